Source: an optimization exercise on an open RTL-to-GDS flow (aim: small area). Production flows keep margins and buffers that such runs may drop.
The RTL was checked by simulation tests, not by an equivalence proof against the original design.
Runs are listed by start time; runs that overlapped did not see each other's results, and the first one shown may already differ from the original design.
Not every run is shown, and edits may drop behaviour that the tests do not exercise.

===== config.mk =====
export PLATFORM = sky130hd
export DESIGN_NAME = Loop
export DESIGN_NICKNAME = Loop
export VERILOG_FILES = /design/flow/design.v
export SDC_FILE = /design/flow/constraint.sdc
export NUM_CORES = 4
export LEC_CHECK = 0
export CAP_MARGIN = 20
export CORE_MARGIN = 2
export CORE_UTILIZATION = 40
export SLEW_MARGIN = 20

===== constraint.sdc =====
create_clock -name core_clock -period 45.0 [get_ports {clk}]
set_input_delay 9.0000 -clock core_clock [delete_from_list [all_inputs] [get_ports {clk}]]
set_output_delay 9.0000 -clock core_clock [all_outputs]
set_load 0.01 [all_outputs]

===== design.v =====
`timescale 1ps/1fs
module TDC_ENCODER(
	input wire [63:0] samples,
	input wire inv_dir,
	output reg [15:0] edges1,  
	output reg [15:0] edges2   
);
	reg [60:0] rises;
	reg [60:0] falls;
	reg [63:0] vec_samples;
	always @(*) begin
		if(inv_dir) begin
			vec_samples = ~samples;
		end else begin
			vec_samples = samples;
		end
		rises = ~vec_samples[60:0] & ~vec_samples[61:1] & ~vec_samples[62:2] & vec_samples[63:3];
		falls = vec_samples[60:0] & vec_samples[61:1] & vec_samples[62:2] & ~vec_samples[63:3];
		priority_encoder(rises, edges1);
		priority_encoder(falls, edges2);	
	end
	task priority_encoder(
		input [60:0] in,    
		output reg [15:0] out  
	);
		begin
			out = 16'd0;  
			if (in[1]) begin
				out = {6'd1, 10'd0};
			end else if (in[2]) begin
				out = {6'd2, 10'd0};
			end else if (in[3]) begin
				out = {6'd3, 10'd0};
			end else if (in[4]) begin
				out = {6'd4, 10'd0};
			end else if (in[5]) begin
				out = {6'd5, 10'd0};
			end else if (in[6]) begin
				out = {6'd6, 10'd0};
			end else if (in[7]) begin
				out = {6'd7, 10'd0};
			end else if (in[8]) begin
				out = {6'd8, 10'd0};
			end else if (in[9]) begin
				out = {6'd9, 10'd0};
			end else if (in[10]) begin
				out = {6'd10, 10'd0};
			end else if (in[11]) begin
				out = {6'd11, 10'd0};
			end else if (in[12]) begin
				out = {6'd12, 10'd0};
			end else if (in[13]) begin
				out = {6'd13, 10'd0};
			end else if (in[14]) begin
				out = {6'd14, 10'd0};
			end else if (in[15]) begin
				out = {6'd15, 10'd0};
			end else if (in[16]) begin
				out = {6'd16, 10'd0};
			end else if (in[17]) begin
				out = {6'd17, 10'd0};
			end else if (in[18]) begin
				out = {6'd18, 10'd0};
			end else if (in[19]) begin
				out = {6'd19, 10'd0};
			end else if (in[20]) begin
				out = {6'd20, 10'd0};
			end else if (in[21]) begin
				out = {6'd21, 10'd0};
			end else if (in[22]) begin
				out = {6'd22, 10'd0};
			end else if (in[23]) begin
				out = {6'd23, 10'd0};
			end else if (in[24]) begin
				out = {6'd24, 10'd0};
			end else if (in[25]) begin
				out = {6'd25, 10'd0};
			end else if (in[26]) begin
				out = {6'd26, 10'd0};
			end else if (in[27]) begin
				out = {6'd27, 10'd0};
			end else if (in[28]) begin
				out = {6'd28, 10'd0};
			end else if (in[29]) begin
				out = {6'd29, 10'd0};
			end else if (in[30]) begin
				out = {6'd30, 10'd0};
			end else if (in[31]) begin
				out = {6'd31, 10'd0};
			end else if (in[32]) begin
				out = {6'd32, 10'd0};
			end else if (in[33]) begin
				out = {6'd33, 10'd0};
			end else if (in[34]) begin
				out = {6'd34, 10'd0};
			end else if (in[35]) begin
				out = {6'd35, 10'd0};
			end else if (in[36]) begin
				out = {6'd36, 10'd0};
			end else if (in[37]) begin
				out = {6'd37, 10'd0};
			end else if (in[38]) begin
				out = {6'd38, 10'd0};
			end else if (in[39]) begin
				out = {6'd39, 10'd0};
			end else if (in[40]) begin
				out = {6'd40, 10'd0};
			end else if (in[41]) begin
				out = {6'd41, 10'd0};
			end else if (in[42]) begin
				out = {6'd42, 10'd0};
			end else if (in[43]) begin
				out = {6'd43, 10'd0};
			end else if (in[44]) begin
				out = {6'd44, 10'd0};
			end else if (in[45]) begin
				out = {6'd45, 10'd0};
			end else if (in[46]) begin
				out = {6'd46, 10'd0};
			end else if (in[47]) begin
				out = {6'd47, 10'd0};
			end else if (in[48]) begin
				out = {6'd48, 10'd0};
			end else if (in[49]) begin
				out = {6'd49, 10'd0};
			end else if (in[50]) begin
				out = {6'd50, 10'd0};
			end else if (in[51]) begin
				out = {6'd51, 10'd0};
			end else if (in[52]) begin
				out = {6'd52, 10'd0};
			end else if (in[53]) begin
				out = {6'd53, 10'd0};
			end else if (in[54]) begin
				out = {6'd54, 10'd0};
			end else if (in[55]) begin
				out = {6'd55, 10'd0};
			end else if (in[56]) begin
				out = {6'd56, 10'd0};
			end else if (in[57]) begin
				out = {6'd57, 10'd0};
			end else if (in[58]) begin
				out = {6'd58, 10'd0};
			end else if (in[59]) begin
				out = {6'd59, 10'd0};
			end else if (in[60]) begin
				out = {6'd60, 10'd0};
			end else begin
				out = 16'd0;
			end
		end
	endtask
endmodule
`timescale 1ps/1fs
module Per( 
	input wire clk,
	input wire [11:0] edges1,
	input wire [11:0] edges2,
	input wire [2:0] alpha,
	input wire rst,
	input wire rst_l,
	input wire [11:0] overwrite_effp,
	output reg [11:0] r2f,
	output reg [11:0] f2r,
	output wire [11:0] eff_period
);
wire [19:0] diff1;
wire [19:0] diff2;
wire [19:0] ext1;
wire [19:0] ext2;
wire [19:0] sum1;
wire [19:0] sum2;
wire [11:0] cr2f;
wire [11:0] cf2r;
wire bt;
wire isZero;
wire roz;
assign bt =	(edges2 > edges1);
assign isZero=(edges1==0)&(edges2==0);
assign diff1  = {edges2 - edges1,8'b0};
assign ext1 = (rst)? {12'h800,8'b0}  :{f2r,8'b0};  
assign sum1 = (diff1 >> alpha) + ext1 - (ext1 >> alpha);
assign diff2  = {edges1 - edges2,8'b0};
assign ext2 = (rst)? {12'h800,8'b0}  :{r2f,8'b0};
assign sum2 = (diff2 >> alpha) + ext2 - (ext2 >> alpha);
assign cr2f = (~bt) ? sum2[19:8]+sum2[7] : ((~rst)|(~isZero)) ? r2f : 12'h800;
assign cf2r = (bt) ? sum1[19:8]+sum1[7]  : ((~rst)|(isZero)) ? f2r : 12'h800;
assign roz=rst|isZero;
assign eff_period=(rst_l)?overwrite_effp:cr2f+cf2r;
always @(posedge clk or posedge rst) begin
	if (rst) begin
		r2f <= 12'h800;
		f2r <= 12'h800;
	end 
	else begin
		if (isZero) begin
			r2f <= 12'h800;
			f2r <= 12'h800;
		end else begin
			r2f <= cr2f;
			f2r <= cf2r;
		end		
	end
end
endmodule
`timescale 1ps/1fs
module DPD( 
	input wire clk,
	input wire [15:0] edges1,
	input wire [15:0] edges2,
	input wire [15:0] eff_period,
	input wire inv_dpd,
	input wire [15:0] frac,
	input wire openLoop,
	input wire rst_l,
	input wire [18:0] overwrite_dpd,
	output reg [15:0] finst1,
	output reg [15:0] finst2,
	output reg [15:0] ferror1,
	output reg [15:0] ferror2,
	output reg signed [18:0] dpd_out,
	output reg [15:0] prev_edges1,
	output reg [15:0] prev_edges2,
	output reg [2:0]counter,
	input wire rst_cnt
);
wire [16:0] diff1;
wire [16:0] diff2;
wire [31:0] fracper;
wire [32:0] extfracper;
wire [32:0] extper;
wire [32:0] exthalfper;
wire [32:0] extfinst1;
wire [32:0] extfinst2;
wire [32:0] sum1;
wire [32:0] sum2;
wire [32:0] extferror1;
wire [32:0] negextferror1;
wire [32:0] extferror2;
wire [32:0] negextferror2;
wire signed [16:0] avgerror;
wire signed [19:0] avgerror2;
wire signed [15:0] cferror1;
wire signed [15:0] cferror2;
wire signed [19:0] pdpd_out;
wire signed [19:0] rdpd_out;
wire signed [19:0] extdpd_out;
wire signed [19:0] ndpd_out;
wire signed [18:0] cdpd_out2;
wire [15:0] cfinst1;
wire [15:0] cfinst2;
assign diff1=(inv_dpd)?{1'b0,edges1}-{1'b0,prev_edges1}:{1'b0,prev_edges1}-{1'b0,edges1};
assign diff2=(inv_dpd)?{1'b0,edges2}-{1'b0,prev_edges2}:{1'b0,prev_edges2}-{1'b0,edges2};
assign cfinst1=(diff1[16]) ? (diff1 + {1'b0, eff_period}) :(diff1[15:0] > eff_period) ? (diff1 - {1'b0, eff_period}) : diff1[15:0];			
assign cfinst2=(diff2[16]) ? (diff2 + {1'b0, eff_period}) :(diff2[15:0] > eff_period) ? (diff2 - {1'b0, eff_period}) : diff2[15:0];
assign fracper =eff_period*frac;
assign extfracper={1'b0,fracper};
assign extper={1'b0,eff_period,16'h0000};
assign exthalfper={2'b00,eff_period,15'h0000};
assign extfinst1={1'b0,cfinst1,16'h0000};
assign extfinst2={1'b0,cfinst2,16'h0000};
assign sum1=extfinst1-extfracper+exthalfper;
assign sum2=extfinst2-extfracper+exthalfper;
assign extferror1=(sum1>extper)?sum1-extper-exthalfper:sum1-exthalfper;
assign negextferror1=-extferror1;
assign cferror1 = (extferror1[32])?-(negextferror1[31:16]+negextferror1[15]):extferror1[31:16]+extferror1[15];
assign extferror2=(sum2>extper)?sum2-extper-exthalfper:sum2-exthalfper;
assign negextferror2=-extferror2;
assign cferror2 = (extferror2[32])?-(negextferror2[31:16]+negextferror2[15]):extferror2[31:16]+extferror2[15];
assign avgerror={cferror2[15],cferror2} + {cferror1[15],cferror1};
assign avgerror2={{3{avgerror[16]}},avgerror};
assign extdpd_out=(rst_cnt)? 0 : {dpd_out,1'b0};
assign rdpd_out = extdpd_out+avgerror2;
assign pdpd_out = (rst_cnt)? 0: (~rdpd_out[19]&extdpd_out[19]&avgerror2[19]) ? -20'd524286 : rdpd_out[19]&~extdpd_out[19]&~avgerror2[19] ? 20'd524286 :rdpd_out;
assign ndpd_out = -pdpd_out;
assign cdpd_out2 =(counter>0)?0:(pdpd_out>0)?pdpd_out[19:1]+pdpd_out[0]:-(ndpd_out[19:1]+ndpd_out[0]); 
always @(posedge clk or posedge rst_cnt) begin
		if (rst_cnt) begin
			prev_edges1 <= 0;
			prev_edges2 <= 0;
			finst1 <= 0;
			finst2 <= 0;
			ferror1 <= 0;
			ferror2 <= 0;
			counter <= 1;
			dpd_out <= 0;
		end else begin
			finst1 <= cfinst1;
			finst2 <= cfinst2;
			ferror1 <= cferror1;
			ferror2 <= cferror2;
			prev_edges1 <= edges1;
			prev_edges2 <= edges2;
			if (counter == 1) begin
				counter <= 2;
			end else if (counter == 2) begin
				counter <= 0;
			end else begin
				counter <= 0;
			end
			if ((openLoop==1)|(counter > 0)) begin
				dpd_out <= 0;
			end else if (rst_l==1) begin
				dpd_out <= overwrite_dpd;
			end  else begin
				dpd_out <= cdpd_out2;
			end
		end
end
endmodule
`timescale 1ps/1fs
module DLF( 
	input wire 		 clk,
	input wire 		 rst,
	input wire [19:0] 	 dpd_out,
	input wire [3:0] 	 beta,
	input wire [10:0] 	 knormal,
	input wire [15:0] 	 dlf_bias,
	output reg signed [28:0] dlf_int,
	output reg signed [19:0] dlf_prop,
	output reg [15:0] 	 dlf_out
);
wire [28:0] w1;
wire [28:0] dlf_prop_ext;
wire [28:0] nsumext;
wire [28:0] psumext;
wire [39:0] pmul;
wire [39:0] nmul;
wire lt16bit;
wire signed [28:0] rdlf_int;
wire signed [28:0] cdlf_int2;
wire signed [28:0] cdlf_int3;
wire signed [28:0] cdlf_int;
wire signed [19:0] cdlf_prop;
wire signed [15:0] cdlf_out;
wire [15:0] cdlf_t;
assign w1 = {{9{dpd_out[19]}}, dpd_out};
assign rdlf_int= dlf_int;
assign cdlf_int3 = dlf_int + w1;
assign cdlf_int2=(rdlf_int[28]&w1[28]& ~cdlf_int3[28])?29'b1000000000000000000000000000:(~rdlf_int[28]&~w1[28]& cdlf_int3[28])?29'b01111111111111111111111111111:cdlf_int3; 
assign cdlf_prop=dpd_out;
assign cdlf_int=cdlf_int2>>>beta;
assign dlf_prop_ext=(cdlf_prop[19])?-{9'b0,-cdlf_prop}:{9'b0,cdlf_prop};
assign psumext=dlf_prop_ext+cdlf_int;
assign nsumext=-psumext;
assign pmul= psumext*knormal;
assign nmul= nsumext*knormal;
assign lt16bit= (psumext[28]) ? (nmul>40'd2147483648) ? 1 : 0 :(pmul>40'd2147483648)? 1: 0;
assign cdlf_out =(psumext[28]) ? (lt16bit) ? -16'd32768:-(nmul[31:16] + nmul[15]):(lt16bit)? 16'd32768 :pmul[31:16] + pmul[15];
assign cdlf_t=dlf_bias + cdlf_out;
always @(posedge clk or posedge rst) 
  begin
	if(rst) begin
		dlf_int <=0;
		dlf_prop<=0;
		dlf_out <=0;
	end else begin
		dlf_int <=cdlf_int2;
		dlf_prop<=dpd_out;
		dlf_out <=cdlf_t;
	end
end
endmodule
`timescale 1ps/1fs
module Loop(
	input wire clk,
	input wire rst,
	input wire [63:0] samples,
	input wire inv_dir,
	input wire inv_dpd,
	input wire [2:0] alpha,
	input wire rst_l_per,
	input wire [11:0] overwrite_effp,
	input wire openLoop,
	input wire rst_l_dpd,
	input wire [18:0] overwrite_dpd,
	input wire [15:0] frac,
	input wire [3:0] beta,
	input wire [10:0] knormal,
	input wire [15:0] dlf_bias,
	output wire [15:0] dlf_out
);
	wire [15:0] edges1;
	wire [15:0] edges2;
	wire [11:0] eff_period;
	wire [18:0] dpd_out;
	TDC_ENCODER tdc_encoder (
		.inv_dir(inv_dir),
		.samples(samples),
		.edges1(edges1),
		.edges2(edges2)
	); 
	Per period_estimator (
		.clk(clk),
		.edges1(edges1[15:4]),
		.edges2(edges2[15:4]),
		.alpha(alpha),
		.rst(rst),
		.eff_period(eff_period),
		.rst_l(rst_l_per),
		.overwrite_effp(overwrite_effp)
	); 
	DPD dpd (
		.clk(clk),
		.edges1(edges1),
		.edges2(edges2),
		.eff_period({eff_period,4'b0}),
		.frac(frac),
		.dpd_out(dpd_out),
		.rst_cnt(rst),
		.openLoop(openLoop),
		.rst_l(rst_l_dpd),
		.overwrite_dpd(overwrite_dpd),
		.inv_dpd(inv_dpd)
	);
	DLF dlf (
		.clk(clk),
		.rst(rst),
		.dpd_out({dpd_out,1'b0}),
		.beta(beta),
		.knormal(knormal),
		.dlf_bias(dlf_bias),
		.dlf_out(dlf_out)
	);
endmodule

===== run.sh =====
#!/bin/bash
# synth_recipe.tcl (not shown) runs the flow's synth.tcl, then flattens the netlist and writes it again
# the make line also repeats each setting of config.mk as NAME=value (left out here)
make -C /OpenROAD-flow-scripts/flow DESIGN_CONFIG=/design/flow/config.mk WORK_HOME=/design/flow/orfs CLKGATE_MAP_FILE= SYNTH_SCRIPT=/design/flow/synth_recipe.tcl finish

==> results.sh, run 1 <==
export IMPL_finalMaxSlewViolations=0
export IMPL_min_period_over_period_pct=91.8
export IMPL_hold_depth=1
export IMPL_start_util_pct=40.4
export IMPL_cts_max_level=3
export IMPL_synth_fp_nets=9070
export IMPL_synth_top_area_cell="fa_1"
export IMPL_hold_viol_final=0
export IMPL_synthesis_area_um2=59000
export IMPL_mostFrequentLayoutCells="nand2_1 (971), inv_1 (920), fa_1 (707)"
export IMPL_cpPeakStageDelay_ps=820
export IMPL_clkLatencyLatePin_ps=430
export IMPL_layout_drive_gt1_share_pct=4.33
export IMPL_grt_pass1_vias=53427
export IMPL_cts_root_buf="clkbuf_16"
export IMPL_grtUsageTotal_pct=22.2
export IMPL_pin_count=168
export IMPL_overflow=0
export IMPL_ctsResizeCount=0
export IMPL_fp_dieArea_um2=151000
export IMPL_critPathSlowestCell="clkdlybuf4s50_1"
export IMPL_synth_edf_count=0
export IMPL_wl_per_cell_um=17.7
export IMPL_grt_pass1_wl_um=277000
export IMPL_first_pass_iters=6
export IMPL_crit_required_ps=45330
export IMPL_cp_max_fo=28
export IMPL_area_growth_pct=6.23
export IMPL_fin_nets=8979
export IMPL_netlist_instances=7619
export IMPL_grt_max_degree=102
export IMPL_synth_seq_cells=102
export IMPL_port_buffers=166
export IMPL_setup_violations=0
export IMPL_min_from="dpd.counter[1]"
export IMPL_gp_congestion=0.897
export IMPL_netlist_cell_type_count=126
export IMPL_status="timing/DRC/antenna clean"
export IMPL_async_reset_ff_share_pct=100
export IMPL_cts_buffers=9
export IMPL_seq_area_frac_synth_pct=4.33
export IMPL_yosys_area_top_type_share_pct=24.0
export IMPL_crit_path_end_kind="flop"
export IMPL_arrival_ps=41630
export IMPL_cts_sinks=102
export IMPL_path_clk_slew_ps=80
export IMPL_vias=52765
export IMPL_fp_row_count=140
export IMPL_holdWs_ps=476
export IMPL_cp_start_kind="input pin"
export IMPL_crit_type="input pin to flop"
export IMPL_hold_path_class="flop to flop"
export IMPL_core_area_um2=146000
export IMPL_ant_nets=0
export IMPL_critPathMostFrequentCell="ha_1"
export IMPL_synth_area_leaders="fa_1 (24%), ha_1 (13%), nand2_1 (6.2%), inv_1 (5.9%), xnor2_1 (4.4%)"
export IMPL_synth_main_ff_cell="dfrtp_1"
export IMPL_tritoncts="done"
export IMPL_remaining_drc_errors=0
export IMPL_dp_final_hpwl_um=133000
export IMPL_ff2ff_path_depth=109
export IMPL_totalWireLength_um=167000
export IMPL_tightest_slew_ps=998
export IMPL_die_h_um=388
export IMPL_final_common_cell="nand2_1"
export IMPL_antenna_found_initial=5
export IMPL_startpoint="samples[56]"
export IMPL_period_needed_ps=41300
export IMPL_synth_avg_cell_area_um2=7.74
export IMPL_ys_warn_count=4
export IMPL_ctsHoldBuffers=0
export IMPL_die_x_um=388
export IMPL_first_iter_violations=3317
export IMPL_skew_ps=19.5
export IMPL_cap_violations=0
export IMPL_cts_setup_buffers=0
export IMPL_viasPerCell=5.58
export IMPL_clockBufferDepth=2
export IMPL_fmax_ghz=0.0242
export IMPL_tns_ps=0
export IMPL_r2r_start="period_estimator.f2r[4]"
export IMPL_relSlewSlack_pct=33.2
export IMPL_rsz0062_at_grt="false"
-- synth_stat cells (all sizes together), types with 152 or more instances --
master and count:
nand2 971, inv 925, fa 707, ha 592, nor2 489, a21oi 395
o21ai 336, clkbuf 310, xnor2 298, and2 296, nor3 158, nor2b 154
xor2 152
-- critical path, delay by kind of cell --
family	cells	cell delay, ps
buffers and inverters	10	2460
multiplexers	5	1540
AO/OA/AOI/OAI	55	13420
adder cells (fa/ha/maj)	19	8050
XOR/XNOR	6	1320
AND/OR/NAND/NOR	27	5780
-- metrics by stage --
step | instances | util, % | instance area [um2] | worst slack [ps]
after floorplan | 7619 | - | 59000 | 6790
after global placement | 9434 | 42.7 | 62400 | 3750
after detailed placement | 9434 | 42.7 | 62400 | 3590
after CTS | 9450 | 42.9 | 62700 | 3930
after global routing | 9450 | 42.9 | 62700 | 1480
final | 9453 | 42.9 | 62700 | 3700
-- routing by layer --
metal | track usage (%) | routed length, um
met2 | 37.7 | 78000
met4 | 4.70 | 3150
met3 | 2.39 | 8450
met1 | 30.4 | 77700
met5 | 0 | 27
-- final timing paths --
kind                                       end  slack (ps)
max in group asynchronous      dlf.dlf_out[13]       34610
hold reg to reg                 dpd.counter[1]         480
setup / recovery               dpd.dpd_out[18]        3700
min in group asynchronous  dpd.prev_edges2[12]        9030
hold / removal                  dpd.counter[1]         480
setup reg to reg               dpd.dpd_out[18]       16380
-- state kept, by name, indices dropped and copies added (netlist names) --
signal / count
dpd.counter: 2
dlf.dlf_out: 16
period_estimator.f2r: 12
dpd.prev_edges2: 6
period_estimator.r2f: 12
dpd.prev_edges1: 6
dpd.dpd_out: 19
dlf.dlf_int: 29
-- layout make-up --
type,instances,area [um2]
inverters,927,3480
clock inverters,7,77.6
repair buffers,261,2290
flip-flops and latches,102,2560
clock buffers,9,225
fillers,15010,83400
multi-input cells,6227,51600
diodes,3,7.51
well taps,1917,2400
-- cell families after synthesis --
| group | after synthesis | share of synthesized area, % |
|---|---|---|
| fa+ha+maj | 1304 | 36.6 |
| simple gates | 2677 | 22.2 |
| buf+inv | 1290 | 8.33 |
| flops | 102 | 4.33 |
| other cells | 1 | 0.00636 |
| mux | 200 | 3.74 |
| xor+xnor | 451 | 6.74 |
| compound gates | 1594 | 18.0 |
Power of run 1 is not shown: default switching activity piles up to over one toggle a cycle in this logic, so the estimate is an artifact.
==> run 2: changes to the inputs <==
==> design.v (replaced) <==
module TDC_ENCODER(
	input  wire [63:0] samples,
	input  wire        inv_dir,
	output wire [5:0]  pos1,
	output wire [5:0]  pos2
);
	wire [60:1] rises;
	wire [60:1] falls;
	genvar i;
	generate for (i = 1; i <= 60; i = i + 1) begin : g_edge
		assign rises[i] = ~samples[i] & ~samples[i+1] & ~samples[i+2] &  samples[i+3];
		assign falls[i] =  samples[i] &  samples[i+1] &  samples[i+2] & ~samples[i+3];
	end endgenerate
	reg [5:0] pr, pf;
	integer k;
	always @(*) begin
		pr = 6'd0;
		pf = 6'd0;
		for (k = 60; k >= 1; k = k - 1) begin
			if (rises[k]) pr = k[5:0];
			if (falls[k]) pf = k[5:0];
		end
	end
	assign pos1 = inv_dir ? pf : pr;
	assign pos2 = inv_dir ? pr : pf;
endmodule
module Per(
	input  wire        clk,
	input  wire        rst,
	input  wire [5:0]  p1,
	input  wire [5:0]  p2,
	input  wire [2:0]  alpha,
	input  wire        rst_l,
	input  wire [11:0] overwrite_effp,
	output wire [11:0] eff_period
);
	reg [11:0] r2f;
	reg [11:0] f2r;
	wire [6:0]  df     = {1'b0, p2} - {1'b0, p1};
	wire        bt     = ~df[6] & (|df[5:0]);        
	wire [5:0]  d      = bt ? df[5:0] : -df[5:0];    
	wire        isZero = ~|{p1, p2};
	wire [11:0] x = bt ? f2r : r2f;                  
	wire [11:0] y = bt ? r2f : f2r;                  
	wire signed [12:0] v  = {1'b0, d, 6'b0} - {1'b0, x};
	wire signed [12:0] sh = v >>> alpha;
	wire [7:0]  vv = {v[6:0], 1'b0};
	wire        rb = vv[alpha];                      
	wire [11:0] nw = x + sh[11:0] + {11'b0, rb};
	assign eff_period = rst_l ? overwrite_effp : nw + y;
	always @(posedge clk or posedge rst) begin
		if (rst) begin
			r2f <= 12'h800;
			f2r <= 12'h800;
		end else if (isZero) begin
			r2f <= 12'h800;
			f2r <= 12'h800;
		end else if (bt) begin
			f2r <= nw;
		end else begin
			r2f <= nw;
		end
	end
endmodule
module FERR(
	input  wire [5:0]  p,
	input  wire [5:0]  pp,
	input  wire        inv_dpd,
	input  wire [11:0] eff,
	input  wire [12:0] Th,
	input  wire        Tl_nz,
	input  wire [12:0] Gh,
	input  wire [15:0] Gl,
	output wire [15:0] ferr
);
	wire [6:0]  t  = {1'b0, pp} - {1'b0, p};
	wire [6:0]  q  = inv_dpd ? -t : t;
	wire [12:0] Q  = {q, 6'b0};
	wire [12:0] qm = Q - {1'b0, eff};
	wire [12:0] qp = Q + {1'b0, eff};
	wire        gt = ~qm[12] & (|qm);
	wire [11:0] c  = q[6] ? qp[11:0] : gt ? qm[11:0] : Q[11:0];
	wire [12:0] Sh  = {1'b0, c} + Th;
	wire [13:0] U   = {1'b0, Sh} - {2'b0, eff};
	wire        cmp = ~U[13] & ((|U[12:0]) | Tl_nz);
	wire [12:0] Eh  = {1'b0, c} + Gh - (cmp ? {1'b0, eff} : 13'd0);
	wire        rnd = Gl[11] & ~(Eh[12] & ~|Gl[10:0]);
	assign ferr = {Eh[11:0], Gl[15:12]} + {15'b0, rnd};
endmodule
module DPD(
	input  wire        clk,
	input  wire        rst,
	input  wire [5:0]  p1,
	input  wire [5:0]  p2,
	input  wire [11:0] eff,
	input  wire        inv_dpd,
	input  wire [15:0] frac,
	input  wire        openLoop,
	input  wire        rst_l,
	input  wire [18:0] overwrite_dpd,
	output reg  [18:0] dpd_out
);
	reg  [5:0] prev1;
	reg  [5:0] prev2;
	reg        cnt1;    
	reg        cnt2;    
	wire [27:0] M  = eff * frac;
	wire [28:0] G  = -{1'b0, M};
	wire [28:0] T  = G + {2'b0, eff, 15'b0};
	wire [15:0] fe1, fe2;
	FERR e1(.p(p1), .pp(prev1), .inv_dpd(inv_dpd), .eff(eff), .Th(T[28:16]), .Tl_nz(|T[15:0]),
		.Gh(G[28:16]), .Gl(G[15:0]), .ferr(fe1));
	FERR e2(.p(p2), .pp(prev2), .inv_dpd(inv_dpd), .eff(eff), .Th(T[28:16]), .Tl_nz(|T[15:0]),
		.Gh(G[28:16]), .Gl(G[15:0]), .ferr(fe2));
	wire [16:0] avg = {fe2[15], fe2} + {fe1[15], fe1};
	wire [19:0] X   = {dpd_out[18], dpd_out} + {{4{avg[16]}}, avg[16:1]};
	wire        ovf = X[19] ^ X[18];
	wire [18:0] cd  = ovf ? (X[19] ? 19'h40001 : 19'h3ffff) : X[18:0] + {18'b0, avg[0] & ~X[18]};
	always @(posedge clk) begin
		prev1 <= p1;
		prev2 <= p2;
	end
	always @(posedge clk or posedge rst) begin
		if (rst) begin
			cnt1    <= 1'b1;
			cnt2    <= 1'b0;
			dpd_out <= 19'd0;
		end else begin
			cnt1 <= 1'b0;
			cnt2 <= cnt1;
			if (openLoop | cnt1 | cnt2)
				dpd_out <= 19'd0;
			else if (rst_l)
				dpd_out <= overwrite_dpd;
			else
				dpd_out <= cd;
		end
	end
endmodule
module DLF(
	input  wire        clk,
	input  wire        rst,
	input  wire [18:0] dpd,
	input  wire [3:0]  beta,
	input  wire [10:0] knormal,
	input  wire [15:0] dlf_bias,
	output reg  [15:0] dlf_out
);
	reg  [28:0] dlf_int;
	wire [28:0] w  = {{9{dpd[18]}}, dpd, 1'b0};
	wire [28:0] s  = dlf_int + w;
	wire signed [28:0] i2 = (dlf_int[28] & w[28] & ~s[28]) ? 29'h8000000 :
	                 (~dlf_int[28] & ~w[28] & s[28]) ? 29'h0fffffff : s;
	wire [28:0] sh = i2 >>> beta;
	wire [28:0] ps = w + sh;
	wire        neg = ps[28];
	wire [28:0] mag = neg ? -ps : ps;
	wire [39:0] P   = mag * knormal;
	wire        lt  = P > 40'd2147483648;
	wire [15:0] val = P[31:16] + {15'b0, P[15]};
	wire [15:0] co  = lt ? 16'h8000 : neg ? -val : val;
	always @(posedge clk or posedge rst) begin
		if (rst) begin
			dlf_int <= 29'd0;
			dlf_out <= 16'd0;
		end else begin
			dlf_int <= i2;
			dlf_out <= dlf_bias + co;
		end
	end
endmodule
module Loop(
	input wire clk,
	input wire rst,
	input wire [63:0] samples,
	input wire inv_dir,
	input wire inv_dpd,
	input wire [2:0] alpha,
	input wire rst_l_per,
	input wire [11:0] overwrite_effp,
	input wire openLoop,
	input wire rst_l_dpd,
	input wire [18:0] overwrite_dpd,
	input wire [15:0] frac,
	input wire [3:0] beta,
	input wire [10:0] knormal,
	input wire [15:0] dlf_bias,
	output wire [15:0] dlf_out
);
	wire [5:0]  pos1;
	wire [5:0]  pos2;
	wire [11:0] eff_period;
	wire [18:0] dpd_out;
	TDC_ENCODER tdc_encoder (
		.samples(samples),
		.inv_dir(inv_dir),
		.pos1(pos1),
		.pos2(pos2)
	);
	Per period_estimator (
		.clk(clk),
		.rst(rst),
		.p1(pos1),
		.p2(pos2),
		.alpha(alpha),
		.rst_l(rst_l_per),
		.overwrite_effp(overwrite_effp),
		.eff_period(eff_period)
	);
	DPD dpd (
		.clk(clk),
		.rst(rst),
		.p1(pos1),
		.p2(pos2),
		.eff(eff_period),
		.inv_dpd(inv_dpd),
		.frac(frac),
		.openLoop(openLoop),
		.rst_l(rst_l_dpd),
		.overwrite_dpd(overwrite_dpd),
		.dpd_out(dpd_out)
	);
	DLF dlf (
		.clk(clk),
		.rst(rst),
		.dpd(dpd_out),
		.beta(beta),
		.knormal(knormal),
		.dlf_bias(dlf_bias),
		.dlf_out(dlf_out)
	);
endmodule
--- a/config.mk
+++ b/config.mk
@@ -5,6 +5,7 @@
 export SDC_FILE = /design/flow/constraint.sdc
 export NUM_CORES = 4
 export LEC_CHECK = 0
+export ABC_AREA = 1
 export CAP_MARGIN = 20
 export CORE_MARGIN = 2
 export CORE_UTILIZATION = 40
==> run 2 against run 1 <==
Net effect: synthesized cell count down 27%; area after synthesis shrank 36%; via count decreased by 36%; hold slack worse by 51 ps; sequential share of layout area up 2.0 points; cell count is 27% lower; register-to-register slack improved by 3000 ps; clock skew increased by 8.8 ps; cell area down 34%; wire length decreased by 39%; die area decreased by 36%.
==> results.sh, run 2 <==
export IMPL_layout_drive_gt1_share_pct=2.67
export IMPL_seq_area_frac_synth_pct=6.61
export IMPL_crit_type="input pin to flop"
export IMPL_tritoncts="done"
export IMPL_wl_met1_um=46300
export IMPL_dp_final_hpwl_um=86800
export IMPL_critPathSlowestCell="xnor2_1"
export IMPL_route_met3_wl_um=4340
export IMPL_core_area_um2=93500
export IMPL_ctsHoldBuffers=0
export IMPL_first_pass_iters=7
export IMPL_gp_congestion=0.915
export IMPL_fin_nets=6627
export IMPL_period_needed_ps=39590
export IMPL_netlist_cell_type_count=70
export IMPL_rsz0062_at_grt="false"
export IMPL_fill_cells=9778
export IMPL_synth_top_area_cell="fa_1"
export IMPL_path_buf_inv=21
export IMPL_largest_register_ffs=29
export IMPL_yosys_area_top_type_share_pct=22.6
export IMPL_grt_pass1_wl_um=168000
export IMPL_port_buffers=166
export IMPL_largest_registers="dlf.dlf_int: 29 flops, dpd.dpd_out: 19 flops, dlf.dlf_out: 16 flops"
export IMPL_clkLatencyLatePin_ps=400
export IMPL_die_h_um=311
export IMPL_mostFrequentLayoutCells="nand2_1 (1171), inv_1 (1145), nor2_1 (527)"
export IMPL_cts_buffers=9
export IMPL_critPathMostFrequentCell="nand2_1"
export IMPL_fp_dieArea_um2=96900
export IMPL_arrival_ps=39900
export IMPL_wl_per_cell_um=14.9
export IMPL_cts_setup_buffers=0
export IMPL_cp_max_fo=52
export IMPL_crit_required_ps=45310
export IMPL_fmax_ghz=0.0253
export IMPL_synth_avg_cell_area_um2=6.84
export IMPL_pin_count=168
export IMPL_ys_warn_count=4
export IMPL_synth_seq_cells=102
export IMPL_fp_row_count=112
export IMPL_cts_root_buf="clkbuf_16"
export IMPL_vias=33721
export IMPL_cp_start_kind="input pin"
export IMPL_start_util_pct=40.4
export IMPL_synth_most_common_cell="nand2_1"
export IMPL_regMostFlops="dlf.dlf_int"
export IMPL_cts_max_level=3
export IMPL_synth_main_ff_cell="dfrtp_1"
export IMPL_synth_fp_nets=6542
export IMPL_path_clk_slew_ps=90
export IMPL_hold_viol_final=0
export IMPL_totalWireLength_um=102000
export IMPL_skew_ps=28.3
export IMPL_remaining_drc_errors=0
export IMPL_grt_max_degree=60
export IMPL_setup_violations=0
export IMPL_synth_area_leaders="fa_1 (23%), ha_1 (14%), nand2_1 (12%), inv_1 (11%), xor2_1 (6.5%)"
export IMPL_antenna_found_initial=4
export IMPL_netlist_instances=5527
export IMPL_synth_edf_count=0
export IMPL_grtUsageTotal_pct=21.2
export IMPL_tns_ps=0
export IMPL_finalMaxSlewViolations=0
export IMPL_async_reset_ff_share_pct=88.2
export IMPL_viasPerCell=4.91
export IMPL_tightest_slew_ps=1080
export IMPL_clockBufferDepth=2
export IMPL_overflow=0
export IMPL_ant_nets=0
export IMPL_ctsResizeCount=0
export IMPL_cpPeakStageDelay_ps=720
export IMPL_area_growth_pct=8.68
export IMPL_relSlewSlack_pct=27.8
export IMPL_cts_sinks=102
export IMPL_first_iter_violations=1986
export IMPL_die_x_um=311
export IMPL_cap_violations=0
export IMPL_synthTopCellsByCount="nand2_1 (1171), inv_1 (1146), nor2_1 (528)"
export IMPL_status="timing/DRC/antenna clean"
export IMPL_dr_wl_met2_um=48600
export IMPL_dr_max_layer_used="met4"
export IMPL_crit_path_end_kind="flop"
export IMPL_synthesis_area_um2=37800
export IMPL_multi_input_area_um2=30400
export IMPL_hold_path_class="flop to flop"
export IMPL_final_common_cell="nand2_1"
export IMPL_grt_pass1_vias=33490
export IMPL_regArea_um2=2500
export IMPL_min_period_over_period_pct=88.0
export IMPL_cp_top_family="simple AND/OR/NAND/NOR gates"
[run 2: cell families (layout without fill, tap and decap cells)]
group,count (synthesis),count (layout),synth area share (%)
simple gates,2155,2155,23.6
buf+inv,1286,1376,12.9
fa+ha+maj,863,863,37.1
compound gates,740,740,10.9
xor+xnor,367,367,8.59
flops,102,102,6.61
mux,13,13,0.348
other cells,1,2,0.00992
[run 2: path summary, 6_finish.rpt]
check	start	endpoint	slack, ps	cells past startpoint
worst max-delay path	samples[57]	dpd.dpd_out[15]	5410	203
worst min-delay path	dpd.cnt1	dpd.cnt2	420	0
worst max register to register	period_estimator.f2r[0]	dpd.dpd_out[15]	19400	135
worst min register to register	dpd.cnt1	dpd.cnt2	420	0
max in group asynchronous	rst	dlf.dlf_out[2]	34800	3
min in group asynchronous	rst	period_estimator.r2f[10]	9010	2
[run 2: area by class of cell]
class / instances / share of cell area (%)
diodes: 1 / 0.00609
inverters: 1168 / 10.7
multi-input cells: 4139 / 74.1
well taps: 1254 / 3.82
clock inverters: 6 / 0.213
clock buffers: 10 / 0.558
repair buffers: 192 / 4.51
flip-flops and latches: 102 / 6.08
[run 2: stage by stage]
step                utilization, %  setup slack (ps)  instance area (um2)  hold WS, ps  cells
finish                        43.9              5410                41100          424   6872
global route                  43.9              2070                41100          434   6872
CTS                           43.9              5400                41100          413   6871
detailed placement            43.6              5020                40700          400   6855
global placement              43.6              5370                40700          397   6855
floorplan                        -              9730                37800          389   5527
[run 2: worst reg2reg max path, delay by kind of cell, from the launching register on]
| family | cells | cell delay (ps) |
|---|---|---|
| AOI/OAI and AO/OA | 46 | 7760 |
| and+or+nand+nor | 37 | 5020 |
| buffers and inverters | 19 | 1590 |
| xor gates and xnor gates | 12 | 2610 |
| DFF | 1 | 350 |
| adders and majority gates | 21 | 8180 |
[run 2: per-layer routing]
| layer | global-route usage, % | vias up |
|---|---|---|
| li1 | - | 17253 |
| met1 | 28.0 | 15688 |
| met2 | 36.8 | 653 |
| met3 | 2.12 | 127 |
| met4 | 5.84 | 0 |
| met5 | 0 | - |
Power of run 2 is left out for the same reason.
==> run 3: changes to the inputs <==
==> design.v (replaced) <==
module PENC(
	input  wire [63:0] in,      
	output wire [5:0]  pos      
);
	wire [31:0] e1, o1;
	wire [15:0] e2, o2, ie2, io2;
	wire [7:0]  e3, o3;
	wire [15:0] ie3, io3;
	wire [3:0]  e4, o4;
	wire [11:0] ie4, io4;
	wire [1:0]  e5, o5;
	wire [7:0]  ie5, io5;
	wire [31:0] v1, i1;
	wire [15:0] v2;
	wire [31:0] i2;
	wire [7:0]  v3;
	wire [23:0] i3;
	wire [3:0]  v4;
	wire [15:0] i4;
	wire [1:0]  v5;
	wire [9:0]  i5;
	genvar k;
	generate
		for (k = 0; k < 32; k = k + 1) begin : s1
			assign e1[k] = in[2*k];
			assign o1[k] = in[2*k+1];
		end
		for (k = 0; k < 16; k = k + 1) begin : s2
			assign e2[k] = v1[2*k];
			assign o2[k] = v1[2*k+1];
			assign ie2[k] = i1[2*k];
			assign io2[k] = i1[2*k+1];
		end
		for (k = 0; k < 8; k = k + 1) begin : s3
			assign e3[k] = v2[2*k];
			assign o3[k] = v2[2*k+1];
			assign ie3[2*k+1:2*k] = i2[4*k+1:4*k];
			assign io3[2*k+1:2*k] = i2[4*k+3:4*k+2];
		end
		for (k = 0; k < 4; k = k + 1) begin : s4
			assign e4[k] = v3[2*k];
			assign o4[k] = v3[2*k+1];
			assign ie4[3*k+2:3*k] = i3[6*k+2:6*k];
			assign io4[3*k+2:3*k] = i3[6*k+5:6*k+3];
		end
		for (k = 0; k < 2; k = k + 1) begin : s5
			assign e5[k] = v4[2*k];
			assign o5[k] = v4[2*k+1];
			assign ie5[4*k+3:4*k] = i4[8*k+3:8*k];
			assign io5[4*k+3:4*k] = i4[8*k+7:8*k+4];
		end
	endgenerate
	assign v1 = e1 | o1;
	assign i1 = ~e1 & o1;
	assign v2 = e2 | o2;
	generate
		for (k = 0; k < 16; k = k + 1) begin : m2
			assign i2[2*k+1:2*k] = {~e2[k] & o2[k], ie2[k] | (~e2[k] & io2[k])};
		end
		for (k = 0; k < 8; k = k + 1) begin : m3
			assign i3[3*k+2:3*k] = {~e3[k] & o3[k], ie3[2*k+1:2*k] | ({2{~e3[k]}} & io3[2*k+1:2*k])};
		end
		for (k = 0; k < 4; k = k + 1) begin : m4
			assign i4[4*k+3:4*k] = {~e4[k] & o4[k], ie4[3*k+2:3*k] | ({3{~e4[k]}} & io4[3*k+2:3*k])};
		end
		for (k = 0; k < 2; k = k + 1) begin : m5
			assign i5[5*k+4:5*k] = {~e5[k] & o5[k], ie5[4*k+3:4*k] | ({4{~e5[k]}} & io5[4*k+3:4*k])};
		end
	endgenerate
	assign v3 = e3 | o3;
	assign v4 = e4 | o4;
	assign v5 = e5 | o5;
	assign pos = {~v5[0] & v5[1], i5[4:0] | ({5{~v5[0]}} & i5[9:5])};
endmodule
module TDC_ENCODER(
	input  wire [63:0] samples,
	input  wire        inv_dir,
	output wire [5:0]  pos1,
	output wire [5:0]  pos2
);
	wire [59:0] r = ~samples[60:1] & ~samples[61:2] & ~samples[62:3] &  samples[63:4];
	wire [59:0] f =  samples[60:1] &  samples[61:2] &  samples[62:3] & ~samples[63:4];
	wire [5:0] pr, pf;
	PENC enc_r (.in({3'b0, r, 1'b0}), .pos(pr));
	PENC enc_f (.in({3'b0, f, 1'b0}), .pos(pf));
	assign pos1 = inv_dir ? pf : pr;
	assign pos2 = inv_dir ? pr : pf;
endmodule
module Per(
	input  wire        clk,
	input  wire        rst,
	input  wire [5:0]  p1,
	input  wire [5:0]  p2,
	input  wire [2:0]  alpha,
	input  wire        rst_l,
	input  wire [11:0] overwrite_effp,
	output wire [11:0] eff_period
);
	reg [11:0] r2f;
	reg [11:0] f2r;
	wire [6:0]  df;                                  
	wire df_c1 = (p2[0] & ~p1[0]) | (p2[0] & 1'b1) | (~p1[0] & 1'b1);
	wire df_c2 = (p2[1] & ~p1[1]) | (p2[1] & df_c1) | (~p1[1] & df_c1);
	wire df_c3 = (p2[2] & ~p1[2]) | (p2[2] & df_c2) | (~p1[2] & df_c2);
	wire df_c4 = (p2[3] & ~p1[3]) | (p2[3] & df_c3) | (~p1[3] & df_c3);
	wire df_c5 = (p2[4] & ~p1[4]) | (p2[4] & df_c4) | (~p1[4] & df_c4);
	wire df_c6 = (p2[5] & ~p1[5]) | (p2[5] & df_c5) | (~p1[5] & df_c5);
	assign df = {1'b1 ^ df_c6, p2[5] ^ ~p1[5] ^ df_c5, p2[4] ^ ~p1[4] ^ df_c4, p2[3] ^ ~p1[3] ^ df_c3, p2[2] ^ ~p1[2] ^ df_c2, p2[1] ^ ~p1[1] ^ df_c1, p2[0] ^ ~p1[0] ^ 1'b1};
	wire        bt     = ~df[6] & (|df[5:0]);        
	wire        m      = ~bt;
	wire [6:0]  dx     = df ^ {7{m}};
	wire        isZero = ~|{p1, p2};
	wire [11:0] x = bt ? f2r : r2f;                  
	wire [11:0] y = bt ? r2f : f2r;                  
	wire [12:0] v;                                   
	wire [12:0] v_x1 = {dx, 6'b0} ^ {6'b0, m, 6'b0} ^ {1'b1, ~x};
	wire [12:0] v_k1 = ({dx, 6'b0} & {6'b0, m, 6'b0}) | ({dx, 6'b0} & {1'b1, ~x}) | ({6'b0, m, 6'b0} & {1'b1, ~x});
	wire [12:0] v_sa1 = {dx, 6'b0};
	wire [12:0] v_ca1 = {6'b0, m, 6'b0};
	wire [12:0] v_fs = v_x1;
	wire [12:0] v_fc = {v_k1[11:0], 1'b0};
	wire v_c1 = (v_fs[0] & v_fc[0]) | (v_fs[0] & 1'b1) | (v_fc[0] & 1'b1);
	wire v_c2 = (v_fs[1] & v_fc[1]) | (v_fs[1] & v_c1) | (v_fc[1] & v_c1);
	wire v_c3 = (v_fs[2] & v_fc[2]) | (v_fs[2] & v_c2) | (v_fc[2] & v_c2);
	wire v_c4 = (v_fs[3] & v_fc[3]) | (v_fs[3] & v_c3) | (v_fc[3] & v_c3);
	wire v_c5 = (v_fs[4] & v_fc[4]) | (v_fs[4] & v_c4) | (v_fc[4] & v_c4);
	wire v_c6 = (v_fs[5] & v_fc[5]) | (v_fs[5] & v_c5) | (v_fc[5] & v_c5);
	wire v_c7 = (v_fs[6] & v_fc[6]) | (v_fs[6] & v_c6) | (v_fc[6] & v_c6);
	wire v_c8 = (v_fs[7] & v_fc[7]) | (v_fs[7] & v_c7) | (v_fc[7] & v_c7);
	wire v_c9 = (v_fs[8] & v_fc[8]) | (v_fs[8] & v_c8) | (v_fc[8] & v_c8);
	wire v_c10 = (v_fs[9] & v_fc[9]) | (v_fs[9] & v_c9) | (v_fc[9] & v_c9);
	wire v_c11 = (v_fs[10] & v_fc[10]) | (v_fs[10] & v_c10) | (v_fc[10] & v_c10);
	wire v_c12 = (v_fs[11] & v_fc[11]) | (v_fs[11] & v_c11) | (v_fc[11] & v_c11);
	assign v = {v_fs[12] ^ v_fc[12] ^ v_c12, v_fs[11] ^ v_fc[11] ^ v_c11, v_fs[10] ^ v_fc[10] ^ v_c10, v_fs[9] ^ v_fc[9] ^ v_c9, v_fs[8] ^ v_fc[8] ^ v_c8, v_fs[7] ^ v_fc[7] ^ v_c7, v_fs[6] ^ v_fc[6] ^ v_c6, v_fs[5] ^ v_fc[5] ^ v_c5, v_fs[4] ^ v_fc[4] ^ v_c4, v_fs[3] ^ v_fc[3] ^ v_c3, v_fs[2] ^ v_fc[2] ^ v_c2, v_fs[1] ^ v_fc[1] ^ v_c1, v_fs[0] ^ v_fc[0] ^ 1'b1};
	wire signed [12:0] vs = v;
	wire [12:0] sh = vs >>> alpha;
	wire [7:0]  vv = {v[6:0], 1'b0};
	wire        rb = vv[alpha];                      
	wire [11:0] nw;
	wire nw_c1 = (x[0] & sh[0]) | (x[0] & rb) | (sh[0] & rb);
	wire nw_c2 = (x[1] & sh[1]) | (x[1] & nw_c1) | (sh[1] & nw_c1);
	wire nw_c3 = (x[2] & sh[2]) | (x[2] & nw_c2) | (sh[2] & nw_c2);
	wire nw_c4 = (x[3] & sh[3]) | (x[3] & nw_c3) | (sh[3] & nw_c3);
	wire nw_c5 = (x[4] & sh[4]) | (x[4] & nw_c4) | (sh[4] & nw_c4);
	wire nw_c6 = (x[5] & sh[5]) | (x[5] & nw_c5) | (sh[5] & nw_c5);
	wire nw_c7 = (x[6] & sh[6]) | (x[6] & nw_c6) | (sh[6] & nw_c6);
	wire nw_c8 = (x[7] & sh[7]) | (x[7] & nw_c7) | (sh[7] & nw_c7);
	wire nw_c9 = (x[8] & sh[8]) | (x[8] & nw_c8) | (sh[8] & nw_c8);
	wire nw_c10 = (x[9] & sh[9]) | (x[9] & nw_c9) | (sh[9] & nw_c9);
	wire nw_c11 = (x[10] & sh[10]) | (x[10] & nw_c10) | (sh[10] & nw_c10);
	assign nw = {x[11] ^ sh[11] ^ nw_c11, x[10] ^ sh[10] ^ nw_c10, x[9] ^ sh[9] ^ nw_c9, x[8] ^ sh[8] ^ nw_c8, x[7] ^ sh[7] ^ nw_c7, x[6] ^ sh[6] ^ nw_c6, x[5] ^ sh[5] ^ nw_c5, x[4] ^ sh[4] ^ nw_c4, x[3] ^ sh[3] ^ nw_c3, x[2] ^ sh[2] ^ nw_c2, x[1] ^ sh[1] ^ nw_c1, x[0] ^ sh[0] ^ rb};
	wire [11:0] er;
	wire [11:0] er_x1 = x ^ y ^ sh[11:0];
	wire [11:0] er_k1 = (x & y) | (x & sh[11:0]) | (y & sh[11:0]);
	wire [11:0] er_sa1 = x;
	wire [11:0] er_ca1 = y;
	wire [11:0] er_fs = er_x1;
	wire [11:0] er_fc = {er_k1[10:0], 1'b0};
	wire er_c1 = (er_fs[0] & er_fc[0]) | (er_fs[0] & rb) | (er_fc[0] & rb);
	wire er_c2 = (er_fs[1] & er_fc[1]) | (er_fs[1] & er_c1) | (er_fc[1] & er_c1);
	wire er_c3 = (er_fs[2] & er_fc[2]) | (er_fs[2] & er_c2) | (er_fc[2] & er_c2);
	wire er_c4 = (er_fs[3] & er_fc[3]) | (er_fs[3] & er_c3) | (er_fc[3] & er_c3);
	wire er_c5 = (er_fs[4] & er_fc[4]) | (er_fs[4] & er_c4) | (er_fc[4] & er_c4);
	wire er_c6 = (er_fs[5] & er_fc[5]) | (er_fs[5] & er_c5) | (er_fc[5] & er_c5);
	wire er_c7 = (er_fs[6] & er_fc[6]) | (er_fs[6] & er_c6) | (er_fc[6] & er_c6);
	wire er_c8 = (er_fs[7] & er_fc[7]) | (er_fs[7] & er_c7) | (er_fc[7] & er_c7);
	wire er_c9 = (er_fs[8] & er_fc[8]) | (er_fs[8] & er_c8) | (er_fc[8] & er_c8);
	wire er_c10 = (er_fs[9] & er_fc[9]) | (er_fs[9] & er_c9) | (er_fc[9] & er_c9);
	wire er_c11 = (er_fs[10] & er_fc[10]) | (er_fs[10] & er_c10) | (er_fc[10] & er_c10);
	assign er = {er_fs[11] ^ er_fc[11] ^ er_c11, er_fs[10] ^ er_fc[10] ^ er_c10, er_fs[9] ^ er_fc[9] ^ er_c9, er_fs[8] ^ er_fc[8] ^ er_c8, er_fs[7] ^ er_fc[7] ^ er_c7, er_fs[6] ^ er_fc[6] ^ er_c6, er_fs[5] ^ er_fc[5] ^ er_c5, er_fs[4] ^ er_fc[4] ^ er_c4, er_fs[3] ^ er_fc[3] ^ er_c3, er_fs[2] ^ er_fc[2] ^ er_c2, er_fs[1] ^ er_fc[1] ^ er_c1, er_fs[0] ^ er_fc[0] ^ rb};
	assign eff_period = rst_l ? overwrite_effp : er;
	always @(posedge clk or posedge rst) begin
		if (rst) begin
			r2f <= 12'h800;
			f2r <= 12'h800;
		end else if (isZero) begin
			r2f <= 12'h800;
			f2r <= 12'h800;
		end else if (bt) begin
			f2r <= nw;
		end else begin
			r2f <= nw;
		end
	end
endmodule
module DPD(
	input  wire        clk,
	input  wire        rst,
	input  wire [5:0]  p1,
	input  wire [5:0]  p2,
	input  wire [11:0] eff,
	input  wire        inv_dpd,
	input  wire [15:0] frac,
	input  wire        openLoop,
	input  wire        rst_l,
	input  wire [18:0] overwrite_dpd,
	output reg  [18:0] dpd_out
);
	reg  [5:0] prev1;
	reg  [5:0] prev2;
	reg        cnt1;    
	reg        cnt2;    
	wire [28:0] T;
	wire [28:0] T_t1_1x = {2'b0, eff, 15'h0fff} ^ (({17'b0, ~(eff & {12{frac[0]}})} << 0) | 29'h10010000) ^ ({17'b0, ~(eff & {12{frac[1]}})} << 1);
	wire [28:0] T_t1_1k = ({2'b0, eff, 15'h0fff} & (({17'b0, ~(eff & {12{frac[0]}})} << 0) | 29'h10010000)) | ({2'b0, eff, 15'h0fff} & ({17'b0, ~(eff & {12{frac[1]}})} << 1)) | ((({17'b0, ~(eff & {12{frac[0]}})} << 0) | 29'h10010000) & ({17'b0, ~(eff & {12{frac[1]}})} << 1));
	wire [28:0] T_t1_2x = ({17'b0, ~(eff & {12{frac[2]}})} << 2) ^ ({17'b0, ~(eff & {12{frac[3]}})} << 3) ^ ({17'b0, ~(eff & {12{frac[4]}})} << 4);
	wire [28:0] T_t1_2k = (({17'b0, ~(eff & {12{frac[2]}})} << 2) & ({17'b0, ~(eff & {12{frac[3]}})} << 3)) | (({17'b0, ~(eff & {12{frac[2]}})} << 2) & ({17'b0, ~(eff & {12{frac[4]}})} << 4)) | (({17'b0, ~(eff & {12{frac[3]}})} << 3) & ({17'b0, ~(eff & {12{frac[4]}})} << 4));
	wire [28:0] T_t1_3x = ({17'b0, ~(eff & {12{frac[5]}})} << 5) ^ ({17'b0, ~(eff & {12{frac[6]}})} << 6) ^ ({17'b0, ~(eff & {12{frac[7]}})} << 7);
	wire [28:0] T_t1_3k = (({17'b0, ~(eff & {12{frac[5]}})} << 5) & ({17'b0, ~(eff & {12{frac[6]}})} << 6)) | (({17'b0, ~(eff & {12{frac[5]}})} << 5) & ({17'b0, ~(eff & {12{frac[7]}})} << 7)) | (({17'b0, ~(eff & {12{frac[6]}})} << 6) & ({17'b0, ~(eff & {12{frac[7]}})} << 7));
	wire [28:0] T_t1_4x = ({17'b0, ~(eff & {12{frac[8]}})} << 8) ^ ({17'b0, ~(eff & {12{frac[9]}})} << 9) ^ ({17'b0, ~(eff & {12{frac[10]}})} << 10);
	wire [28:0] T_t1_4k = (({17'b0, ~(eff & {12{frac[8]}})} << 8) & ({17'b0, ~(eff & {12{frac[9]}})} << 9)) | (({17'b0, ~(eff & {12{frac[8]}})} << 8) & ({17'b0, ~(eff & {12{frac[10]}})} << 10)) | (({17'b0, ~(eff & {12{frac[9]}})} << 9) & ({17'b0, ~(eff & {12{frac[10]}})} << 10));
	wire [28:0] T_t1_5x = ({17'b0, ~(eff & {12{frac[11]}})} << 11) ^ ({17'b0, ~(eff & {12{frac[12]}})} << 12) ^ ({17'b0, ~(eff & {12{frac[13]}})} << 13);
	wire [28:0] T_t1_5k = (({17'b0, ~(eff & {12{frac[11]}})} << 11) & ({17'b0, ~(eff & {12{frac[12]}})} << 12)) | (({17'b0, ~(eff & {12{frac[11]}})} << 11) & ({17'b0, ~(eff & {12{frac[13]}})} << 13)) | (({17'b0, ~(eff & {12{frac[12]}})} << 12) & ({17'b0, ~(eff & {12{frac[13]}})} << 13));
	wire [28:0] T_t2_1x = T_t1_1x ^ {T_t1_1k[27:0], 1'b0} ^ T_t1_2x;
	wire [28:0] T_t2_1k = (T_t1_1x & {T_t1_1k[27:0], 1'b0}) | (T_t1_1x & T_t1_2x) | ({T_t1_1k[27:0], 1'b0} & T_t1_2x);
	wire [28:0] T_t2_2x = {T_t1_2k[27:0], 1'b0} ^ T_t1_3x ^ {T_t1_3k[27:0], 1'b0};
	wire [28:0] T_t2_2k = ({T_t1_2k[27:0], 1'b0} & T_t1_3x) | ({T_t1_2k[27:0], 1'b0} & {T_t1_3k[27:0], 1'b0}) | (T_t1_3x & {T_t1_3k[27:0], 1'b0});
	wire [28:0] T_t2_3x = T_t1_4x ^ {T_t1_4k[27:0], 1'b0} ^ T_t1_5x;
	wire [28:0] T_t2_3k = (T_t1_4x & {T_t1_4k[27:0], 1'b0}) | (T_t1_4x & T_t1_5x) | ({T_t1_4k[27:0], 1'b0} & T_t1_5x);
	wire [28:0] T_t2_4x = {T_t1_5k[27:0], 1'b0} ^ ({17'b0, ~(eff & {12{frac[14]}})} << 14) ^ ({17'b0, ~(eff & {12{frac[15]}})} << 15);
	wire [28:0] T_t2_4k = ({T_t1_5k[27:0], 1'b0} & ({17'b0, ~(eff & {12{frac[14]}})} << 14)) | ({T_t1_5k[27:0], 1'b0} & ({17'b0, ~(eff & {12{frac[15]}})} << 15)) | (({17'b0, ~(eff & {12{frac[14]}})} << 14) & ({17'b0, ~(eff & {12{frac[15]}})} << 15));
	wire [28:0] T_t3_1x = T_t2_1x ^ {T_t2_1k[27:0], 1'b0} ^ T_t2_2x;
	wire [28:0] T_t3_1k = (T_t2_1x & {T_t2_1k[27:0], 1'b0}) | (T_t2_1x & T_t2_2x) | ({T_t2_1k[27:0], 1'b0} & T_t2_2x);
	wire [28:0] T_t3_2x = {T_t2_2k[27:0], 1'b0} ^ T_t2_3x ^ {T_t2_3k[27:0], 1'b0};
	wire [28:0] T_t3_2k = ({T_t2_2k[27:0], 1'b0} & T_t2_3x) | ({T_t2_2k[27:0], 1'b0} & {T_t2_3k[27:0], 1'b0}) | (T_t2_3x & {T_t2_3k[27:0], 1'b0});
	wire [28:0] T_t4_1x = T_t3_1x ^ {T_t3_1k[27:0], 1'b0} ^ T_t3_2x;
	wire [28:0] T_t4_1k = (T_t3_1x & {T_t3_1k[27:0], 1'b0}) | (T_t3_1x & T_t3_2x) | ({T_t3_1k[27:0], 1'b0} & T_t3_2x);
	wire [28:0] T_t4_2x = {T_t3_2k[27:0], 1'b0} ^ T_t2_4x ^ {T_t2_4k[27:0], 1'b0};
	wire [28:0] T_t4_2k = ({T_t3_2k[27:0], 1'b0} & T_t2_4x) | ({T_t3_2k[27:0], 1'b0} & {T_t2_4k[27:0], 1'b0}) | (T_t2_4x & {T_t2_4k[27:0], 1'b0});
	wire [28:0] T_t5_1x = T_t4_1x ^ {T_t4_1k[27:0], 1'b0} ^ T_t4_2x;
	wire [28:0] T_t5_1k = (T_t4_1x & {T_t4_1k[27:0], 1'b0}) | (T_t4_1x & T_t4_2x) | ({T_t4_1k[27:0], 1'b0} & T_t4_2x);
	wire [28:0] T_t6_1x = T_t5_1x ^ {T_t5_1k[27:0], 1'b0} ^ {T_t4_2k[27:0], 1'b0};
	wire [28:0] T_t6_1k = (T_t5_1x & {T_t5_1k[27:0], 1'b0}) | (T_t5_1x & {T_t4_2k[27:0], 1'b0}) | ({T_t5_1k[27:0], 1'b0} & {T_t4_2k[27:0], 1'b0});
	wire [28:0] T_fs = T_t6_1x;
	wire [28:0] T_fc = {T_t6_1k[27:0], 1'b0};
	wire [15:0] T_b0;
	wire T_co0;
	wire T_b0_c1 = T_fs[0] & T_fc[0];
	wire T_b0_c2 = (T_fs[1] & T_fc[1]) | (T_fs[1] & T_b0_c1) | (T_fc[1] & T_b0_c1);
	wire T_b0_c3 = (T_fs[2] & T_fc[2]) | (T_fs[2] & T_b0_c2) | (T_fc[2] & T_b0_c2);
	wire T_b0_c4 = (T_fs[3] & T_fc[3]) | (T_fs[3] & T_b0_c3) | (T_fc[3] & T_b0_c3);
	wire T_b0_c5 = (T_fs[4] & T_fc[4]) | (T_fs[4] & T_b0_c4) | (T_fc[4] & T_b0_c4);
	wire T_b0_c6 = (T_fs[5] & T_fc[5]) | (T_fs[5] & T_b0_c5) | (T_fc[5] & T_b0_c5);
	wire T_b0_c7 = (T_fs[6] & T_fc[6]) | (T_fs[6] & T_b0_c6) | (T_fc[6] & T_b0_c6);
	wire T_b0_c8 = (T_fs[7] & T_fc[7]) | (T_fs[7] & T_b0_c7) | (T_fc[7] & T_b0_c7);
	wire T_b0_c9 = (T_fs[8] & T_fc[8]) | (T_fs[8] & T_b0_c8) | (T_fc[8] & T_b0_c8);
	wire T_b0_c10 = (T_fs[9] & T_fc[9]) | (T_fs[9] & T_b0_c9) | (T_fc[9] & T_b0_c9);
	wire T_b0_c11 = (T_fs[10] & T_fc[10]) | (T_fs[10] & T_b0_c10) | (T_fc[10] & T_b0_c10);
	wire T_b0_c12 = (T_fs[11] & T_fc[11]) | (T_fs[11] & T_b0_c11) | (T_fc[11] & T_b0_c11);
	wire T_b0_c13 = (T_fs[12] & T_fc[12]) | (T_fs[12] & T_b0_c12) | (T_fc[12] & T_b0_c12);
	wire T_b0_c14 = (T_fs[13] & T_fc[13]) | (T_fs[13] & T_b0_c13) | (T_fc[13] & T_b0_c13);
	wire T_b0_c15 = (T_fs[14] & T_fc[14]) | (T_fs[14] & T_b0_c14) | (T_fc[14] & T_b0_c14);
	wire T_b0_c16 = (T_fs[15] & T_fc[15]) | (T_fs[15] & T_b0_c15) | (T_fc[15] & T_b0_c15);
	assign T_b0 = {T_fs[15] ^ T_fc[15] ^ T_b0_c15, T_fs[14] ^ T_fc[14] ^ T_b0_c14, T_fs[13] ^ T_fc[13] ^ T_b0_c13, T_fs[12] ^ T_fc[12] ^ T_b0_c12, T_fs[11] ^ T_fc[11] ^ T_b0_c11, T_fs[10] ^ T_fc[10] ^ T_b0_c10, T_fs[9] ^ T_fc[9] ^ T_b0_c9, T_fs[8] ^ T_fc[8] ^ T_b0_c8, T_fs[7] ^ T_fc[7] ^ T_b0_c7, T_fs[6] ^ T_fc[6] ^ T_b0_c6, T_fs[5] ^ T_fc[5] ^ T_b0_c5, T_fs[4] ^ T_fc[4] ^ T_b0_c4, T_fs[3] ^ T_fc[3] ^ T_b0_c3, T_fs[2] ^ T_fc[2] ^ T_b0_c2, T_fs[1] ^ T_fc[1] ^ T_b0_c1, T_fs[0] ^ T_fc[0]};
	assign T_co0 = T_b0_c16;
	wire [4:0] T_b1_0;
	wire T_b1_0_co;
	wire T_b1_0_c1 = T_fs[16] & T_fc[16];
	wire T_b1_0_c2 = (T_fs[17] & T_fc[17]) | (T_fs[17] & T_b1_0_c1) | (T_fc[17] & T_b1_0_c1);
	wire T_b1_0_c3 = (T_fs[18] & T_fc[18]) | (T_fs[18] & T_b1_0_c2) | (T_fc[18] & T_b1_0_c2);
	wire T_b1_0_c4 = (T_fs[19] & T_fc[19]) | (T_fs[19] & T_b1_0_c3) | (T_fc[19] & T_b1_0_c3);
	wire T_b1_0_c5 = (T_fs[20] & T_fc[20]) | (T_fs[20] & T_b1_0_c4) | (T_fc[20] & T_b1_0_c4);
	assign T_b1_0 = {T_fs[20] ^ T_fc[20] ^ T_b1_0_c4, T_fs[19] ^ T_fc[19] ^ T_b1_0_c3, T_fs[18] ^ T_fc[18] ^ T_b1_0_c2, T_fs[17] ^ T_fc[17] ^ T_b1_0_c1, T_fs[16] ^ T_fc[16]};
	assign T_b1_0_co = T_b1_0_c5;
	wire [4:0] T_b1_1;
	wire T_b1_1_co;
	wire T_b1_1_c1 = (T_fs[16] & T_fc[16]) | (T_fs[16] & 1'b1) | (T_fc[16] & 1'b1);
	wire T_b1_1_c2 = (T_fs[17] & T_fc[17]) | (T_fs[17] & T_b1_1_c1) | (T_fc[17] & T_b1_1_c1);
	wire T_b1_1_c3 = (T_fs[18] & T_fc[18]) | (T_fs[18] & T_b1_1_c2) | (T_fc[18] & T_b1_1_c2);
	wire T_b1_1_c4 = (T_fs[19] & T_fc[19]) | (T_fs[19] & T_b1_1_c3) | (T_fc[19] & T_b1_1_c3);
	wire T_b1_1_c5 = (T_fs[20] & T_fc[20]) | (T_fs[20] & T_b1_1_c4) | (T_fc[20] & T_b1_1_c4);
	assign T_b1_1 = {T_fs[20] ^ T_fc[20] ^ T_b1_1_c4, T_fs[19] ^ T_fc[19] ^ T_b1_1_c3, T_fs[18] ^ T_fc[18] ^ T_b1_1_c2, T_fs[17] ^ T_fc[17] ^ T_b1_1_c1, T_fs[16] ^ T_fc[16] ^ 1'b1};
	assign T_b1_1_co = T_b1_1_c5;
	wire [4:0] T_b1 = T_co0 ? T_b1_1 : T_b1_0;
	wire T_co1 = T_co0 ? T_b1_1_co : T_b1_0_co;
	wire [3:0] T_b2_0;
	wire T_b2_0_co;
	wire T_b2_0_c1 = T_fs[21] & T_fc[21];
	wire T_b2_0_c2 = (T_fs[22] & T_fc[22]) | (T_fs[22] & T_b2_0_c1) | (T_fc[22] & T_b2_0_c1);
	wire T_b2_0_c3 = (T_fs[23] & T_fc[23]) | (T_fs[23] & T_b2_0_c2) | (T_fc[23] & T_b2_0_c2);
	wire T_b2_0_c4 = (T_fs[24] & T_fc[24]) | (T_fs[24] & T_b2_0_c3) | (T_fc[24] & T_b2_0_c3);
	assign T_b2_0 = {T_fs[24] ^ T_fc[24] ^ T_b2_0_c3, T_fs[23] ^ T_fc[23] ^ T_b2_0_c2, T_fs[22] ^ T_fc[22] ^ T_b2_0_c1, T_fs[21] ^ T_fc[21]};
	assign T_b2_0_co = T_b2_0_c4;
	wire [3:0] T_b2_1;
	wire T_b2_1_co;
	wire T_b2_1_c1 = (T_fs[21] & T_fc[21]) | (T_fs[21] & 1'b1) | (T_fc[21] & 1'b1);
	wire T_b2_1_c2 = (T_fs[22] & T_fc[22]) | (T_fs[22] & T_b2_1_c1) | (T_fc[22] & T_b2_1_c1);
	wire T_b2_1_c3 = (T_fs[23] & T_fc[23]) | (T_fs[23] & T_b2_1_c2) | (T_fc[23] & T_b2_1_c2);
	wire T_b2_1_c4 = (T_fs[24] & T_fc[24]) | (T_fs[24] & T_b2_1_c3) | (T_fc[24] & T_b2_1_c3);
	assign T_b2_1 = {T_fs[24] ^ T_fc[24] ^ T_b2_1_c3, T_fs[23] ^ T_fc[23] ^ T_b2_1_c2, T_fs[22] ^ T_fc[22] ^ T_b2_1_c1, T_fs[21] ^ T_fc[21] ^ 1'b1};
	assign T_b2_1_co = T_b2_1_c4;
	wire [3:0] T_b2 = T_co1 ? T_b2_1 : T_b2_0;
	wire T_co2 = T_co1 ? T_b2_1_co : T_b2_0_co;
	wire [3:0] T_b3_0;
	wire T_b3_0_c1 = T_fs[25] & T_fc[25];
	wire T_b3_0_c2 = (T_fs[26] & T_fc[26]) | (T_fs[26] & T_b3_0_c1) | (T_fc[26] & T_b3_0_c1);
	wire T_b3_0_c3 = (T_fs[27] & T_fc[27]) | (T_fs[27] & T_b3_0_c2) | (T_fc[27] & T_b3_0_c2);
	assign T_b3_0 = {T_fs[28] ^ T_fc[28] ^ T_b3_0_c3, T_fs[27] ^ T_fc[27] ^ T_b3_0_c2, T_fs[26] ^ T_fc[26] ^ T_b3_0_c1, T_fs[25] ^ T_fc[25]};
	wire [3:0] T_b3_1;
	wire T_b3_1_c1 = (T_fs[25] & T_fc[25]) | (T_fs[25] & 1'b1) | (T_fc[25] & 1'b1);
	wire T_b3_1_c2 = (T_fs[26] & T_fc[26]) | (T_fs[26] & T_b3_1_c1) | (T_fc[26] & T_b3_1_c1);
	wire T_b3_1_c3 = (T_fs[27] & T_fc[27]) | (T_fs[27] & T_b3_1_c2) | (T_fc[27] & T_b3_1_c2);
	assign T_b3_1 = {T_fs[28] ^ T_fc[28] ^ T_b3_1_c3, T_fs[27] ^ T_fc[27] ^ T_b3_1_c2, T_fs[26] ^ T_fc[26] ^ T_b3_1_c1, T_fs[25] ^ T_fc[25] ^ 1'b1};
	wire [3:0] T_b3 = T_co2 ? T_b3_1 : T_b3_0;
	assign T = {T_b3, T_b2, T_b1, T_b0};
	wire        Tl_nz = |T[15:0];
	wire [15:0] El    = T[15:0] ^ {eff[0], 15'b0};    
	wire        bk    = eff[0] & ~T[15];              
	wire        El_z  = ~|El[10:0];
	wire [5:0]  nel;                                  
	wire nel_c1 = ~eff[0] & 1'b1;
	wire nel_c2 = ~eff[1] & nel_c1;
	wire nel_c3 = ~eff[2] & nel_c2;
	wire nel_c4 = ~eff[3] & nel_c3;
	wire nel_c5 = ~eff[4] & nel_c4;
	assign nel = {~eff[5] ^ nel_c5, ~eff[4] ^ nel_c4, ~eff[3] ^ nel_c3, ~eff[2] ^ nel_c2, ~eff[1] ^ nel_c1, ~eff[0] ^ 1'b1};
	wire        beff  = |eff[5:0];
	wire [5:0]  a1 = inv_dpd ? p1 : prev1;
	wire [5:0]  b1 = inv_dpd ? prev1 : p1;
	wire [6:0]  q1;                   
	wire q1_c1 = (a1[0] & ~b1[0]) | (a1[0] & 1'b1) | (~b1[0] & 1'b1);
	wire q1_c2 = (a1[1] & ~b1[1]) | (a1[1] & q1_c1) | (~b1[1] & q1_c1);
	wire q1_c3 = (a1[2] & ~b1[2]) | (a1[2] & q1_c2) | (~b1[2] & q1_c2);
	wire q1_c4 = (a1[3] & ~b1[3]) | (a1[3] & q1_c3) | (~b1[3] & q1_c3);
	wire q1_c5 = (a1[4] & ~b1[4]) | (a1[4] & q1_c4) | (~b1[4] & q1_c4);
	wire q1_c6 = (a1[5] & ~b1[5]) | (a1[5] & q1_c5) | (~b1[5] & q1_c5);
	assign q1 = {1'b1 ^ q1_c6, a1[5] ^ ~b1[5] ^ q1_c5, a1[4] ^ ~b1[4] ^ q1_c4, a1[3] ^ ~b1[3] ^ q1_c3, a1[2] ^ ~b1[2] ^ q1_c2, a1[1] ^ ~b1[1] ^ q1_c1, a1[0] ^ ~b1[0] ^ 1'b1};
	wire [5:0]  hp1;
	wire hp1_c1 = q1[0] & eff[6];
	wire hp1_c2 = (q1[1] & eff[7]) | (q1[1] & hp1_c1) | (eff[7] & hp1_c1);
	wire hp1_c3 = (q1[2] & eff[8]) | (q1[2] & hp1_c2) | (eff[8] & hp1_c2);
	wire hp1_c4 = (q1[3] & eff[9]) | (q1[3] & hp1_c3) | (eff[9] & hp1_c3);
	wire hp1_c5 = (q1[4] & eff[10]) | (q1[4] & hp1_c4) | (eff[10] & hp1_c4);
	assign hp1 = {q1[5] ^ eff[11] ^ hp1_c5, q1[4] ^ eff[10] ^ hp1_c4, q1[3] ^ eff[9] ^ hp1_c3, q1[2] ^ eff[8] ^ hp1_c2, q1[1] ^ eff[7] ^ hp1_c1, q1[0] ^ eff[6]};
	wire [6:0]  hm1;
	wire hm1_c1 = (q1[0] & ~eff[6]) | (q1[0] & ~beff) | (~eff[6] & ~beff);
	wire hm1_c2 = (q1[1] & ~eff[7]) | (q1[1] & hm1_c1) | (~eff[7] & hm1_c1);
	wire hm1_c3 = (q1[2] & ~eff[8]) | (q1[2] & hm1_c2) | (~eff[8] & hm1_c2);
	wire hm1_c4 = (q1[3] & ~eff[9]) | (q1[3] & hm1_c3) | (~eff[9] & hm1_c3);
	wire hm1_c5 = (q1[4] & ~eff[10]) | (q1[4] & hm1_c4) | (~eff[10] & hm1_c4);
	wire hm1_c6 = (q1[5] & ~eff[11]) | (q1[5] & hm1_c5) | (~eff[11] & hm1_c5);
	assign hm1 = {1'b1 ^ hm1_c6, q1[5] ^ ~eff[11] ^ hm1_c5, q1[4] ^ ~eff[10] ^ hm1_c4, q1[3] ^ ~eff[9] ^ hm1_c3, q1[2] ^ ~eff[8] ^ hm1_c2, q1[1] ^ ~eff[7] ^ hm1_c1, q1[0] ^ ~eff[6] ^ ~beff};
	wire        gt1 = ~hm1[6] & ((|hm1[5:0]) | beff);
	wire [11:0] c1  = q1[6] ? {hp1, eff[5:0]} : gt1 ? {hm1[5:0], nel} : {q1[5:0], 6'b0};
	wire [12:0] Sh1;
	wire Sh1_c1 = c1[0] & T[16];
	wire Sh1_c2 = (c1[1] & T[17]) | (c1[1] & Sh1_c1) | (T[17] & Sh1_c1);
	wire Sh1_c3 = (c1[2] & T[18]) | (c1[2] & Sh1_c2) | (T[18] & Sh1_c2);
	wire Sh1_c4 = (c1[3] & T[19]) | (c1[3] & Sh1_c3) | (T[19] & Sh1_c3);
	wire Sh1_c5 = (c1[4] & T[20]) | (c1[4] & Sh1_c4) | (T[20] & Sh1_c4);
	wire Sh1_c6 = (c1[5] & T[21]) | (c1[5] & Sh1_c5) | (T[21] & Sh1_c5);
	wire Sh1_c7 = (c1[6] & T[22]) | (c1[6] & Sh1_c6) | (T[22] & Sh1_c6);
	wire Sh1_c8 = (c1[7] & T[23]) | (c1[7] & Sh1_c7) | (T[23] & Sh1_c7);
	wire Sh1_c9 = (c1[8] & T[24]) | (c1[8] & Sh1_c8) | (T[24] & Sh1_c8);
	wire Sh1_c10 = (c1[9] & T[25]) | (c1[9] & Sh1_c9) | (T[25] & Sh1_c9);
	wire Sh1_c11 = (c1[10] & T[26]) | (c1[10] & Sh1_c10) | (T[26] & Sh1_c10);
	wire Sh1_c12 = (c1[11] & T[27]) | (c1[11] & Sh1_c11) | (T[27] & Sh1_c11);
	assign Sh1 = {T[28] ^ Sh1_c12, c1[11] ^ T[27] ^ Sh1_c11, c1[10] ^ T[26] ^ Sh1_c10, c1[9] ^ T[25] ^ Sh1_c9, c1[8] ^ T[24] ^ Sh1_c8, c1[7] ^ T[23] ^ Sh1_c7, c1[6] ^ T[22] ^ Sh1_c6, c1[5] ^ T[21] ^ Sh1_c5, c1[4] ^ T[20] ^ Sh1_c4, c1[3] ^ T[19] ^ Sh1_c3, c1[2] ^ T[18] ^ Sh1_c2, c1[1] ^ T[17] ^ Sh1_c1, c1[0] ^ T[16]};
	wire [13:0] U1;
	wire U1_c1 = (Sh1[0] & ~eff[0]) | (Sh1[0] & 1'b1) | (~eff[0] & 1'b1);
	wire U1_c2 = (Sh1[1] & ~eff[1]) | (Sh1[1] & U1_c1) | (~eff[1] & U1_c1);
	wire U1_c3 = (Sh1[2] & ~eff[2]) | (Sh1[2] & U1_c2) | (~eff[2] & U1_c2);
	wire U1_c4 = (Sh1[3] & ~eff[3]) | (Sh1[3] & U1_c3) | (~eff[3] & U1_c3);
	wire U1_c5 = (Sh1[4] & ~eff[4]) | (Sh1[4] & U1_c4) | (~eff[4] & U1_c4);
	wire U1_c6 = (Sh1[5] & ~eff[5]) | (Sh1[5] & U1_c5) | (~eff[5] & U1_c5);
	wire U1_c7 = (Sh1[6] & ~eff[6]) | (Sh1[6] & U1_c6) | (~eff[6] & U1_c6);
	wire U1_c8 = (Sh1[7] & ~eff[7]) | (Sh1[7] & U1_c7) | (~eff[7] & U1_c7);
	wire U1_c9 = (Sh1[8] & ~eff[8]) | (Sh1[8] & U1_c8) | (~eff[8] & U1_c8);
	wire U1_c10 = (Sh1[9] & ~eff[9]) | (Sh1[9] & U1_c9) | (~eff[9] & U1_c9);
	wire U1_c11 = (Sh1[10] & ~eff[10]) | (Sh1[10] & U1_c10) | (~eff[10] & U1_c10);
	wire U1_c12 = (Sh1[11] & ~eff[11]) | (Sh1[11] & U1_c11) | (~eff[11] & U1_c11);
	wire U1_c13 = (Sh1[12] & 1'b1) | (Sh1[12] & U1_c12) | (1'b1 & U1_c12);
	assign U1 = {1'b1 ^ U1_c13, Sh1[12] ^ 1'b1 ^ U1_c12, Sh1[11] ^ ~eff[11] ^ U1_c11, Sh1[10] ^ ~eff[10] ^ U1_c10, Sh1[9] ^ ~eff[9] ^ U1_c9, Sh1[8] ^ ~eff[8] ^ U1_c8, Sh1[7] ^ ~eff[7] ^ U1_c7, Sh1[6] ^ ~eff[6] ^ U1_c6, Sh1[5] ^ ~eff[5] ^ U1_c5, Sh1[4] ^ ~eff[4] ^ U1_c4, Sh1[3] ^ ~eff[3] ^ U1_c3, Sh1[2] ^ ~eff[2] ^ U1_c2, Sh1[1] ^ ~eff[1] ^ U1_c1, Sh1[0] ^ ~eff[0] ^ 1'b1};
	wire        cmp1 = ~U1[13] & ((|U1[12:0]) | Tl_nz);
	wire [12:0] E01;                  
	wire [12:0] E11;                  
	wire E01_c1 = (Sh1[0] & ~eff[1]) | (Sh1[0] & ~bk) | (~eff[1] & ~bk);
	wire E01_c2 = (Sh1[1] & ~eff[2]) | (Sh1[1] & E01_c1) | (~eff[2] & E01_c1);
	wire E01_c3 = (Sh1[2] & ~eff[3]) | (Sh1[2] & E01_c2) | (~eff[3] & E01_c2);
	wire E01_c4 = (Sh1[3] & ~eff[4]) | (Sh1[3] & E01_c3) | (~eff[4] & E01_c3);
	wire E01_c5 = (Sh1[4] & ~eff[5]) | (Sh1[4] & E01_c4) | (~eff[5] & E01_c4);
	wire E01_c6 = (Sh1[5] & ~eff[6]) | (Sh1[5] & E01_c5) | (~eff[6] & E01_c5);
	wire E01_c7 = (Sh1[6] & ~eff[7]) | (Sh1[6] & E01_c6) | (~eff[7] & E01_c6);
	wire E01_c8 = (Sh1[7] & ~eff[8]) | (Sh1[7] & E01_c7) | (~eff[8] & E01_c7);
	wire E01_c9 = (Sh1[8] & ~eff[9]) | (Sh1[8] & E01_c8) | (~eff[9] & E01_c8);
	wire E01_c10 = (Sh1[9] & ~eff[10]) | (Sh1[9] & E01_c9) | (~eff[10] & E01_c9);
	wire E01_c11 = (Sh1[10] & ~eff[11]) | (Sh1[10] & E01_c10) | (~eff[11] & E01_c10);
	wire E01_c12 = (Sh1[11] & 1'b1) | (Sh1[11] & E01_c11) | (1'b1 & E01_c11);
	assign E01 = {Sh1[12] ^ 1'b1 ^ E01_c12, Sh1[11] ^ 1'b1 ^ E01_c11, Sh1[10] ^ ~eff[11] ^ E01_c10, Sh1[9] ^ ~eff[10] ^ E01_c9, Sh1[8] ^ ~eff[9] ^ E01_c8, Sh1[7] ^ ~eff[8] ^ E01_c7, Sh1[6] ^ ~eff[7] ^ E01_c6, Sh1[5] ^ ~eff[6] ^ E01_c5, Sh1[4] ^ ~eff[5] ^ E01_c4, Sh1[3] ^ ~eff[4] ^ E01_c3, Sh1[2] ^ ~eff[3] ^ E01_c2, Sh1[1] ^ ~eff[2] ^ E01_c1, Sh1[0] ^ ~eff[1] ^ ~bk};
	wire E11_c1 = (U1[0] & ~eff[1]) | (U1[0] & ~bk) | (~eff[1] & ~bk);
	wire E11_c2 = (U1[1] & ~eff[2]) | (U1[1] & E11_c1) | (~eff[2] & E11_c1);
	wire E11_c3 = (U1[2] & ~eff[3]) | (U1[2] & E11_c2) | (~eff[3] & E11_c2);
	wire E11_c4 = (U1[3] & ~eff[4]) | (U1[3] & E11_c3) | (~eff[4] & E11_c3);
	wire E11_c5 = (U1[4] & ~eff[5]) | (U1[4] & E11_c4) | (~eff[5] & E11_c4);
	wire E11_c6 = (U1[5] & ~eff[6]) | (U1[5] & E11_c5) | (~eff[6] & E11_c5);
	wire E11_c7 = (U1[6] & ~eff[7]) | (U1[6] & E11_c6) | (~eff[7] & E11_c6);
	wire E11_c8 = (U1[7] & ~eff[8]) | (U1[7] & E11_c7) | (~eff[8] & E11_c7);
	wire E11_c9 = (U1[8] & ~eff[9]) | (U1[8] & E11_c8) | (~eff[9] & E11_c8);
	wire E11_c10 = (U1[9] & ~eff[10]) | (U1[9] & E11_c9) | (~eff[10] & E11_c9);
	wire E11_c11 = (U1[10] & ~eff[11]) | (U1[10] & E11_c10) | (~eff[11] & E11_c10);
	wire E11_c12 = (U1[11] & 1'b1) | (U1[11] & E11_c11) | (1'b1 & E11_c11);
	assign E11 = {U1[12] ^ 1'b1 ^ E11_c12, U1[11] ^ 1'b1 ^ E11_c11, U1[10] ^ ~eff[11] ^ E11_c10, U1[9] ^ ~eff[10] ^ E11_c9, U1[8] ^ ~eff[9] ^ E11_c8, U1[7] ^ ~eff[8] ^ E11_c7, U1[6] ^ ~eff[7] ^ E11_c6, U1[5] ^ ~eff[6] ^ E11_c5, U1[4] ^ ~eff[5] ^ E11_c4, U1[3] ^ ~eff[4] ^ E11_c3, U1[2] ^ ~eff[3] ^ E11_c2, U1[1] ^ ~eff[2] ^ E11_c1, U1[0] ^ ~eff[1] ^ ~bk};
	wire [12:0] Eh1 = cmp1 ? E11 : E01;
	wire        rnd1 = El[11] & ~(Eh1[12] & El_z);
	wire        wrap1 = rnd1 & (&{Eh1[10:0], El[15:12]}) & ~Eh1[11];
	wire [5:0]  a2 = inv_dpd ? p2 : prev2;
	wire [5:0]  b2 = inv_dpd ? prev2 : p2;
	wire [6:0]  q2;                   
	wire q2_c1 = (a2[0] & ~b2[0]) | (a2[0] & 1'b1) | (~b2[0] & 1'b1);
	wire q2_c2 = (a2[1] & ~b2[1]) | (a2[1] & q2_c1) | (~b2[1] & q2_c1);
	wire q2_c3 = (a2[2] & ~b2[2]) | (a2[2] & q2_c2) | (~b2[2] & q2_c2);
	wire q2_c4 = (a2[3] & ~b2[3]) | (a2[3] & q2_c3) | (~b2[3] & q2_c3);
	wire q2_c5 = (a2[4] & ~b2[4]) | (a2[4] & q2_c4) | (~b2[4] & q2_c4);
	wire q2_c6 = (a2[5] & ~b2[5]) | (a2[5] & q2_c5) | (~b2[5] & q2_c5);
	assign q2 = {1'b1 ^ q2_c6, a2[5] ^ ~b2[5] ^ q2_c5, a2[4] ^ ~b2[4] ^ q2_c4, a2[3] ^ ~b2[3] ^ q2_c3, a2[2] ^ ~b2[2] ^ q2_c2, a2[1] ^ ~b2[1] ^ q2_c1, a2[0] ^ ~b2[0] ^ 1'b1};
	wire [5:0]  hp2;
	wire hp2_c1 = q2[0] & eff[6];
	wire hp2_c2 = (q2[1] & eff[7]) | (q2[1] & hp2_c1) | (eff[7] & hp2_c1);
	wire hp2_c3 = (q2[2] & eff[8]) | (q2[2] & hp2_c2) | (eff[8] & hp2_c2);
	wire hp2_c4 = (q2[3] & eff[9]) | (q2[3] & hp2_c3) | (eff[9] & hp2_c3);
	wire hp2_c5 = (q2[4] & eff[10]) | (q2[4] & hp2_c4) | (eff[10] & hp2_c4);
	assign hp2 = {q2[5] ^ eff[11] ^ hp2_c5, q2[4] ^ eff[10] ^ hp2_c4, q2[3] ^ eff[9] ^ hp2_c3, q2[2] ^ eff[8] ^ hp2_c2, q2[1] ^ eff[7] ^ hp2_c1, q2[0] ^ eff[6]};
	wire [6:0]  hm2;
	wire hm2_c1 = (q2[0] & ~eff[6]) | (q2[0] & ~beff) | (~eff[6] & ~beff);
	wire hm2_c2 = (q2[1] & ~eff[7]) | (q2[1] & hm2_c1) | (~eff[7] & hm2_c1);
	wire hm2_c3 = (q2[2] & ~eff[8]) | (q2[2] & hm2_c2) | (~eff[8] & hm2_c2);
	wire hm2_c4 = (q2[3] & ~eff[9]) | (q2[3] & hm2_c3) | (~eff[9] & hm2_c3);
	wire hm2_c5 = (q2[4] & ~eff[10]) | (q2[4] & hm2_c4) | (~eff[10] & hm2_c4);
	wire hm2_c6 = (q2[5] & ~eff[11]) | (q2[5] & hm2_c5) | (~eff[11] & hm2_c5);
	assign hm2 = {1'b1 ^ hm2_c6, q2[5] ^ ~eff[11] ^ hm2_c5, q2[4] ^ ~eff[10] ^ hm2_c4, q2[3] ^ ~eff[9] ^ hm2_c3, q2[2] ^ ~eff[8] ^ hm2_c2, q2[1] ^ ~eff[7] ^ hm2_c1, q2[0] ^ ~eff[6] ^ ~beff};
	wire        gt2 = ~hm2[6] & ((|hm2[5:0]) | beff);
	wire [11:0] c2  = q2[6] ? {hp2, eff[5:0]} : gt2 ? {hm2[5:0], nel} : {q2[5:0], 6'b0};
	wire [12:0] Sh2;
	wire Sh2_c1 = c2[0] & T[16];
	wire Sh2_c2 = (c2[1] & T[17]) | (c2[1] & Sh2_c1) | (T[17] & Sh2_c1);
	wire Sh2_c3 = (c2[2] & T[18]) | (c2[2] & Sh2_c2) | (T[18] & Sh2_c2);
	wire Sh2_c4 = (c2[3] & T[19]) | (c2[3] & Sh2_c3) | (T[19] & Sh2_c3);
	wire Sh2_c5 = (c2[4] & T[20]) | (c2[4] & Sh2_c4) | (T[20] & Sh2_c4);
	wire Sh2_c6 = (c2[5] & T[21]) | (c2[5] & Sh2_c5) | (T[21] & Sh2_c5);
	wire Sh2_c7 = (c2[6] & T[22]) | (c2[6] & Sh2_c6) | (T[22] & Sh2_c6);
	wire Sh2_c8 = (c2[7] & T[23]) | (c2[7] & Sh2_c7) | (T[23] & Sh2_c7);
	wire Sh2_c9 = (c2[8] & T[24]) | (c2[8] & Sh2_c8) | (T[24] & Sh2_c8);
	wire Sh2_c10 = (c2[9] & T[25]) | (c2[9] & Sh2_c9) | (T[25] & Sh2_c9);
	wire Sh2_c11 = (c2[10] & T[26]) | (c2[10] & Sh2_c10) | (T[26] & Sh2_c10);
	wire Sh2_c12 = (c2[11] & T[27]) | (c2[11] & Sh2_c11) | (T[27] & Sh2_c11);
	assign Sh2 = {T[28] ^ Sh2_c12, c2[11] ^ T[27] ^ Sh2_c11, c2[10] ^ T[26] ^ Sh2_c10, c2[9] ^ T[25] ^ Sh2_c9, c2[8] ^ T[24] ^ Sh2_c8, c2[7] ^ T[23] ^ Sh2_c7, c2[6] ^ T[22] ^ Sh2_c6, c2[5] ^ T[21] ^ Sh2_c5, c2[4] ^ T[20] ^ Sh2_c4, c2[3] ^ T[19] ^ Sh2_c3, c2[2] ^ T[18] ^ Sh2_c2, c2[1] ^ T[17] ^ Sh2_c1, c2[0] ^ T[16]};
	wire [13:0] U2;
	wire U2_c1 = (Sh2[0] & ~eff[0]) | (Sh2[0] & 1'b1) | (~eff[0] & 1'b1);
	wire U2_c2 = (Sh2[1] & ~eff[1]) | (Sh2[1] & U2_c1) | (~eff[1] & U2_c1);
	wire U2_c3 = (Sh2[2] & ~eff[2]) | (Sh2[2] & U2_c2) | (~eff[2] & U2_c2);
	wire U2_c4 = (Sh2[3] & ~eff[3]) | (Sh2[3] & U2_c3) | (~eff[3] & U2_c3);
	wire U2_c5 = (Sh2[4] & ~eff[4]) | (Sh2[4] & U2_c4) | (~eff[4] & U2_c4);
	wire U2_c6 = (Sh2[5] & ~eff[5]) | (Sh2[5] & U2_c5) | (~eff[5] & U2_c5);
	wire U2_c7 = (Sh2[6] & ~eff[6]) | (Sh2[6] & U2_c6) | (~eff[6] & U2_c6);
	wire U2_c8 = (Sh2[7] & ~eff[7]) | (Sh2[7] & U2_c7) | (~eff[7] & U2_c7);
	wire U2_c9 = (Sh2[8] & ~eff[8]) | (Sh2[8] & U2_c8) | (~eff[8] & U2_c8);
	wire U2_c10 = (Sh2[9] & ~eff[9]) | (Sh2[9] & U2_c9) | (~eff[9] & U2_c9);
	wire U2_c11 = (Sh2[10] & ~eff[10]) | (Sh2[10] & U2_c10) | (~eff[10] & U2_c10);
	wire U2_c12 = (Sh2[11] & ~eff[11]) | (Sh2[11] & U2_c11) | (~eff[11] & U2_c11);
	wire U2_c13 = (Sh2[12] & 1'b1) | (Sh2[12] & U2_c12) | (1'b1 & U2_c12);
	assign U2 = {1'b1 ^ U2_c13, Sh2[12] ^ 1'b1 ^ U2_c12, Sh2[11] ^ ~eff[11] ^ U2_c11, Sh2[10] ^ ~eff[10] ^ U2_c10, Sh2[9] ^ ~eff[9] ^ U2_c9, Sh2[8] ^ ~eff[8] ^ U2_c8, Sh2[7] ^ ~eff[7] ^ U2_c7, Sh2[6] ^ ~eff[6] ^ U2_c6, Sh2[5] ^ ~eff[5] ^ U2_c5, Sh2[4] ^ ~eff[4] ^ U2_c4, Sh2[3] ^ ~eff[3] ^ U2_c3, Sh2[2] ^ ~eff[2] ^ U2_c2, Sh2[1] ^ ~eff[1] ^ U2_c1, Sh2[0] ^ ~eff[0] ^ 1'b1};
	wire        cmp2 = ~U2[13] & ((|U2[12:0]) | Tl_nz);
	wire [12:0] E02;                  
	wire [12:0] E12;                  
	wire E02_c1 = (Sh2[0] & ~eff[1]) | (Sh2[0] & ~bk) | (~eff[1] & ~bk);
	wire E02_c2 = (Sh2[1] & ~eff[2]) | (Sh2[1] & E02_c1) | (~eff[2] & E02_c1);
	wire E02_c3 = (Sh2[2] & ~eff[3]) | (Sh2[2] & E02_c2) | (~eff[3] & E02_c2);
	wire E02_c4 = (Sh2[3] & ~eff[4]) | (Sh2[3] & E02_c3) | (~eff[4] & E02_c3);
	wire E02_c5 = (Sh2[4] & ~eff[5]) | (Sh2[4] & E02_c4) | (~eff[5] & E02_c4);
	wire E02_c6 = (Sh2[5] & ~eff[6]) | (Sh2[5] & E02_c5) | (~eff[6] & E02_c5);
	wire E02_c7 = (Sh2[6] & ~eff[7]) | (Sh2[6] & E02_c6) | (~eff[7] & E02_c6);
	wire E02_c8 = (Sh2[7] & ~eff[8]) | (Sh2[7] & E02_c7) | (~eff[8] & E02_c7);
	wire E02_c9 = (Sh2[8] & ~eff[9]) | (Sh2[8] & E02_c8) | (~eff[9] & E02_c8);
	wire E02_c10 = (Sh2[9] & ~eff[10]) | (Sh2[9] & E02_c9) | (~eff[10] & E02_c9);
	wire E02_c11 = (Sh2[10] & ~eff[11]) | (Sh2[10] & E02_c10) | (~eff[11] & E02_c10);
	wire E02_c12 = (Sh2[11] & 1'b1) | (Sh2[11] & E02_c11) | (1'b1 & E02_c11);
	assign E02 = {Sh2[12] ^ 1'b1 ^ E02_c12, Sh2[11] ^ 1'b1 ^ E02_c11, Sh2[10] ^ ~eff[11] ^ E02_c10, Sh2[9] ^ ~eff[10] ^ E02_c9, Sh2[8] ^ ~eff[9] ^ E02_c8, Sh2[7] ^ ~eff[8] ^ E02_c7, Sh2[6] ^ ~eff[7] ^ E02_c6, Sh2[5] ^ ~eff[6] ^ E02_c5, Sh2[4] ^ ~eff[5] ^ E02_c4, Sh2[3] ^ ~eff[4] ^ E02_c3, Sh2[2] ^ ~eff[3] ^ E02_c2, Sh2[1] ^ ~eff[2] ^ E02_c1, Sh2[0] ^ ~eff[1] ^ ~bk};
	wire E12_c1 = (U2[0] & ~eff[1]) | (U2[0] & ~bk) | (~eff[1] & ~bk);
	wire E12_c2 = (U2[1] & ~eff[2]) | (U2[1] & E12_c1) | (~eff[2] & E12_c1);
	wire E12_c3 = (U2[2] & ~eff[3]) | (U2[2] & E12_c2) | (~eff[3] & E12_c2);
	wire E12_c4 = (U2[3] & ~eff[4]) | (U2[3] & E12_c3) | (~eff[4] & E12_c3);
	wire E12_c5 = (U2[4] & ~eff[5]) | (U2[4] & E12_c4) | (~eff[5] & E12_c4);
	wire E12_c6 = (U2[5] & ~eff[6]) | (U2[5] & E12_c5) | (~eff[6] & E12_c5);
	wire E12_c7 = (U2[6] & ~eff[7]) | (U2[6] & E12_c6) | (~eff[7] & E12_c6);
	wire E12_c8 = (U2[7] & ~eff[8]) | (U2[7] & E12_c7) | (~eff[8] & E12_c7);
	wire E12_c9 = (U2[8] & ~eff[9]) | (U2[8] & E12_c8) | (~eff[9] & E12_c8);
	wire E12_c10 = (U2[9] & ~eff[10]) | (U2[9] & E12_c9) | (~eff[10] & E12_c9);
	wire E12_c11 = (U2[10] & ~eff[11]) | (U2[10] & E12_c10) | (~eff[11] & E12_c10);
	wire E12_c12 = (U2[11] & 1'b1) | (U2[11] & E12_c11) | (1'b1 & E12_c11);
	assign E12 = {U2[12] ^ 1'b1 ^ E12_c12, U2[11] ^ 1'b1 ^ E12_c11, U2[10] ^ ~eff[11] ^ E12_c10, U2[9] ^ ~eff[10] ^ E12_c9, U2[8] ^ ~eff[9] ^ E12_c8, U2[7] ^ ~eff[8] ^ E12_c7, U2[6] ^ ~eff[7] ^ E12_c6, U2[5] ^ ~eff[6] ^ E12_c5, U2[4] ^ ~eff[5] ^ E12_c4, U2[3] ^ ~eff[4] ^ E12_c3, U2[2] ^ ~eff[3] ^ E12_c2, U2[1] ^ ~eff[2] ^ E12_c1, U2[0] ^ ~eff[1] ^ ~bk};
	wire [12:0] Eh2 = cmp2 ? E12 : E02;
	wire        rnd2 = El[11] & ~(Eh2[12] & El_z);
	wire        wrap2 = rnd2 & (&{Eh2[10:0], El[15:12]}) & ~Eh2[11];
	wire [19:0] X;
	wire [19:0] X_t1_1x = {dpd_out[18], dpd_out} ^ {{5{Eh1[11]}}, Eh1[11:0], El[15:13]} ^ {{5{Eh2[11]}}, Eh2[11:0], El[15:13]};
	wire [19:0] X_t1_1k = ({dpd_out[18], dpd_out} & {{5{Eh1[11]}}, Eh1[11:0], El[15:13]}) | ({dpd_out[18], dpd_out} & {{5{Eh2[11]}}, Eh2[11:0], El[15:13]}) | ({{5{Eh1[11]}}, Eh1[11:0], El[15:13]} & {{5{Eh2[11]}}, Eh2[11:0], El[15:13]});
	wire [19:0] X_t2_1x = X_t1_1x ^ {X_t1_1k[18:0], 1'b0} ^ {{4{wrap1 | wrap2}}, wrap1 ^ wrap2, 14'b0, El[12]};
	wire [19:0] X_t2_1k = (X_t1_1x & {X_t1_1k[18:0], 1'b0}) | (X_t1_1x & {{4{wrap1 | wrap2}}, wrap1 ^ wrap2, 14'b0, El[12]}) | ({X_t1_1k[18:0], 1'b0} & {{4{wrap1 | wrap2}}, wrap1 ^ wrap2, 14'b0, El[12]});
	wire [19:0] X_fs = X_t2_1x;
	wire [19:0] X_fc = {X_t2_1k[18:0], 1'b0};
	wire [4:0] X_b0;
	wire X_co0;
	wire X_b0_c1 = (X_fs[0] & X_fc[0]) | (X_fs[0] & rnd1 & rnd2) | (X_fc[0] & rnd1 & rnd2);
	wire X_b0_c2 = (X_fs[1] & X_fc[1]) | (X_fs[1] & X_b0_c1) | (X_fc[1] & X_b0_c1);
	wire X_b0_c3 = (X_fs[2] & X_fc[2]) | (X_fs[2] & X_b0_c2) | (X_fc[2] & X_b0_c2);
	wire X_b0_c4 = (X_fs[3] & X_fc[3]) | (X_fs[3] & X_b0_c3) | (X_fc[3] & X_b0_c3);
	wire X_b0_c5 = (X_fs[4] & X_fc[4]) | (X_fs[4] & X_b0_c4) | (X_fc[4] & X_b0_c4);
	assign X_b0 = {X_fs[4] ^ X_fc[4] ^ X_b0_c4, X_fs[3] ^ X_fc[3] ^ X_b0_c3, X_fs[2] ^ X_fc[2] ^ X_b0_c2, X_fs[1] ^ X_fc[1] ^ X_b0_c1, X_fs[0] ^ X_fc[0] ^ rnd1 & rnd2};
	assign X_co0 = X_b0_c5;
	wire [4:0] X_b1_0;
	wire X_b1_0_co;
	wire X_b1_0_c1 = X_fs[5] & X_fc[5];
	wire X_b1_0_c2 = (X_fs[6] & X_fc[6]) | (X_fs[6] & X_b1_0_c1) | (X_fc[6] & X_b1_0_c1);
	wire X_b1_0_c3 = (X_fs[7] & X_fc[7]) | (X_fs[7] & X_b1_0_c2) | (X_fc[7] & X_b1_0_c2);
	wire X_b1_0_c4 = (X_fs[8] & X_fc[8]) | (X_fs[8] & X_b1_0_c3) | (X_fc[8] & X_b1_0_c3);
	wire X_b1_0_c5 = (X_fs[9] & X_fc[9]) | (X_fs[9] & X_b1_0_c4) | (X_fc[9] & X_b1_0_c4);
	assign X_b1_0 = {X_fs[9] ^ X_fc[9] ^ X_b1_0_c4, X_fs[8] ^ X_fc[8] ^ X_b1_0_c3, X_fs[7] ^ X_fc[7] ^ X_b1_0_c2, X_fs[6] ^ X_fc[6] ^ X_b1_0_c1, X_fs[5] ^ X_fc[5]};
	assign X_b1_0_co = X_b1_0_c5;
	wire [4:0] X_b1_1;
	wire X_b1_1_co;
	wire X_b1_1_c1 = (X_fs[5] & X_fc[5]) | (X_fs[5] & 1'b1) | (X_fc[5] & 1'b1);
	wire X_b1_1_c2 = (X_fs[6] & X_fc[6]) | (X_fs[6] & X_b1_1_c1) | (X_fc[6] & X_b1_1_c1);
	wire X_b1_1_c3 = (X_fs[7] & X_fc[7]) | (X_fs[7] & X_b1_1_c2) | (X_fc[7] & X_b1_1_c2);
	wire X_b1_1_c4 = (X_fs[8] & X_fc[8]) | (X_fs[8] & X_b1_1_c3) | (X_fc[8] & X_b1_1_c3);
	wire X_b1_1_c5 = (X_fs[9] & X_fc[9]) | (X_fs[9] & X_b1_1_c4) | (X_fc[9] & X_b1_1_c4);
	assign X_b1_1 = {X_fs[9] ^ X_fc[9] ^ X_b1_1_c4, X_fs[8] ^ X_fc[8] ^ X_b1_1_c3, X_fs[7] ^ X_fc[7] ^ X_b1_1_c2, X_fs[6] ^ X_fc[6] ^ X_b1_1_c1, X_fs[5] ^ X_fc[5] ^ 1'b1};
	assign X_b1_1_co = X_b1_1_c5;
	wire [4:0] X_b1 = X_co0 ? X_b1_1 : X_b1_0;
	wire X_co1 = X_co0 ? X_b1_1_co : X_b1_0_co;
	wire [4:0] X_b2_0;
	wire X_b2_0_co;
	wire X_b2_0_c1 = X_fs[10] & X_fc[10];
	wire X_b2_0_c2 = (X_fs[11] & X_fc[11]) | (X_fs[11] & X_b2_0_c1) | (X_fc[11] & X_b2_0_c1);
	wire X_b2_0_c3 = (X_fs[12] & X_fc[12]) | (X_fs[12] & X_b2_0_c2) | (X_fc[12] & X_b2_0_c2);
	wire X_b2_0_c4 = (X_fs[13] & X_fc[13]) | (X_fs[13] & X_b2_0_c3) | (X_fc[13] & X_b2_0_c3);
	wire X_b2_0_c5 = (X_fs[14] & X_fc[14]) | (X_fs[14] & X_b2_0_c4) | (X_fc[14] & X_b2_0_c4);
	assign X_b2_0 = {X_fs[14] ^ X_fc[14] ^ X_b2_0_c4, X_fs[13] ^ X_fc[13] ^ X_b2_0_c3, X_fs[12] ^ X_fc[12] ^ X_b2_0_c2, X_fs[11] ^ X_fc[11] ^ X_b2_0_c1, X_fs[10] ^ X_fc[10]};
	assign X_b2_0_co = X_b2_0_c5;
	wire [4:0] X_b2_1;
	wire X_b2_1_co;
	wire X_b2_1_c1 = (X_fs[10] & X_fc[10]) | (X_fs[10] & 1'b1) | (X_fc[10] & 1'b1);
	wire X_b2_1_c2 = (X_fs[11] & X_fc[11]) | (X_fs[11] & X_b2_1_c1) | (X_fc[11] & X_b2_1_c1);
	wire X_b2_1_c3 = (X_fs[12] & X_fc[12]) | (X_fs[12] & X_b2_1_c2) | (X_fc[12] & X_b2_1_c2);
	wire X_b2_1_c4 = (X_fs[13] & X_fc[13]) | (X_fs[13] & X_b2_1_c3) | (X_fc[13] & X_b2_1_c3);
	wire X_b2_1_c5 = (X_fs[14] & X_fc[14]) | (X_fs[14] & X_b2_1_c4) | (X_fc[14] & X_b2_1_c4);
	assign X_b2_1 = {X_fs[14] ^ X_fc[14] ^ X_b2_1_c4, X_fs[13] ^ X_fc[13] ^ X_b2_1_c3, X_fs[12] ^ X_fc[12] ^ X_b2_1_c2, X_fs[11] ^ X_fc[11] ^ X_b2_1_c1, X_fs[10] ^ X_fc[10] ^ 1'b1};
	assign X_b2_1_co = X_b2_1_c5;
	wire [4:0] X_b2 = X_co1 ? X_b2_1 : X_b2_0;
	wire X_co2 = X_co1 ? X_b2_1_co : X_b2_0_co;
	wire [4:0] X_b3_0;
	wire X_b3_0_c1 = X_fs[15] & X_fc[15];
	wire X_b3_0_c2 = (X_fs[16] & X_fc[16]) | (X_fs[16] & X_b3_0_c1) | (X_fc[16] & X_b3_0_c1);
	wire X_b3_0_c3 = (X_fs[17] & X_fc[17]) | (X_fs[17] & X_b3_0_c2) | (X_fc[17] & X_b3_0_c2);
	wire X_b3_0_c4 = (X_fs[18] & X_fc[18]) | (X_fs[18] & X_b3_0_c3) | (X_fc[18] & X_b3_0_c3);
	assign X_b3_0 = {X_fs[19] ^ X_fc[19] ^ X_b3_0_c4, X_fs[18] ^ X_fc[18] ^ X_b3_0_c3, X_fs[17] ^ X_fc[17] ^ X_b3_0_c2, X_fs[16] ^ X_fc[16] ^ X_b3_0_c1, X_fs[15] ^ X_fc[15]};
	wire [4:0] X_b3_1;
	wire X_b3_1_c1 = (X_fs[15] & X_fc[15]) | (X_fs[15] & 1'b1) | (X_fc[15] & 1'b1);
	wire X_b3_1_c2 = (X_fs[16] & X_fc[16]) | (X_fs[16] & X_b3_1_c1) | (X_fc[16] & X_b3_1_c1);
	wire X_b3_1_c3 = (X_fs[17] & X_fc[17]) | (X_fs[17] & X_b3_1_c2) | (X_fc[17] & X_b3_1_c2);
	wire X_b3_1_c4 = (X_fs[18] & X_fc[18]) | (X_fs[18] & X_b3_1_c3) | (X_fc[18] & X_b3_1_c3);
	assign X_b3_1 = {X_fs[19] ^ X_fc[19] ^ X_b3_1_c4, X_fs[18] ^ X_fc[18] ^ X_b3_1_c3, X_fs[17] ^ X_fc[17] ^ X_b3_1_c2, X_fs[16] ^ X_fc[16] ^ X_b3_1_c1, X_fs[15] ^ X_fc[15] ^ 1'b1};
	wire [4:0] X_b3 = X_co2 ? X_b3_1 : X_b3_0;
	assign X = {X_b3, X_b2, X_b1, X_b0};
	wire        ovf = X[19] ^ X[18];
	wire        rup = (rnd1 ^ rnd2) & ~X[18];        
	wire [18:0] ones = {&X[17:0], &X[16:0], &X[15:0], &X[14:0], &X[13:0], &X[12:0], &X[11:0],
	                    &X[10:0], &X[9:0], &X[8:0], &X[7:0], &X[6:0], &X[5:0], &X[4:0], &X[3:0],
	                    &X[2:0], &X[1:0], X[0], 1'b1};
	wire [18:0] Xr  = X[18:0] ^ ({19{rup}} & ones);
	wire [18:0] cd  = ovf ? (X[19] ? 19'h40001 : 19'h3ffff) : Xr;
	always @(posedge clk) begin
		prev1 <= p1;
		prev2 <= p2;
	end
	always @(posedge clk or posedge rst) begin
		if (rst) begin
			cnt1    <= 1'b1;
			cnt2    <= 1'b0;
			dpd_out <= 19'd0;
		end else begin
			cnt1 <= 1'b0;
			cnt2 <= cnt1;
			if (openLoop | cnt1 | cnt2)
				dpd_out <= 19'd0;
			else if (rst_l)
				dpd_out <= overwrite_dpd;
			else
				dpd_out <= cd;
		end
	end
endmodule
module DLF(
	input  wire        clk,
	input  wire        rst,
	input  wire [18:0] dpd,
	input  wire [3:0]  beta,
	input  wire [10:0] knormal,
	input  wire [15:0] dlf_bias,
	output reg  [15:0] dlf_out
);
	reg  [28:0] dlf_int;
	wire [28:0] w = {{9{dpd[18]}}, dpd, 1'b0};
	wire [28:0] s;
	assign s = dlf_int + w;
	wire signed [28:0] i2 = (dlf_int[28] & w[28] & ~s[28]) ? 29'h8000000 :
	                        (~dlf_int[28] & ~w[28] & s[28]) ? 29'h0fffffff : s;
	wire [28:0] sh = i2 >>> beta;
	wire [28:0] ps;
	assign ps = w + sh;
	wire        neg = ps[28];
	wire [27:0] m1  = ps[27:0] ^ {28{neg}};    
	wire [31:0] pv;
	wire        pov;
	wire [31:0] pv_x1 = {16'b0, 1'b1, 4'b0, {11{neg}} & knormal} ^ ({4'b0, m1 & {28{knormal[0]}}} << 0) ^ ({4'b0, m1 & {28{knormal[1]}}} << 1);
	wire [31:0] pv_k1 = ({16'b0, 1'b1, 4'b0, {11{neg}} & knormal} & ({4'b0, m1 & {28{knormal[0]}}} << 0)) | ({16'b0, 1'b1, 4'b0, {11{neg}} & knormal} & ({4'b0, m1 & {28{knormal[1]}}} << 1)) | (({4'b0, m1 & {28{knormal[0]}}} << 0) & ({4'b0, m1 & {28{knormal[1]}}} << 1));
	wire [31:0] pv_sa1 = {16'b0, 1'b1, 4'b0, {11{neg}} & knormal};
	wire [31:0] pv_ca1 = ({4'b0, m1 & {28{knormal[0]}}} << 0);
	wire [31:0] pv_x2 = {pv_x1[31:1], pv_sa1[0:0]} ^ {pv_k1[30:1], 1'b0, pv_ca1[0:0]} ^ ({4'b0, m1 & {28{knormal[2]}}} << 2);
	wire [31:0] pv_k2 = ({pv_x1[31:1], pv_sa1[0:0]} & {pv_k1[30:1], 1'b0, pv_ca1[0:0]}) | ({pv_x1[31:1], pv_sa1[0:0]} & ({4'b0, m1 & {28{knormal[2]}}} << 2)) | ({pv_k1[30:1], 1'b0, pv_ca1[0:0]} & ({4'b0, m1 & {28{knormal[2]}}} << 2));
	wire [31:0] pv_sa2 = {pv_x1[31:1], pv_sa1[0:0]};
	wire [31:0] pv_ca2 = {pv_k1[30:1], 1'b0, pv_ca1[0:0]};
	wire [31:0] pv_x3 = {pv_x2[31:2], pv_sa2[1:0]} ^ {pv_k2[30:2], 1'b0, pv_ca2[1:0]} ^ ({4'b0, m1 & {28{knormal[3]}}} << 3);
	wire [31:0] pv_k3 = ({pv_x2[31:2], pv_sa2[1:0]} & {pv_k2[30:2], 1'b0, pv_ca2[1:0]}) | ({pv_x2[31:2], pv_sa2[1:0]} & ({4'b0, m1 & {28{knormal[3]}}} << 3)) | ({pv_k2[30:2], 1'b0, pv_ca2[1:0]} & ({4'b0, m1 & {28{knormal[3]}}} << 3));
	wire [31:0] pv_sa3 = {pv_x2[31:2], pv_sa2[1:0]};
	wire [31:0] pv_ca3 = {pv_k2[30:2], 1'b0, pv_ca2[1:0]};
	wire [31:0] pv_x4 = {pv_x3[31:3], pv_sa3[2:0]} ^ {pv_k3[30:3], 1'b0, pv_ca3[2:0]} ^ ({4'b0, m1 & {28{knormal[4]}}} << 4);
	wire [31:0] pv_k4 = ({pv_x3[31:3], pv_sa3[2:0]} & {pv_k3[30:3], 1'b0, pv_ca3[2:0]}) | ({pv_x3[31:3], pv_sa3[2:0]} & ({4'b0, m1 & {28{knormal[4]}}} << 4)) | ({pv_k3[30:3], 1'b0, pv_ca3[2:0]} & ({4'b0, m1 & {28{knormal[4]}}} << 4));
	wire [31:0] pv_sa4 = {pv_x3[31:3], pv_sa3[2:0]};
	wire [31:0] pv_ca4 = {pv_k3[30:3], 1'b0, pv_ca3[2:0]};
	wire [31:0] pv_x5 = {pv_x4[31:4], pv_sa4[3:0]} ^ {pv_k4[30:4], 1'b0, pv_ca4[3:0]} ^ ({4'b0, m1 & {28{knormal[5]}}} << 5);
	wire [31:0] pv_k5 = ({pv_x4[31:4], pv_sa4[3:0]} & {pv_k4[30:4], 1'b0, pv_ca4[3:0]}) | ({pv_x4[31:4], pv_sa4[3:0]} & ({4'b0, m1 & {28{knormal[5]}}} << 5)) | ({pv_k4[30:4], 1'b0, pv_ca4[3:0]} & ({4'b0, m1 & {28{knormal[5]}}} << 5));
	wire [31:0] pv_sa5 = {pv_x4[31:4], pv_sa4[3:0]};
	wire [31:0] pv_ca5 = {pv_k4[30:4], 1'b0, pv_ca4[3:0]};
	wire [31:0] pv_x6 = {pv_x5[31:5], pv_sa5[4:0]} ^ {pv_k5[30:5], 1'b0, pv_ca5[4:0]} ^ ({4'b0, m1 & {28{knormal[6]}}} << 6);
	wire [31:0] pv_k6 = ({pv_x5[31:5], pv_sa5[4:0]} & {pv_k5[30:5], 1'b0, pv_ca5[4:0]}) | ({pv_x5[31:5], pv_sa5[4:0]} & ({4'b0, m1 & {28{knormal[6]}}} << 6)) | ({pv_k5[30:5], 1'b0, pv_ca5[4:0]} & ({4'b0, m1 & {28{knormal[6]}}} << 6));
	wire [31:0] pv_sa6 = {pv_x5[31:5], pv_sa5[4:0]};
	wire [31:0] pv_ca6 = {pv_k5[30:5], 1'b0, pv_ca5[4:0]};
	wire [31:0] pv_x7 = {pv_x6[31:6], pv_sa6[5:0]} ^ {pv_k6[30:6], 1'b0, pv_ca6[5:0]} ^ ({4'b0, m1 & {28{knormal[7]}}} << 7);
	wire [31:0] pv_k7 = ({pv_x6[31:6], pv_sa6[5:0]} & {pv_k6[30:6], 1'b0, pv_ca6[5:0]}) | ({pv_x6[31:6], pv_sa6[5:0]} & ({4'b0, m1 & {28{knormal[7]}}} << 7)) | ({pv_k6[30:6], 1'b0, pv_ca6[5:0]} & ({4'b0, m1 & {28{knormal[7]}}} << 7));
	wire [31:0] pv_sa7 = {pv_x6[31:6], pv_sa6[5:0]};
	wire [31:0] pv_ca7 = {pv_k6[30:6], 1'b0, pv_ca6[5:0]};
	wire [31:0] pv_x8 = {pv_x7[31:7], pv_sa7[6:0]} ^ {pv_k7[30:7], 1'b0, pv_ca7[6:0]} ^ ({4'b0, m1 & {28{knormal[8]}}} << 8);
	wire [31:0] pv_k8 = ({pv_x7[31:7], pv_sa7[6:0]} & {pv_k7[30:7], 1'b0, pv_ca7[6:0]}) | ({pv_x7[31:7], pv_sa7[6:0]} & ({4'b0, m1 & {28{knormal[8]}}} << 8)) | ({pv_k7[30:7], 1'b0, pv_ca7[6:0]} & ({4'b0, m1 & {28{knormal[8]}}} << 8));
	wire [31:0] pv_sa8 = {pv_x7[31:7], pv_sa7[6:0]};
	wire [31:0] pv_ca8 = {pv_k7[30:7], 1'b0, pv_ca7[6:0]};
	wire [31:0] pv_x9 = {pv_x8[31:8], pv_sa8[7:0]} ^ {pv_k8[30:8], 1'b0, pv_ca8[7:0]} ^ ({4'b0, m1 & {28{knormal[9]}}} << 9);
	wire [31:0] pv_k9 = ({pv_x8[31:8], pv_sa8[7:0]} & {pv_k8[30:8], 1'b0, pv_ca8[7:0]}) | ({pv_x8[31:8], pv_sa8[7:0]} & ({4'b0, m1 & {28{knormal[9]}}} << 9)) | ({pv_k8[30:8], 1'b0, pv_ca8[7:0]} & ({4'b0, m1 & {28{knormal[9]}}} << 9));
	wire [31:0] pv_sa9 = {pv_x8[31:8], pv_sa8[7:0]};
	wire [31:0] pv_ca9 = {pv_k8[30:8], 1'b0, pv_ca8[7:0]};
	wire [31:0] pv_x10 = {pv_x9[31:9], pv_sa9[8:0]} ^ {pv_k9[30:9], 1'b0, pv_ca9[8:0]} ^ ({4'b0, m1 & {28{knormal[10]}}} << 10);
	wire [31:0] pv_k10 = ({pv_x9[31:9], pv_sa9[8:0]} & {pv_k9[30:9], 1'b0, pv_ca9[8:0]}) | ({pv_x9[31:9], pv_sa9[8:0]} & ({4'b0, m1 & {28{knormal[10]}}} << 10)) | ({pv_k9[30:9], 1'b0, pv_ca9[8:0]} & ({4'b0, m1 & {28{knormal[10]}}} << 10));
	wire [31:0] pv_sa10 = {pv_x9[31:9], pv_sa9[8:0]};
	wire [31:0] pv_ca10 = {pv_k9[30:9], 1'b0, pv_ca9[8:0]};
	wire [31:0] pv_fs = {pv_x10[31:10], pv_sa10[9:0]};
	wire [31:0] pv_fc = {pv_k10[30:10], 1'b0, pv_ca10[9:0]};
	wire pv_co;
	wire pv_c1 = pv_fs[0] & pv_fc[0];
	wire pv_c2 = (pv_fs[1] & pv_fc[1]) | (pv_fs[1] & pv_c1) | (pv_fc[1] & pv_c1);
	wire pv_c3 = (pv_fs[2] & pv_fc[2]) | (pv_fs[2] & pv_c2) | (pv_fc[2] & pv_c2);
	wire pv_c4 = (pv_fs[3] & pv_fc[3]) | (pv_fs[3] & pv_c3) | (pv_fc[3] & pv_c3);
	wire pv_c5 = (pv_fs[4] & pv_fc[4]) | (pv_fs[4] & pv_c4) | (pv_fc[4] & pv_c4);
	wire pv_c6 = (pv_fs[5] & pv_fc[5]) | (pv_fs[5] & pv_c5) | (pv_fc[5] & pv_c5);
	wire pv_c7 = (pv_fs[6] & pv_fc[6]) | (pv_fs[6] & pv_c6) | (pv_fc[6] & pv_c6);
	wire pv_c8 = (pv_fs[7] & pv_fc[7]) | (pv_fs[7] & pv_c7) | (pv_fc[7] & pv_c7);
	wire pv_c9 = (pv_fs[8] & pv_fc[8]) | (pv_fs[8] & pv_c8) | (pv_fc[8] & pv_c8);
	wire pv_c10 = (pv_fs[9] & pv_fc[9]) | (pv_fs[9] & pv_c9) | (pv_fc[9] & pv_c9);
	wire pv_c11 = (pv_fs[10] & pv_fc[10]) | (pv_fs[10] & pv_c10) | (pv_fc[10] & pv_c10);
	wire pv_c12 = (pv_fs[11] & pv_fc[11]) | (pv_fs[11] & pv_c11) | (pv_fc[11] & pv_c11);
	wire pv_c13 = (pv_fs[12] & pv_fc[12]) | (pv_fs[12] & pv_c12) | (pv_fc[12] & pv_c12);
	wire pv_c14 = (pv_fs[13] & pv_fc[13]) | (pv_fs[13] & pv_c13) | (pv_fc[13] & pv_c13);
	wire pv_c15 = (pv_fs[14] & pv_fc[14]) | (pv_fs[14] & pv_c14) | (pv_fc[14] & pv_c14);
	wire pv_c16 = (pv_fs[15] & pv_fc[15]) | (pv_fs[15] & pv_c15) | (pv_fc[15] & pv_c15);
	wire pv_c17 = (pv_fs[16] & pv_fc[16]) | (pv_fs[16] & pv_c16) | (pv_fc[16] & pv_c16);
	wire pv_c18 = (pv_fs[17] & pv_fc[17]) | (pv_fs[17] & pv_c17) | (pv_fc[17] & pv_c17);
	wire pv_c19 = (pv_fs[18] & pv_fc[18]) | (pv_fs[18] & pv_c18) | (pv_fc[18] & pv_c18);
	wire pv_c20 = (pv_fs[19] & pv_fc[19]) | (pv_fs[19] & pv_c19) | (pv_fc[19] & pv_c19);
	wire pv_c21 = (pv_fs[20] & pv_fc[20]) | (pv_fs[20] & pv_c20) | (pv_fc[20] & pv_c20);
	wire pv_c22 = (pv_fs[21] & pv_fc[21]) | (pv_fs[21] & pv_c21) | (pv_fc[21] & pv_c21);
	wire pv_c23 = (pv_fs[22] & pv_fc[22]) | (pv_fs[22] & pv_c22) | (pv_fc[22] & pv_c22);
	wire pv_c24 = (pv_fs[23] & pv_fc[23]) | (pv_fs[23] & pv_c23) | (pv_fc[23] & pv_c23);
	wire pv_c25 = (pv_fs[24] & pv_fc[24]) | (pv_fs[24] & pv_c24) | (pv_fc[24] & pv_c24);
	wire pv_c26 = (pv_fs[25] & pv_fc[25]) | (pv_fs[25] & pv_c25) | (pv_fc[25] & pv_c25);
	wire pv_c27 = (pv_fs[26] & pv_fc[26]) | (pv_fs[26] & pv_c26) | (pv_fc[26] & pv_c26);
	wire pv_c28 = (pv_fs[27] & pv_fc[27]) | (pv_fs[27] & pv_c27) | (pv_fc[27] & pv_c27);
	wire pv_c29 = (pv_fs[28] & pv_fc[28]) | (pv_fs[28] & pv_c28) | (pv_fc[28] & pv_c28);
	wire pv_c30 = (pv_fs[29] & pv_fc[29]) | (pv_fs[29] & pv_c29) | (pv_fc[29] & pv_c29);
	wire pv_c31 = (pv_fs[30] & pv_fc[30]) | (pv_fs[30] & pv_c30) | (pv_fc[30] & pv_c30);
	wire pv_c32 = (pv_fs[31] & pv_fc[31]) | (pv_fs[31] & pv_c31) | (pv_fc[31] & pv_c31);
	assign pv = {pv_fs[31] ^ pv_fc[31] ^ pv_c31, pv_fs[30] ^ pv_fc[30] ^ pv_c30, pv_fs[29] ^ pv_fc[29] ^ pv_c29, pv_fs[28] ^ pv_fc[28] ^ pv_c28, pv_fs[27] ^ pv_fc[27] ^ pv_c27, pv_fs[26] ^ pv_fc[26] ^ pv_c26, pv_fs[25] ^ pv_fc[25] ^ pv_c25, pv_fs[24] ^ pv_fc[24] ^ pv_c24, pv_fs[23] ^ pv_fc[23] ^ pv_c23, pv_fs[22] ^ pv_fc[22] ^ pv_c22, pv_fs[21] ^ pv_fc[21] ^ pv_c21, pv_fs[20] ^ pv_fc[20] ^ pv_c20, pv_fs[19] ^ pv_fc[19] ^ pv_c19, pv_fs[18] ^ pv_fc[18] ^ pv_c18, pv_fs[17] ^ pv_fc[17] ^ pv_c17, pv_fs[16] ^ pv_fc[16] ^ pv_c16, pv_fs[15] ^ pv_fc[15] ^ pv_c15, pv_fs[14] ^ pv_fc[14] ^ pv_c14, pv_fs[13] ^ pv_fc[13] ^ pv_c13, pv_fs[12] ^ pv_fc[12] ^ pv_c12, pv_fs[11] ^ pv_fc[11] ^ pv_c11, pv_fs[10] ^ pv_fc[10] ^ pv_c10, pv_fs[9] ^ pv_fc[9] ^ pv_c9, pv_fs[8] ^ pv_fc[8] ^ pv_c8, pv_fs[7] ^ pv_fc[7] ^ pv_c7, pv_fs[6] ^ pv_fc[6] ^ pv_c6, pv_fs[5] ^ pv_fc[5] ^ pv_c5, pv_fs[4] ^ pv_fc[4] ^ pv_c4, pv_fs[3] ^ pv_fc[3] ^ pv_c3, pv_fs[2] ^ pv_fc[2] ^ pv_c2, pv_fs[1] ^ pv_fc[1] ^ pv_c1, pv_fs[0] ^ pv_fc[0]};
	assign pv_co = pv_c32;
	assign pov = (|(m1[27:27] & {1{knormal[5]}})) | (|(m1[27:26] & {2{knormal[6]}})) | (|(m1[27:25] & {3{knormal[7]}})) | (|(m1[27:24] & {4{knormal[8]}})) | (|(m1[27:23] & {5{knormal[9]}})) | (|(m1[27:22] & {6{knormal[10]}})) | pv_k1[31] | pv_k2[31] | pv_k3[31] | pv_k4[31] | pv_k5[31] | pv_k6[31] | pv_k7[31] | pv_k8[31] | pv_k9[31] | pv_k10[31] | pv_co;
	wire        lt   = pov | (pv[31] & ((|pv[30:16]) | (pv[15] & (|pv[14:0]))));
	wire [15:0] opnd = lt ? 16'h8000 : (pv[31:16] ^ {16{neg}});
	wire        cin  = neg & ~lt;
	wire [15:0] o;
	assign o = dlf_bias + opnd + {15'b0, cin};
	always @(posedge clk or posedge rst) begin
		if (rst) begin
			dlf_int <= 29'd0;
			dlf_out <= 16'd0;
		end else begin
			dlf_int <= i2;
			dlf_out <= o;
		end
	end
endmodule
module Loop(
	input wire clk,
	input wire rst,
	input wire [63:0] samples,
	input wire inv_dir,
	input wire inv_dpd,
	input wire [2:0] alpha,
	input wire rst_l_per,
	input wire [11:0] overwrite_effp,
	input wire openLoop,
	input wire rst_l_dpd,
	input wire [18:0] overwrite_dpd,
	input wire [15:0] frac,
	input wire [3:0] beta,
	input wire [10:0] knormal,
	input wire [15:0] dlf_bias,
	output wire [15:0] dlf_out
);
	wire [5:0]  pos1;
	wire [5:0]  pos2;
	wire [11:0] eff_period;
	wire [18:0] dpd_out;
	TDC_ENCODER tdc_encoder (
		.samples(samples),
		.inv_dir(inv_dir),
		.pos1(pos1),
		.pos2(pos2)
	);
	Per period_estimator (
		.clk(clk),
		.rst(rst),
		.p1(pos1),
		.p2(pos2),
		.alpha(alpha),
		.rst_l(rst_l_per),
		.overwrite_effp(overwrite_effp),
		.eff_period(eff_period)
	);
	DPD dpd (
		.clk(clk),
		.rst(rst),
		.p1(pos1),
		.p2(pos2),
		.eff(eff_period),
		.inv_dpd(inv_dpd),
		.frac(frac),
		.openLoop(openLoop),
		.rst_l(rst_l_dpd),
		.overwrite_dpd(overwrite_dpd),
		.dpd_out(dpd_out)
	);
	DLF dlf (
		.clk(clk),
		.rst(rst),
		.dpd(dpd_out),
		.beta(beta),
		.knormal(knormal),
		.dlf_bias(dlf_bias),
		.dlf_out(dlf_out)
	);
endmodule
==> run 3 against run 2 <==
Net effect: critical path type unchanged; core utilization is 0.23 points higher; critical path depth fell by 83; still clean; largest cell class unchanged; via count is 13% lower.
==> results.sh, run 3 <==
export IMPL_synthesis_area_um2=34600
export IMPL_mostFrequentLayoutCells="nand2_1 (1118), inv_1 (830), fa_1 (593)"
export IMPL_vias=29407
export IMPL_min_period_over_period_pct=88.7
export IMPL_clkLatencyLatePin_ps=420
export IMPL_start_util_pct=40.5
export IMPL_fp_dieArea_um2=88800
export IMPL_overflow=0
export IMPL_fin_nets=5757
export IMPL_netlist_cell_type_count=68
export IMPL_ys_warn_count=3
export IMPL_synthTopCellsByCount="nand2_1 (1118), inv_1 (831), fa_1 (593)"
export IMPL_crit_required_ps=45270
export IMPL_grt_max_degree=70
export IMPL_cts_root_buf="clkbuf_16"
export IMPL_tritoncts="done"
export IMPL_regMostFlops="dlf.dlf_int"
export IMPL_antenna_found_initial=4
export IMPL_cp_max_fo=64
export IMPL_ant_nets=0
export IMPL_cp_start_kind="input pin"
export IMPL_synth_most_common_cell="nand2_1"
export IMPL_final_area_um2=37700
export IMPL_relSlewSlack_pct=29.6
export IMPL_largest_register_ffs=29
export IMPL_multi_input_area_um2=28300
export IMPL_gp_congestion=0.938
export IMPL_finalMaxSlewViolations=0
export IMPL_path_clk_slew_ps=110
export IMPL_first_pass_iters=5
export IMPL_cts_setup_buffers=0
export IMPL_port_buffers=166
export IMPL_skew_ps=28.5
export IMPL_tns_ps=0
export IMPL_cap_violations=0
export IMPL_critPathSlowestCell="clkdlybuf4s50_1"
export IMPL_pin_count=168
export IMPL_wl_per_cell_um=15.6
export IMPL_cts_buffers=9
export IMPL_crit_path_end_kind="flop"
export IMPL_netlist_instances=4645
export IMPL_synth_avg_cell_area_um2=7.44
export IMPL_fmax_ghz=0.0251
export IMPL_die_h_um=298
export IMPL_first_iter_violations=1577
export IMPL_seq_area_frac_synth_pct=7.22
export IMPL_hold_viol_final=0
export IMPL_fin_util_pct=44.2
export IMPL_holdWs_ps=413
export IMPL_clockBufferDepth=2
export IMPL_grt_pass1_wl_um=156000
export IMPL_regArea_um2=2500
export IMPL_cp_top_family="adder cells"
export IMPL_totalWireLength_um=91900
export IMPL_largest_registers="dlf.dlf_int: 29 flops, dpd.dpd_out: 19 flops, dlf.dlf_out: 16 flops"
export IMPL_path_buf_inv=16
export IMPL_area_growth_pct=9.17
export IMPL_synth_main_ff_cell="dfrtp_1"
export IMPL_viasPerCell=5.00
export IMPL_synth_top_area_cell="fa_1"
export IMPL_synth_seq_cells=102
export IMPL_dp_final_hpwl_um=77900
export IMPL_hold_path_class="flop to flop"
export IMPL_synth_fp_nets=5668
export IMPL_critPathMostFrequentCell="fa_1"
export IMPL_final_common_cell="nand2_1"
export IMPL_die_x_um=298
export IMPL_synth_edf_count=0
export IMPL_period_needed_ps=39920
export IMPL_remaining_drc_errors=0
export IMPL_rsz0062_at_grt="false"
export IMPL_grt_pass1_vias=30296
export IMPL_ctsResizeCount=0
export IMPL_async_reset_ff_share_pct=88.2
export IMPL_setup_violations=0
export IMPL_num_antenna_cells=0
export IMPL_tightest_slew_ps=1050
export IMPL_grtUsageTotal_pct=21.5
export IMPL_core_area_um2=85400
export IMPL_crit_type="input pin to flop"
export IMPL_fill_cells=8909
export IMPL_fp_row_count=107
export IMPL_layout_drive_gt1_share_pct=3.92
export IMPL_ctsHoldBuffers=0
export IMPL_status="timing/DRC/antenna clean"
export IMPL_yosys_area_top_type_share_pct=34.4
export IMPL_cts_sinks=102
export IMPL_cpPeakStageDelay_ps=600
export IMPL_arrival_ps=40190
export IMPL_cts_max_level=3
export IMPL_dpl_cell_area_um2=37400
export IMPL_synth_area_leaders="fa_1 (34%), nand2_1 (12%), ha_1 (10%), inv_1 (9.0%), dfrtp_1 (6.3%)"
run 3: worst paths after layout:
check,start,endpoint,slack [ps],depth (start not counted)
max,samples[37],dpd.dpd_out[16],5080,120
min,dpd.cnt1,dpd.cnt2,410,0
max reg2reg,period_estimator.r2f[0],dpd.dpd_out[16],19100,97
min reg2reg,dpd.cnt1,dpd.cnt2,410,0
max in group asynchronous,rst,period_estimator.r2f[11],34990,4
min in group asynchronous,rst,dlf.dlf_int[24],8880,2
run 3: layout make-up:
cell class | instances | area share, %
multi-input combinational | 3546 | 74.9
tap | 1144 | 3.79
clock inverter | 7 | 0.265
timing repair buffer | 198 | 5.09
sequential | 102 | 6.62
inverter | 877 | 8.73
clock buffer | 9 | 0.597
run 3: worst reg2reg max path: cells and delay by family (launching register included):
family	cells	cell delay, ps
adder cells (fa/ha/maj)	45	17640
XOR/XNOR	7	1730
AO/OA/AOI/OAI	8	1480
AND/OR/NAND/NOR	25	3500
flip-flops	1	350
buffers and inverters	12	1060
run 3: kinds of logic after synthesis:
family                     after synthesis  synth area share (%)
adders and majority gates              871                  44.4
other                                    1                0.0109
and+or+nand+nor                       1989                  24.6
AOI/OAI and AO/OA                      537                  8.80
buffers and inverters                  997                  11.1
xor gates and xnor gates               137                  3.56
muxes                                   11                 0.319
DFF                                    102                  7.22
run 3: metal layers:
| layer | vias up | share of wire, % | routed length [um] | global-route usage, % |
|---|---|---|---|---|
| li1 | 14582 | - | - | - |
| met4 | 4 | 1.4 | 1300 | 3.82 |
| met5 | - | 0.029 | 27 | 0 |
| met3 | 78 | 3.7 | 3440 | 2.13 |
| met2 | 476 | 49 | 44600 | 37.6 |
| met1 | 14267 | 46 | 42500 | 29.2 |
run 3: through the flow:
stage,std cells,worst slack [ps]
final,5883,5080
after global placement,5866,4830
after global routing,5883,2990
after CTS,5882,4910
after detailed placement,5866,4500
after floorplan,4645,8500
Power of run 3 is left out for the same reason.

## re-timing with driven ports
No port has a modelled driver above. Below, the same layouts with a new extraction and two added sets of constraints.
Step 1 (the two cells are an assumption about what drives the block):
set clk [get_ports {clk}]
set_driving_cell -lib_cell sky130_fd_sc_hd__clkbuf_16 $clk
set_driving_cell -lib_cell sky130_fd_sc_hd__buf_2 [delete_from_list [all_inputs] $clk]
Step 2 times the ports against the registers' clock, not the clock port: input delays grow and output delays shrink by t, the midpoint of the rising clock arrivals with the driver on.
Slacks: no drivers / after step 1 / after step 2; pairs: no drivers / after step 1.
| run | shift t [ns] | setup slack, ns | worst setup path after step 2 | worst slew at a driven data input, ns |
|---|---|---|---|---|
| run 1 | 0.483 | 3.698 / 3.700 / 3.216 | input to register | 0.10 |
| run 2 | 0.450 | 5.407 / 5.444 / 4.994 | input to register | 0.10 |
| run 3 | 0.463 | 5.081 / 5.112 / 4.649 | input to register | 0.10 |
After both steps setup and hold are still met in every run listed. The setup slack of run 1, which loses most, moves by +0.002 ns with the drivers and by -0.482 ns with both steps.
